This design comes from an exercise in tuning for small area on the open sky130 flow, not from production work. Only simulation tests tie the RTL to the original design; equivalence was not proved. Runs are listed by start time; runs that overlapped did not see each other's results, and the first one shown may already differ from the original design. Not every run is shown, and edits may drop behaviour that the tests do not exercise. Power figures rest on the tool's default switching activity, not on a simulated workload.

===== flow/config.mk =====
export PLATFORM = sky130hd
export DESIGN_NAME = top
export DESIGN_NICKNAME = top
export VERILOG_FILES = /design/flow/design.v
export SDC_FILE = /design/flow/constraint.sdc
export NUM_CORES = 4
export LEC_CHECK = 0
export CAP_MARGIN = 20
export CORE_MARGIN = 2
export CORE_UTILIZATION = 40
export SLEW_MARGIN = 20

===== flow/constraint.sdc =====
create_clock -name core_clock -period 20.0 [get_ports {CLOCK_50}]
set_input_delay 4.0000 -clock core_clock [delete_from_list [all_inputs] [get_ports {CLOCK_50}]]
set_output_delay 4.0000 -clock core_clock [all_outputs]
set_load 0.01 [all_outputs]

===== flow/design.v =====
module pe (
    input  logic clk,
    input  logic rst,
    input  logic signed [7:0]  a_in,
    input  logic signed [7:0]  b_in,
    output logic signed [7:0]  a_out,
    output logic signed [7:0]  b_out,
    output logic signed [31:0] sum
);
    always_ff @(posedge clk) begin
        if (rst) begin
            sum   <= 32'sd0;
            a_out <= 8'sd0;
            b_out <= 8'sd0;
        end else begin
            sum   <= sum + (a_in * b_in);
            a_out <= a_in;
            b_out <= b_in;
        end
    end
endmodule
module systolic_4x4 (
    input  logic clk,
    input  logic rst,
    input  logic [31:0] a_in_row,    
    input  logic [31:0] b_in_col,    
    output logic [511:0] c_out        
);
    logic signed [7:0]  a_bus [0:3][0:4];  
    logic signed [7:0]  b_bus [0:4][0:3];  
    logic signed [31:0] sum   [0:3][0:3];
    genvar r, c;
    generate
        for (r = 0; r < 4; r++) begin : EDGE_A
            assign a_bus[r][0] = a_in_row[8*r +: 8];
        end
        for (c = 0; c < 4; c++) begin : EDGE_B
            assign b_bus[0][c] = b_in_col[8*c +: 8];
        end
    endgenerate
    generate
        for (r = 0; r < 4; r++) begin : ROW
            for (c = 0; c < 4; c++) begin : COL
                pe u_pe (
                    .clk   (clk),
                    .rst   (rst),
                    .a_in  (a_bus[r][c]),
                    .b_in  (b_bus[r][c]),
                    .a_out (a_bus[r][c+1]),
                    .b_out (b_bus[r+1][c]),
                    .sum   (sum[r][c])
                );
            end
        end
    endgenerate
    always_comb begin
        c_out[0 +: 32] = sum[0][0];
        c_out[32 +: 32] = sum[0][1];
        c_out[64 +: 32] = sum[0][2];
        c_out[96 +: 32] = sum[0][3];
        c_out[128 +: 32] = sum[1][0];
        c_out[160 +: 32] = sum[1][1];
        c_out[192 +: 32] = sum[1][2];
        c_out[224 +: 32] = sum[1][3];
        c_out[256 +: 32] = sum[2][0];
        c_out[288 +: 32] = sum[2][1];
        c_out[320 +: 32] = sum[2][2];
        c_out[352 +: 32] = sum[2][3];
        c_out[384 +: 32] = sum[3][0];
        c_out[416 +: 32] = sum[3][1];
        c_out[448 +: 32] = sum[3][2];
        c_out[480 +: 32] = sum[3][3];
    end
endmodule
module uart_rx #(
    parameter int CLK_HZ = 50_000_000,
    parameter int BAUD   = 115200
)(
    input  logic clk,
    input  logic rst,             
    input  logic rx,              
    output logic [7:0] data_out,
    output logic       data_valid
);
    localparam int CLKS_PER_BIT = (CLK_HZ + (BAUD/2)) / BAUD;
    localparam int HALF_BIT     = CLKS_PER_BIT / 2;
    logic rx_ff1, rx_ff2;
    always_ff @(posedge clk) begin
        rx_ff1 <= rx;
        rx_ff2 <= rx_ff1;
    end
    wire rx_s = rx_ff2;
    typedef enum logic [1:0] { IDLE, START, DATA, STOP } state_t;
    state_t state;
    int unsigned count;
    logic [2:0]  bit_idx;
    logic [7:0]  rx_buf;
    always_ff @(posedge clk) begin
        if (rst) begin
            state      <= IDLE;
            count      <= 0;
            bit_idx    <= 0;
            rx_buf     <= 8'h00;
            data_out   <= 8'h00;
            data_valid <= 1'b0;
        end else begin
            data_valid <= 1'b0;  
            case (state)
                IDLE: begin
                    count   <= 0;
                    bit_idx <= 0;
                    if (rx_s == 1'b0) begin
                        state <= START;
                        count <= 0;
                    end
                end
                START: begin
                    if (count == HALF_BIT) begin
                        if (rx_s == 1'b0) begin
                            state   <= DATA;
                            count   <= 0;
                            bit_idx <= 0;
                        end else begin
                            state <= IDLE;  
                        end
                    end else begin
                        count <= count + 1;
                    end
                end
                DATA: begin
                    if (count == CLKS_PER_BIT-1) begin
                        count <= 0;
                        rx_buf[bit_idx] <= rx_s;
                        if (bit_idx == 3'd7) begin
                            state <= STOP;
                        end else begin
                            bit_idx <= bit_idx + 1;
                        end
                    end else begin
                        count <= count + 1;
                    end
                end
                STOP: begin
                    if (count == CLKS_PER_BIT-1) begin
                        count <= 0;
                        data_out   <= rx_buf;
                        data_valid <= 1'b1;
                        state      <= IDLE;
                    end else begin
                        count <= count + 1;
                    end
                end
            endcase
        end
    end
endmodule
module uart_tx #(
    parameter int CLK_HZ = 50_000_000,
    parameter int BAUD   = 115200
)(
    input  logic clk,
    input  logic rst,          
    input  logic [7:0] data_in,
    input  logic       start,  
    output logic       tx,     
    output logic       busy,   
    output logic       done    
);
    localparam int CLKS_PER_BIT = (CLK_HZ + (BAUD/2)) / BAUD;
    typedef enum logic [1:0] { IDLE, START_BIT, DATA_BITS, STOP_BIT } state_t;
    state_t state;
    int unsigned count;
    logic [2:0]  bit_idx;
    logic [7:0]  shreg;
    always_ff @(posedge clk) begin
        if (rst) begin
            state   <= IDLE;
            tx      <= 1'b1;
            busy    <= 1'b0;
            done    <= 1'b0;
            count   <= 0;
            bit_idx <= 0;
            shreg   <= 8'h00;
        end else begin
            done <= 1'b0;  
            case (state)
                IDLE: begin
                    tx   <= 1'b1;
                    busy <= 1'b0;
                    count <= 0;
                    bit_idx <= 0;
                    if (start) begin
                        shreg <= data_in;
                        busy  <= 1'b1;
                        tx    <= 1'b0;  
                        state <= START_BIT;
                        count <= 0;
                    end
                end
                START_BIT: begin
                    busy <= 1'b1;
                    if (count == CLKS_PER_BIT-1) begin
                        count   <= 0;
                        bit_idx <= 0;
                        tx      <= shreg[0];
                        state   <= DATA_BITS;
                    end else begin
                        count <= count + 1;
                    end
                end
                DATA_BITS: begin
                    busy <= 1'b1;
                    if (count == CLKS_PER_BIT-1) begin
                        count <= 0;
                        if (bit_idx == 3'd7) begin
                            tx    <= 1'b1;    
                            state <= STOP_BIT;
                        end else begin
                            bit_idx <= bit_idx + 1;
                            tx      <= shreg[bit_idx + 1];
                        end
                    end else begin
                        count <= count + 1;
                    end
                end
                STOP_BIT: begin
                    busy <= 1'b1;
                    if (count == CLKS_PER_BIT-1) begin
                        count <= 0;
                        tx    <= 1'b1;
                        busy  <= 1'b0;
                        done  <= 1'b1;   
                        state <= IDLE;
                    end else begin
                        count <= count + 1;
                    end
                end
                default: state <= IDLE;
            endcase
        end
    end
endmodule
module top (
    input  logic CLOCK_50,
    input  logic rst,        
    input  logic uart_rx,    
    output logic uart_tx     
);
    logic [7:0] rx_data;
    logic       rx_valid;
    uart_rx #(
        .CLK_HZ(50_000_000),
        .BAUD  (115200)
    ) u_rx (
        .clk        (CLOCK_50),
        .rst        (rst),
        .rx         (uart_rx),
        .data_out   (rx_data),
        .data_valid (rx_valid)
    );
    logic [7:0] tx_data;
    logic       tx_start;
    logic       tx_busy;
    logic       tx_done;
    uart_tx #(
        .CLK_HZ(50_000_000),
        .BAUD  (115200)
    ) u_tx (
        .clk     (CLOCK_50),
        .rst     (rst),
        .data_in (tx_data),
        .start   (tx_start),
        .tx      (uart_tx),
        .busy    (tx_busy),
        .done    (tx_done)
    );
    logic signed [7:0] A [0:3][0:3];
    logic signed [7:0] B [0:3][0:3];
    logic compute_rst;
    logic [31:0]  a_in_row;    
    logic [31:0]  b_in_col;    
    logic [511:0] c_out;       
    systolic_4x4 u_sys (
        .clk      (CLOCK_50),
        .rst      (compute_rst),
        .a_in_row (a_in_row),
        .b_in_col (b_in_col),
        .c_out    (c_out)
    );
    logic [31:0] compute_cycles;
    typedef enum logic [3:0] {
        WAIT_A5,
        RECV_PAYLOAD,
        RECV_DONE,        
        CLEAR_SYS,        
        WAIT_CLEAR,       
        RUN_SYS,
        SEND_ACK,
        WAIT_ACK_DONE,
        SEND_DATA,
        WAIT_DATA_DONE,
        SEND_CYCLES,
        WAIT_CYCLES_DONE,
        SEND_END,
        WAIT_END_DONE
    } state_t;
    state_t state;
    logic [5:0] rx_idx;     
    logic [3:0] t_cycle;    
    logic [6:0] tx_idx;     
    logic [1:0] cyc_idx;    
    function automatic logic [7:0] get_c_byte(input logic [6:0] byte_index);
        logic [3:0]  word_i;
        logic [1:0]  byte_i;
        logic [31:0] w;
        begin
            word_i = byte_index[6:2];   
            byte_i = byte_index[1:0];   
            w = c_out[32*word_i +: 32];
            case (byte_i)
                2'd0: get_c_byte = w[7:0];
                2'd1: get_c_byte = w[15:8];
                2'd2: get_c_byte = w[23:16];
                default: get_c_byte = w[31:24];
            endcase
        end
    endfunction
    function automatic logic [7:0] get_cycle_byte(input logic [1:0] byte_index);
        case (byte_index)
            2'd0: get_cycle_byte = compute_cycles[7:0];
            2'd1: get_cycle_byte = compute_cycles[15:8];
            2'd2: get_cycle_byte = compute_cycles[23:16];
            default: get_cycle_byte = compute_cycles[31:24];
        endcase
    endfunction
    integer i;
    always_comb begin
        for (i = 0; i < 4; i++) begin
            a_in_row[8*i +: 8] = 8'd0;
            b_in_col[8*i +: 8] = 8'd0;
        end
        if (state == RUN_SYS) begin
            for (i = 0; i < 4; i++) begin
                if ((t_cycle >= i) && ((t_cycle - i) < 4))
                    a_in_row[8*i +: 8] = A[i][t_cycle - i];
            end
            for (i = 0; i < 4; i++) begin
                if ((t_cycle >= i) && ((t_cycle - i) < 4))
                    b_in_col[8*i +: 8] = B[t_cycle - i][i];
            end
        end
    end
    always_ff @(posedge CLOCK_50) begin
        tx_start    <= 1'b0;
        compute_rst <= 1'b0;
        if (rst) begin
            state          <= WAIT_A5;
            rx_idx         <= 6'd0;
            t_cycle        <= 4'd0;
            tx_idx         <= 7'd0;
            cyc_idx        <= 2'd0;
            tx_data        <= 8'h00;
            compute_cycles <= 32'd0;
        end else begin
            case (state)
                WAIT_A5: begin
                    rx_idx       <= 6'd0;
                    if (rx_valid && rx_data == 8'hA5) begin
                        state <= RECV_PAYLOAD;
                    end
                end
                RECV_PAYLOAD: begin
                    if (rx_valid) begin
                        if (rx_idx < 6'd16) begin
                            A[rx_idx[3:2]][rx_idx[1:0]] <= $signed(rx_data);
                        end else begin
                            B[rx_idx[3:2]][rx_idx[1:0]] <= $signed(rx_data);
                        end
                        if (rx_idx == 6'd31) begin
                            state <= RECV_DONE;   
                        end else begin
                            rx_idx <= rx_idx + 6'd1;
                        end
                    end
                end
                RECV_DONE: begin
                    state <= CLEAR_SYS;
                end
                CLEAR_SYS: begin
                    compute_rst    <= 1'b1;
                    t_cycle        <= 4'd0;
                    compute_cycles <= 32'd0;
                    state          <= WAIT_CLEAR;
                end
                WAIT_CLEAR: begin
                    state <= RUN_SYS;
                end
                RUN_SYS: begin
                    compute_cycles <= compute_cycles + 32'd1;
                    if (t_cycle == 4'd9) begin
                        state <= SEND_ACK;
                    end else begin
                        t_cycle <= t_cycle + 4'd1;
                    end
                end
                SEND_ACK: begin
                    if (!tx_busy) begin
                        tx_data      <= 8'h5A;
                        tx_start     <= 1'b1;
                        tx_idx       <= 7'd0;
                        state        <= WAIT_ACK_DONE;
                    end
                end
                WAIT_ACK_DONE: begin
                    if (tx_done) begin
                        state <= SEND_DATA;
                    end
                end
                SEND_DATA: begin
                    tx_data      <= get_c_byte(tx_idx);
                    tx_start     <= 1'b1;
                    state        <= WAIT_DATA_DONE;
                end
                WAIT_DATA_DONE: begin
                    if (tx_done) begin
                        if (tx_idx == 7'd63) begin
                            cyc_idx <= 2'd0;
                            state   <= SEND_CYCLES;
                        end else begin
                            tx_idx <= tx_idx + 7'd1;
                            state  <= SEND_DATA;
                        end
                    end
                end
                SEND_CYCLES: begin
                    tx_data      <= get_cycle_byte(cyc_idx);
                    tx_start     <= 1'b1;
                    state        <= WAIT_CYCLES_DONE;
                end
                WAIT_CYCLES_DONE: begin
                    if (tx_done) begin
                        if (cyc_idx == 2'd3) begin
                            state <= SEND_END;
                        end else begin
                            cyc_idx <= cyc_idx + 2'd1;
                            state   <= SEND_CYCLES;
                        end
                    end
                end
                SEND_END: begin
                    tx_data      <= 8'hA6;
                    tx_start     <= 1'b1;
                    state        <= WAIT_END_DONE;
                end
                WAIT_END_DONE: begin
                    if (tx_done) begin
                        state <= WAIT_A5;
                    end
                end
                default: state <= WAIT_A5;
            endcase
        end
    end
endmodule

===== flow/run.sh =====
#!/bin/bash
# synth_recipe.tcl (not shown) runs the flow's synth.tcl, then flattens the netlist and writes it again
# the make line also repeats each setting of config.mk as NAME=value (left out here)
make -C /OpenROAD-flow-scripts/flow DESIGN_CONFIG=/design/flow/config.mk WORK_HOME=/design/flow/orfs CLKGATE_MAP_FILE= SYNTH_SCRIPT=/design/flow/synth_recipe.tcl finish

==> results of run 1 <==
placed cells by master (no fill, tap or decap), types with 76 or more instances in the layout:
cell type / synthesis / routed
xnor2_1: 478 / 462
edfxtp_1: 256 / 256
dfxtp_1: 877 / 869
and3_1: 93 / 93
nand3_1: 164 / 164
fa_1: 896 / 896
o21bai_1: 85 / 85
inv_1: 1340 / 1340
a21oi_1: 545 / 545
nand4_1: 76 / 76
o21ai_0: 282 / 282
nor3_1: 147 / 143
xor2_1: 264 / 263
clkbuf_16: 0 / 137
o21a_1: 76 / 76
and2_1: 706 / 706
nand2_1: 585 / 585
nor2_1: 970 / 969
a21o_1: 297 / 297
nand2b_1: 139 / 139
mux4_2: 316 / 316
ha_1: 1006 / 1005
nor2b_1: 266 / 265
flip-flops by register name, indices dropped and copies added, names as in the netlist, 3 cells and up, named ones only:
register,flops
compute_cycles,32
tx_data,8
u_rx.data_out,8
u_tx.count,32
t_cycle,4
tx_idx,7
u_sys.ROW.COL.u_pe.b_out,96
u_sys.ROW.COL.u_pe.sum,512
u_tx.bit_idx,3
state,4
u_sys.ROW.COL.u_pe.a_out,96
B,128
rx_idx,6
u_rx.bit_idx,3
u_rx.rx_buf,8
u_tx.shreg,8
A,128
u_rx.count,32
metrics by stage:
stage	hold WS, ps	power [mW]	util (%)	instances
finish	332	6.72	43.6	14300
global route	345	7.00	43.6	14300
CTS	337	6.75	43.5	14300
detailed placement	322	4.07	41.7	14000
global placement	314	4.04	41.7	14000
floorplan	310	3.64	-	10900
layout make-up:
| type | count | area share, % |
|---|---|---|
| multi-input cells | 8108 | 64.8 |
| flip-flops and latches | 1133 | 22.3 |
| inverters | 1343 | 4.46 |
| well taps | 3402 | 3.77 |
| clock buffers | 179 | 3.30 |
| clock inverters | 70 | 0.903 |
| repair buffers | 62 | 0.449 |
| diodes | 7 | 0.0155 |
power groups by stage:
stage	logic, mW	clock network (mW)	registers, mW
2_1_floorplan	0.923	0	2.72
3_3_place_gp	1.19	0	2.85
3_5_place_dp	1.22	0	2.85
4_1_cts	1.23	2.70	2.81
5_1_grt	1.37	2.79	2.83
6_report	1.25	2.65	2.81
critical path, delay by kind of cell (launching register included):
family | cells | cell delay [ps]
flops | 1 | 340
buf+inv | 4 | 880
fa+ha+maj | 8 | 3420
compound gates | 10 | 2570
xor+xnor | 3 | 1810
simple gates | 6 | 2050
cell usage after synthesis, drive strengths merged, types with 297 or more instances:
cell type / n
a21o: 297
a21oi: 546
and2: 706
dfxtp: 877
fa: 896
ha: 1006
inv: 1340
mux4: 316
nand2: 585
nor2: 971
o21ai: 297
xnor2: 478
final timing paths:
kind	cells past startpoint	from	slack, ps	end
hold / removal	0	u_rx.rx_ff1	330	u_rx.rx_ff2
hold reg to reg	0	u_rx.rx_ff1	330	u_rx.rx_ff2
setup reg to reg	31	t_cycle[0]	8690	u_sys.ROW[3].COL[0].u_pe.sum[30]
setup / recovery	31	t_cycle[0]	8690	u_sys.ROW[3].COL[0].u_pe.sum[30]
cells by family (layout without fill, tap and decap cells):
group	Yosys count	count (layout)	share of synthesized area [%]
muxes	367	367	7.34
adders and majority gates	1902	1902	29.3
and+or+nand+nor	3354	3354	16.2
DFF	1133	1133	24.2
buffers and inverters	1609	1654	5.85
other	0	7	0
xor gates and xnor gates	745	745	6.29
AOI/OAI and AO/OA	1740	1740	10.9
per-layer routing:
| metal | part of all wire [%] | vias to the layer above | global-route usage (%) |
|---|---|---|---|
| li1 | - | 36600 | - |
| met1 | 43 | 39400 | 29.8 |
| met2 | 47 | 2286 | 37.4 |
| met3 | 6.2 | 461 | 3.07 |
| met4 | 4.3 | 4 | 8.80 |
| met5 | 0.019 | - | 0 |
==> key figures, run 1 <==
Clock tree
  – H-tree levels: 4
  – CTS Buffer Depth: 3
  – Num CTS Buffers: 137
  – Post-CTS Setup Inserts: 0
  – Clock slew at reported path FFs: 60 ps
  – CTS tree: built
  – Hold bufs inserted after CTS: 0
  – Root Driver: clkbuf_16
  – Clk latency of the worst-skew pair: 830 ps
  – PostCTS Resize Cnt: 0
  – CTS Sinks: 1133

Logic synthesis
  – Yosys reg bits: 1133
  – Post-synth top area share: 17.2%
  – Avg Cell Area, Syn: between 9 and 10 um2
  – Post-synth top area cell: fa_1
  – Main flop type after synthesis: dfxtp_1
  – Post-synth ARST share: 0%
  – Mapped Area: 104000 um2
  – Top cells by area, synth: fa_1 17%, dfxtp_1 17%, ha_1 12%
  – Syn Nets: around 13k
  – Post-synthesis sequential area ratio: 24.2%
  – Netlist cell types: 97
  – Synth Instances: 10.9k
  – YS warnings: 10
  – Post-synth EDFFs: 256

Power
  – Pint: 4.63 mW
  – Clock power frac: 39.5%
  – PwrDens: between 50 and 60 nW/um2
  – Logic pwr share: 18.6%
  – Leakage: 50.4 nW
  – Flop pwr share: between 40% and 50%
  – Max IR drop VDD: 0.0000915 V
  – Net Sw Power: 2.09 mW
  – Sw Share: around 31%

Floorplan
  – Rows: 187
  – I/O pins: 4
  – Die Footprint: ~260000 um2
  – Die Wd: 515 um
  – Core area: 259000 um2
  – Die Y: roughly 510 um
  – Initial Util: 40.2%

Setup path
  – WS Path Type: reg -> reg
  – Worst Path Required: approximately 21000 ps
  – CP peak stage delay: 840 ps
  – Critical Path AT: 11960 ps
  – Peak fanout along the critical path: just under 60
  – Slowest CP cell: xnor2_2
  – Setup crit end kind: register
  – Critical Path Start Type: register

Timing
  – Final Cycle Share: 56.5%
  – Headroom to the max-slew limit: 21.2%
  – Final hold violation count: 0
  – Slew Viols, Final: 0
  – TNS Setup: 0 ps
  – Clock skew: 52.2 ps
  – Final setup viols: 0
  – Max Freq: about 90 MHz
  – RSZ-0062 raised after global routing: no
  – Worst-margin pin slew: 1180 ps
  – Period minus WS final: ~11000 ps
  – Final setup margin: a little under 9000 ps

Global routing
  – Pin count of the biggest net entering global routing: 141
  – Initial antenna violation count: 30
  – Vias in the first global route: 81.2k
  – First-pass GRT wire length: 466000 um
  – Gr ovfl total: 0
  – Total track usage: 22.6%

Routing
  – Wire per inst: 20.7 um
  – DRC violations left: 0
  – Routed WL: between 200000 and 300000 um
  – DRT iter0 DRCs: 5927
  – First-pass iteration count of the detailed router: 6
  – Vias: ~79k
  – DR vias/cell: 5.51
  – Remaining antenna violation count after routing: 0

Hold path
  – Worst Hold Class: reg -> reg

Placement
  – Pre-CTS WS: 8740 ps
  – HPWL after DPL: 235000 um
  – Placer Congestion: about 0.95
  – Number of buffers added on ports: 3
  – Dpl cell area: 108000 um2

Status
  – Status: timing/DRC/antenna clean

Finish
  – # fillers: 24.7k
  – Layout cells sized above 1: between 6 and 7%
  – Layout Nets: 12.7k
  – Area delta synth->final: 8.39%
  – Area of the multi-input gates: 73200 um2
  – Reg area: 25300 um2
  – Finished Cell Area: 113000 um2

Job
  – MaxCap Viol Count: 0
==> run 2, diff against run 1 <==
==> flow/design.v (replaced) <==
module top (
    input  logic CLOCK_50,
    input  logic rst,
    input  logic uart_rx,
    output logic uart_tx
);
    localparam logic [8:0] LAST = 9'd433;    
    localparam logic [1:0] M_WAIT = 2'd0, M_PAY = 2'd1, M_TX = 2'd2;
    logic [127:0] ra, rb;
    logic [6:0]   ph;
    logic [8:0]   timer;
    logic [3:0]   per;       
    logic [6:0]   b;         
    logic [1:0]   mode;
    logic         act;
    logic         match;
    logic [3:0]   s;         
    logic [1:0]   cap;
    logic signed [6:0] acc;
    wire [6:0] ph_n = ph + 7'd1;
    wire [6:0] waddr = b[4] ? {b[1:0], b[3:2] + 2'd1, per[2:0]} : {b[3:0], per[2:0]};
    wire win  = act && (mode != M_TX) && !per[3] && (timer[8:7] == 2'b01) && (ph_n == waddr);
    wire wa   = win && (mode == M_PAY) && !b[4];
    wire wb   = win && (mode == M_PAY) &&  b[4];
    always_ff @(posedge CLOCK_50) begin
        ra <= {ra[126:0], wa ? uart_rx : ra[127]};
        rb <= {rb[126:0], wb ? uart_rx : rb[127]};
    end
    wire [1:0] ma = ph[6:5] - b[5:4];
    wire [1:0] mb = ph[6:5] - b[3:2];
    logic atap, btap;
    always_comb begin
        case (ma)
            2'd0: atap = ra[0];
            2'd1: atap = ra[32];
            2'd2: atap = ra[64];
            default: atap = ra[96];
        endcase
        case (mb)
            2'd0: btap = rb[0];
            2'd1: btap = rb[32];
            2'd2: btap = rb[64];
            default: btap = rb[96];
        endcase
    end
    wire [3:0] c    = per + 4'd1;
    wire       cmp  = !c[3] && !b[1];
    wire [3:0] n    = {b[0], c[2:0]};
    wire       k0   = (ph[4:3] == 2'd0);
    wire [3:0] peff = s - {3'd0, k0};
    wire       uval = k0 ? (s != 4'd0 && s <= 4'd8) : (s <= 4'd7);
    wire [3:0] qsum = {1'b0, ph[2:0]} + peff;
    wire       use_ = cmp && uval && (qsum == n) && cap[~ph[3]] && btap;
    wire       neg  = (peff[2:0] == 3'd7) ^ (ph[2:0] == 3'd7);
    wire       capt = (s <= 4'd7) && (ph[2:0] == s[2:0]);
    logic cbit;
    always_comb begin
        case (b)
            7'd127:  cbit = 8'h5A >> c[2:0];
            7'd64:   cbit = 8'h0A >> c[2:0];
            7'd68:   cbit = 8'hA6 >> c[2:0];
            default: cbit = 1'b0;
        endcase
    end
    wire abit = 8'hA5 >> per[2:0];
    wire wrap = (timer == LAST);
    always_ff @(posedge CLOCK_50) begin
        ph <= rst ? 7'd0 : ph_n;
        if (capt) cap[ph[3]] <= atap;
        if (ph[4:0] == 5'd31 && s != 4'd9) s <= s + 4'd1;
        if (use_) acc <= neg ? acc - 7'sd1 : acc + 7'sd1;
        if (win && mode == M_WAIT) match <= match & (uart_rx == abit);
        timer <= timer + 9'd1;
        if (rst) begin
            mode    <= M_WAIT;
            act     <= 1'b0;
            uart_tx <= 1'b1;
        end else if (!act) begin
            if (!uart_rx) begin
                act   <= 1'b1;
                timer <= 9'd0;
                per   <= 4'hF;
                match <= 1'b1;
                s     <= 4'hF;
                if (mode == M_WAIT) b <= 7'd0;
            end
        end else begin
            if (per == 4'd8 && b[1:0] == 2'd3) acc <= 7'sd0;
            if (wrap) begin
                timer <= 9'd0;
                per   <= per + 4'd1;
                s     <= 4'hF;
                if (mode == M_TX) begin
                    if (per == 4'd8) begin
                        per <= 4'hF;
                        if (b == 7'd68) begin
                            mode <= M_WAIT;
                            act  <= 1'b0;
                        end else begin
                            b       <= b + 7'd1;
                            uart_tx <= 1'b0;
                        end
                    end else if (per == 4'd7) begin
                        uart_tx <= 1'b1;
                    end else begin
                        uart_tx <= b[6] ? cbit : acc[0];
                        acc     <= acc >>> 1;
                    end
                end else if (per == 4'd7) begin
                    if (mode == M_WAIT) begin
                        act <= 1'b0;
                        if (match) mode <= M_PAY;
                    end else if (b == 7'd31) begin
                        mode <= M_TX;
                        b    <= 7'd126;
                    end else begin
                        act <= 1'b0;
                        b   <= b + 7'd1;
                    end
                end
            end
        end
    end
endmodule
==> key figures, run 2 <==
Status
  – Status: timing/DRC/antenna clean

Finish
  – Core Util, Final: about 47%
  – Antenna Cells: 0
  – Commonest non-fill, non-tap cell in the layout: dfxtp_1
  – Non-Filler Instances: 916
  – # fillers: 1801
  – Layout Nets: 660
  – Layout cells sized above 1: 8.20%
  – Area delta synth->final: 14.7%
  – Commonest non-fill, non-tap cells in the layout: 287 x dfxtp_1, 34 x nor2_1, 32 x xnor2_1
  – Finished Cell Area: 9530 um2

Clock tree
  – Post-CTS Setup Inserts: 0
  – CTS Buffer Depth: 3
  – CTS tree: built
  – Clk latency of the worst-skew pair: 540 ps
  – Num CTS Buffers: 28
  – Root Driver: clkbuf_16
  – CTS Sinks: 301
  – Hold bufs inserted after CTS: 0
  – H-tree levels: 1
  – PostCTS Resize Cnt: 0
  – Clock slew at reported path FFs: 60 ps

Hold path
  – Worst Hold Class: reg -> reg
  – Worst Hold Depth: 0

Logic synthesis
  – Synth cell count leaders: 287 x dfxtp_1, 34 x nor2_1, 32 x xnor2_1, 31 x inv_1, 27 x ha_1
  – Netlist cell types: 58
  – Avg Cell Area, Syn: 13.7 um2
  – Most common cell in the synthesized netlist: dfxtp_1
  – Main flop type after synthesis: dfxtp_1
  – Post-synth top area cell: dfxtp_1
  – Post-synth EDFFs: 14
  – Yosys reg bits: 301
  – Top cells by area, synth: dfxtp_1 69%, edfxtp_1 5.1%, ha_1 4.1%
  – YS warnings: 1
  – Mapped Area: 8310 um2
  – Post-synthesis sequential area ratio: 74.2%
  – Synth Instances: 605
  – Post-synth top area share: 69.1%
  – Post-synth ARST share: 0%
  – Syn Nets: around 640

Timing
  – RSZ-0062 raised after global routing: no
  – TNS Setup: 0 ps
  – Worst-margin pin slew: 736 ps
  – Final setup margin: 14190 ps
  – Headroom to the max-slew limit: 50.8%
  – Period minus WS final: 5810 ps
  – Clock skew: 8.22 ps
  – Final Cycle Share: 29.0%
  – Hold slack: 322 ps
  – Max Freq: 172 MHz
  – Final hold violation count: 0
  – Final setup viols: 0
  – Slew Viols, Final: 0

Floorplan
  – Die Y: 148 um
  – Rows: 52
  – Initial Util: slightly above 40%
  – I/O pins: 4
  – Die Footprint: 21900 um2
  – Core area: 20300 um2
  – Die Wd: ~150 um

Power
  – Max IR drop VDD: 0.0000675 V
  – PnR Total Power: 1.16 mW
  – Leakage: 3.76 nW
  – PwrDens: 121 nW/um2

Setup path
  – WS Path Type: in -> reg
  – Worst Path Required: around 20000 ps
  – Critical path depth: 5
  – CP peak stage delay: about 800 ps
  – FF-to-FF setup slack: 16190 ps
  – Critical Path Start Type: input port
  – Slowest CP cell: clkdlybuf4s50_1
  – Worst r2r path cells: 14
  – Critical path's top delay family: buffers and inverters
  – Crit path cell chain: clkdlybuf4s50_1 > nor4_2 > a41o_2 > nor2_1 > mux2_2
  – Critical Path AT: 6100 ps
  – Setup crit end kind: register
  – Peak fanout along the critical path: 15
  – CP Buf/Inv Count: 1

Routing
  – DRT iter0 DRCs: 194
  – Wire per inst: 13.1 um
  – DR vias/cell: 4.44
  – First-pass iteration count of the detailed router: 4
  – Vias: just over 4k
  – DRC violations left: 0
  – Remaining antenna violation count after routing: 0
  – Routed WL: about 12000 um

Placement
  – HPWL after DPL: 7500 um
  – Number of buffers added on ports: 3
  – Dpl cell area: 8620 um2
  – Pre-CTS WS: 13370 ps
  – Placer Congestion: 0.788
  – Cell total after placement: 868

Global routing
  – Vias in the first global route: 4126
  – Pin count of the biggest net entering global routing: 16
  – Total track usage: approximately 11%
  – Initial antenna violation count: 0
  – First-pass GRT wire length: approximately 21000 um
  – Gr ovfl total: 0

Job
  – MaxCap Viol Count: 0
==> run 2: cell types whose count changed after synthesis, moves of 315 or more <==
cell,change
inv_1,-1309
ha_1,-979
and2_1,-706
fa_1,-894
nor2_1,-936
mux4_2,-315
xnor2_1,-446
a21oi_1,-528
dfxtp_1,-590
nand2_1,-562
==> run 2: worst paths after layout <==
kind,from,endpoint
worst max-delay path,rst,acc[6]
worst min-delay path,ra[57],ra[58]
worst max register to register,s[0],acc[6]
worst min register to register,ra[57],ra[58]
==> run 2: area by class of cell <==
type / instances / area (um2) / area share (%)
clock buffer: 40 / 808 / 8.48
clock inverter: 8 / 97.6 / 1.02
inverter: 32 / 120 / 1.26
multi-input combinational: 262 / 1970 / 20.7
sequential: 301 / 6170 / 64.7
tap: 270 / 338 / 3.55
timing repair buffer: 3 / 30.0 / 0.315
==> run 2: worst register-to-register path, cell delays in order (launching register included) <==
cell and delay, ps:
dfxtp_1 430, inv_1 120, ha_1 230, ha_1 190
xor2_1 190, nand3_1 130, xnor2_1 550, inv_1 120
fa_1 440, nor2b_1 170, o31a_1 170, o21ai_0 100
and3_1 190, o21ai_0 180, mux2_2 350
==> run 2: where the power goes <==
part           leakage, nW  internal, mW  switching [mW]
Combinational        0.876        0.0148          0.0157
Clock                0.440         0.295           0.211
Sequential            2.44         0.611         0.00851
==> run 2: routing by layer <==
| metal | part of all wire [%] | up-vias | wire length [um] | track usage [%] |
|---|---|---|---|---|
| li1 | - | 2055 | - | - |
| met5 | 0 | - | 0 | 0 |
| met3 | 4.3 | 31 | 519 | 2.67 |
| met1 | 50 | 1928 | 6010 | 16.0 |
| met4 | 3.0 | 0 | 365 | 4.71 |
| met2 | 43 | 57 | 5130 | 17.2 |
==> run 2: cells by family (layout without fill, tap and decap cells) <==
| group | after synthesis | after routing | synth area share, % |
|---|---|---|---|
| AOI/OAI and AO/OA | 52 | 52 | 4.06 |
| xor gates and xnor gates | 47 | 47 | 5.50 |
| adders and majority gates | 29 | 29 | 4.55 |
| buffers and inverters | 42 | 83 | 2.18 |
| DFF | 301 | 301 | 74.2 |
| muxes | 16 | 16 | 2.14 |
| and+or+nand+nor | 118 | 118 | 7.38 |
==> run 3, diff against run 2 <==
--- a/flow/config.mk
+++ b/flow/config.mk
@@ -7,5 +7,7 @@
 export LEC_CHECK = 0
 export CAP_MARGIN = 20
 export CORE_MARGIN = 2
-export CORE_UTILIZATION = 40
+export CORE_UTILIZATION = 60
+export CTS_BUF_LIST = sky130_fd_sc_hd__clkbuf_4
+export CTS_CLUSTER_SIZE = 30
 export SLEW_MARGIN = 20
==> key figures, run 3 <==
Logic synthesis
  – Most common cell in the synthesized netlist: dfxtp_1
  – Post-synth top area share: 69.1%
  – Syn Nets: 637
  – Mux contribution to synthesized area: 2.14%
  – Top cells by area, synth: dfxtp_1 69%, edfxtp_1 5.1%, ha_1 4.1%
  – Synth Area in XOR/XNOR: 5.50%
  – YS warnings: 1
  – Main flop type after synthesis: dfxtp_1
  – Avg Cell Area, Syn: 13.7 um2
  – Synth Instances: 605
  – Largest family of logic cells by synthesized area: simple AND/OR/NAND/NOR gates
  – Post-Synth Simple-Gate Area: 7.38%
  – Post-synth top area cell: dfxtp_1
  – Post-synthesis sequential area ratio: roughly 74%
  – Netlist cell types: between 50 and 60
  – Post-synth ARST share: 0%
  – Synth cell count leaders: 287 x dfxtp_1, 34 x nor2_1, 32 x xnor2_1, 31 x inv_1, 27 x ha_1
  – Synth Area in Compound Gates: 4.07%
  – Post-synth EDFFs: 14
  – Mapped Area: approximately 8300 um2
  – Yosys reg bits: 301
  – Post-Synth Adder-Cell Area: roughly 4.5%

Setup path
  – WS Path Type: in -> reg
  – Critical Path Start Type: input port
  – Worst Path Required: ~20000 ps
  – Critical Path AT: 6210 ps
  – Peak fanout along the critical path: 15
  – Setup crit end kind: register

Timing
  – Hold slack: 312 ps
  – RSZ-0062 raised after global routing: no
  – Final setup viols: 0
  – Slew Viols, Final: 0
  – TNS Setup: 0 ps
  – Worst-margin pin slew: 862 ps
  – Period minus WS final: about 5800 ps
  – Clock skew: 29.5 ps
  – Max Freq: ~170 MHz
  – Final hold violation count: 0
  – Headroom to the max-slew limit: 42.0%
  – Final Cycle Share: 29.0%

Global routing
  – Initial antenna violation count: 0
  – Total track usage: 18.5%
  – Pin count of the biggest net entering global routing: 16
  – Gr ovfl total: 0
  – First-pass GRT wire length: 21300 um
  – Vias in the first global route: 4567

Placement
  – Placer Congestion: 0.839
  – Number of buffers added on ports: 3
  – HPWL after DPL: 7580 um

Finish
  – Antenna Cells: 0
  – Commonest non-fill, non-tap cell in the layout: dfxtp_1
  – Layout Nets: 703
  – Area delta synth->final: 13.2%
  – Layout cells sized above 1: 16.8%
  – Commonest non-fill, non-tap cells in the layout: 287 x dfxtp_1, 105 x clkbuf_4, 34 x nor2_1
  – Core Util, Final: 68.5%

Job
  – MaxCap Viol Count: 0

Clock tree
  – H-tree levels: 3
  – Root Driver: clkbuf_4
  – Post-CTS Setup Inserts: 0
  – Clock slew at reported path FFs: 60 ps
  – CTS Sinks: 301
  – CTS Buffer Depth: 3
  – Num CTS Buffers: 71
  – Hold bufs inserted after CTS: 0
  – Clk latency of the worst-skew pair: 650 ps
  – PostCTS Resize Cnt: 0
  – CTS tree: built

Routing
  – Wire per inst: 13.7 um
  – Routed WL: between 10000 and 15000 um
  – First-pass iteration count of the detailed router: 5
  – DRT iter0 DRCs: 206
  – Vias: 4282
  – DR vias/cell: 4.75
  – DRC violations left: 0
  – Remaining antenna violation count after routing: 0

Power
  – Leakage: around 3.8 nW
  – Max IR drop VDD: 0.0000992 V
  – PnR Total Power: 1.12 mW
  – PwrDens: 119 nW/um2

Floorplan
  – Die Y: 122 um
  – Initial Util: 60.6%
  – Die Wd: 122 um
  – Core area: 13700 um2
  – Die Footprint: approximately 15000 um2
  – Rows: 43
  – I/O pins: 4

Hold path
  – Worst Hold Class: reg -> reg

Status
  – Status: timing/DRC/antenna clean
[run 3: cell counts after synthesis]
No cell type changed its count.
[run 3: worst max-delay path: stages]
cell             delay (ps)
clkdlybuf4s50_1         710
nor4_1                  870
a41o_2                  310
nor2_1                   60
mux2_2                  260
[run 3: final cells by class]
| type | count | area [um2] |
|---|---|---|
| Clock buffer | 105 | 788 |
| Fill cell | 1023 | 4320 |
| Inverter | 32 | 120 |
| Timing Repair Buffer | 3 | 30.0 |
| Sequential cell | 301 | 6170 |
| Multi-Input combinational cell | 262 | 1960 |
| Clock inverter | 19 | 111 |
| Tap cell | 180 | 225 |
[run 3: stage by stage]
step                      instances  worst slack, ps  area, um2
after detailed placement        778            13580       8500
after floorplan                 605            14600       8310
after CTS                       902            14280       9400
final                           902            14200       9400
after global placement          778            13630       8500
after global routing            902            14150       9400
[run 3: path summary, 6_finish.rpt]
kind / from / endpoint / slack (ps) / depth (start not counted)
max: rst / acc[6] / 14200 / 5
min: ra[92] / ra[93] / 310 / 0
max reg2reg: ph[3] / acc[6] / 16050 / 14
min reg2reg: ra[92] / ra[93] / 310 / 0
[run 3: logic make-up after synthesis]
| kind of cell | count (synthesis) |
|---|---|
| multiplexers | 16 |
| flip-flops | 301 |
| AND/OR/NAND/NOR | 118 |
| XOR/XNOR | 47 |
| adder cells (fa/ha/maj) | 29 |
| buffers and inverters | 42 |
| AO/OA/AOI/OAI | 52 |
[run 3: power breakdown]
| group | internal (mW) | switching [mW] | leakage [nW] | total (mW) |
|---|---|---|---|---|
| combinational | 0.0147 | 0.0156 | 0.876 | 0.0303 |
| clock | 0.254 | 0.219 | 0.529 | 0.473 |
| sequential | 0.610 | 0.00869 | 2.44 | 0.619 |
| total | 0.879 | 0.243 | 3.85 | 1.12 |
[run 3: metal layers]
| metal | up-vias | track usage, % | wire length [um] |
|---|---|---|---|
| li1 | 2180 | - | - |
| met2 | 68 | 26.8 | 5580 |
| met4 | 0 | 9.27 | 239 |
| met3 | 28 | 6.98 | 540 |
| met1 | 2006 | 24.5 | 5990 |
| met5 | - | 0 | 0 |
==> run 4, diff against run 3 <==
--- a/flow/config.mk
+++ b/flow/config.mk
@@ -8,6 +8,6 @@
 export CAP_MARGIN = 20
 export CORE_MARGIN = 2
 export CORE_UTILIZATION = 60
-export CTS_BUF_LIST = sky130_fd_sc_hd__clkbuf_4
-export CTS_CLUSTER_SIZE = 30
+export CTS_BUF_LIST = sky130_fd_sc_hd__clkbuf_2 sky130_fd_sc_hd__clkbuf_4
+export CTS_CLUSTER_SIZE = 20
 export SLEW_MARGIN = 20
==> key figures, run 4 <==
Finish
  – Area delta synth->final: 13.2%
  – Layout Nets: ~700
  – Layout cells sized above 1: 16.9%
  – Antenna Cells: 0
  – Commonest non-fill, non-tap cells in the layout: 287 x dfxtp_1, 105 x clkbuf_4, 34 x nor2_1
  – Commonest non-fill, non-tap cell in the layout: dfxtp_1

Status
  – Status: timing/DRC/antenna clean

Logic synthesis
  – Post-synth top area cell: dfxtp_1
  – Netlist cell types: 58
  – Most common cell in the synthesized netlist: dfxtp_1
  – Syn Nets: 637
  – Synth Instances: 605
  – Post-synth ARST share: 0%
  – Post-synthesis sequential area ratio: 74.2%
  – Synth cell count leaders: 287 x dfxtp_1, 34 x nor2_1, 32 x xnor2_1, 31 x inv_1, 27 x ha_1
  – Post-synth top area share: 69.1%
  – YS warnings: 1
  – Top cells by area, synth: dfxtp_1 69%, edfxtp_1 5.1%, ha_1 4.1%
  – Main flop type after synthesis: dfxtp_1
  – Avg Cell Area, Syn: 13.7 um2
  – Yosys reg bits: between 300 and 400
  – Post-synth EDFFs: 14
  – Mapped Area: 8310 um2

Timing
  – Headroom to the max-slew limit: 41.8%
  – Final setup margin: between 10000 and 15000 ps
  – Period minus WS final: 5820 ps
  – Clock skew: 27.9 ps
  – Hold slack: 314 ps
  – Max Freq: 172 MHz
  – TNS Setup: 0 ps
  – RSZ-0062 raised after global routing: no
  – Final hold violation count: 0
  – Final setup viols: 0
  – Worst-margin pin slew: 865 ps
  – Slew Viols, Final: 0
  – Final Cycle Share: 29.1%

Floorplan
  – Rows: 43
  – Core area: 13700 um2
  – Die Wd: roughly 120 um
  – I/O pins: 4
  – Die Y: 122 um
  – Initial Util: 60.6%
  – Die Footprint: 14800 um2

Setup path
  – Worst r2r path cells: 14
  – FF-to-FF setup slack: 16050 ps
  – Worst R2R End: acc[6]
  – Peak fanout along the critical path: 15
  – Reg-to-Reg Start: ph[3]
  – Critical Path AT: 6210 ps
  – CP Launch Point: rst
  – Worst Path Required: roughly 20000 ps
  – WS Path Type: in -> reg
  – Critical Path Start Type: input port
  – Setup crit end kind: register

Clock tree
  – H-tree levels: 3
  – CTS Buffer Depth: 3
  – Num CTS Buffers: between 70 and 80
  – Clock slew at reported path FFs: 60 ps
  – Post-CTS Setup Inserts: 0
  – CTS tree: built
  – Root Driver: clkbuf_4
  – Hold bufs inserted after CTS: 0
  – PostCTS Resize Cnt: 0
  – CTS Sinks: approximately 300
  – Clk latency of the worst-skew pair: 640 ps

Global routing
  – Initial antenna violation count: 0
  – Pin count of the biggest net entering global routing: 16
  – First-pass GRT wire length: between 20000 and 25000 um
  – Total track usage: 18.5%
  – Gr ovfl total: 0
  – Vias in the first global route: around 4.6k

Job
  – MaxCap Viol Count: 0

Routing
  – Remaining antenna violation count after routing: 0
  – Vias: 4343
  – Wire per inst: roughly 14 um
  – DR vias/cell: 4.81
  – DRT iter0 DRCs: 193
  – Routed WL: 12400 um
  – First-pass iteration count of the detailed router: 5
  – DRC violations left: 0

Power
  – Leakage: 3.85 nW
  – PwrDens: 119 nW/um2
  – Max IR drop VDD: 0.0000816 V

Placement
  – Pre-CTS WS: around 14000 ps
  – Placer Congestion: 0.839
  – HPWL after DPL: between 7000 and 8000 um
  – Number of buffers added on ports: 3

Hold path
  – Worst Hold Depth: 0
  – Hold EP: ra[48]
  – Worst Hold Class: reg -> reg
  – Hold Startpoint: ra[47]
==> run 4: cell counts after synthesis <==
Identical to the previous run, type by type.
==> run 4: cells by family after synthesis <==
logic type      synth area share, %
compound gates                 4.06
xor+xnor                       5.50
fa+ha+maj                      4.55
buf+inv                        2.18
flops                          74.2
mux                            2.14
simple gates                   7.38
==> run 4: through the flow <==
step | cells | total power [mW] | utilization [%] | instance area (um2)
after floorplan | 605 | 0.655 | - | 8310
after global placement | 778 | 0.661 | 62.0 | 8500
after detailed placement | 778 | 0.663 | 62.0 | 8500
after CTS | 902 | 1.14 | 68.5 | 9400
after global routing | 902 | 1.18 | 68.5 | 9400
final | 902 | 1.12 | 68.5 | 9400
==> run 4: final cells by class <==
class                   count  area, um2
multi-input cells         262       1960
inverters                  32        120
clock buffers             105        788
clock inverters            19        111
fillers                  1019       4320
well taps                 180        225
flip-flops and latches    301       6170
repair buffers              3       30.0
==> run 4: per-layer routing <==
layer	vias to the layer above	wire, um	GRT usage (%)
li1	2181	-	-
met1	2037	5850	24.6
met2	93	5590	27.0
met3	32	674	6.93
met4	0	282	8.98
met5	-	0	0
==> run 4: critical path, stage by stage <==
cell and delay, ps:
clkdlybuf4s50_1 710, nor4_1 870, a41o_2 320, nor2_1 60
mux2_2 260
==> run 4: how the worst max path moves through the flow <==
stage	end	depth (start not counted)	slack, ps
2_1_floorplan	acc[6]	4	14600
3_3_place_gp	acc[6]	5	13630
3_5_place_dp	acc[6]	5	13580
4_1_cts	acc[6]	5	14270
5_1_grt	acc[6]	5	14150
6_report	acc[6]	5	14180
==> run 4: report_power, final <==
part / internal, mW / total, mW / switching [mW]
Sequential: 0.610 / 0.619 / 0.00869
Clock: 0.255 / 0.474 / 0.220
Combinational: 0.0147 / 0.0304 / 0.0157
Total: 0.879 / 1.12 / 0.244
==> run 5, diff against run 4 <==
--- a/flow/design.v
+++ b/flow/design.v
@@ -65,7 +65,7 @@
     wire abit = 8'hA5 >> per[2:0];
     wire wrap = (timer == LAST);
     always_ff @(posedge CLOCK_50) begin
-        ph <= rst ? 7'd0 : ph_n;
+        ph <= ph_n;
         if (capt) cap[ph[3]] <= atap;
         if (ph[4:0] == 5'd31 && s != 4'd9) s <= s + 4'd1;
         if (use_) acc <= neg ? acc - 7'sd1 : acc + 7'sd1;
@@ -82,26 +82,26 @@
                 per   <= 4'hF;
                 match <= 1'b1;
                 s     <= 4'hF;
-                if (mode == M_WAIT) b <= 7'd0;
+                if (mode == M_WAIT) b <= 7'd96;
             end
         end else begin
-            if (per == 4'd8 && b[1:0] == 2'd3) acc <= 7'sd0;
+            if (per == 4'd8 && b[1:0] == 2'd0) acc <= 7'sd0;
             if (wrap) begin
                 timer <= 9'd0;
                 per   <= per + 4'd1;
                 s     <= 4'hF;
                 if (mode == M_TX) begin
                     if (per == 4'd8) begin
-                        per <= 4'hF;
+                        per     <= 4'hF;
+                        uart_tx <= 1'b0;
+                    end else if (per == 4'd7) begin
+                        uart_tx <= 1'b1;
                         if (b == 7'd68) begin
                             mode <= M_WAIT;
                             act  <= 1'b0;
                         end else begin
-                            b       <= b + 7'd1;
-                            uart_tx <= 1'b0;
+                            b <= b + 7'd1;
                         end
-                    end else if (per == 4'd7) begin
-                        uart_tx <= 1'b1;
                     end else begin
                         uart_tx <= b[6] ? cbit : acc[0];
                         acc     <= acc >>> 1;
@@ -110,9 +110,8 @@
                     if (mode == M_WAIT) begin
                         act <= 1'b0;
                         if (match) mode <= M_PAY;
-                    end else if (b == 7'd31) begin
+                    end else if (b == 7'd127) begin
                         mode <= M_TX;
-                        b    <= 7'd126;
                     end else begin
                         act <= 1'b0;
                         b   <= b + 7'd1;
==> flow/flow/run.sh (new file) <==
#!/bin/bash
# Standard layout (standard.sh) with a smaller clock tree: clkbuf_4 only,
# sink clusters of up to 12 flip-flops within 40 um, and no dummy loads.
set -euo pipefail
export CTS_ARGS="-sink_clustering_enable -repair_clock_nets -dont_use_dummy_load -sink_clustering_size 12 -sink_clustering_max_diameter 40 -buf_list sky130_fd_sc_hd__clkbuf_4"
bash standard.sh > standard_flow.log 2>&1
==> flow/standard.sh (new file) <==
#!/bin/bash
# synth_recipe.tcl (not shown) runs the flow's synth.tcl, then flattens the netlist and writes it again
# the make line also repeats each setting of config.mk as NAME=value (left out here)
make -C /OpenROAD-flow-scripts/flow DESIGN_CONFIG=/design/flow/config.mk WORK_HOME=/design/flow/orfs CLKGATE_MAP_FILE= SYNTH_SCRIPT=/design/flow/synth_recipe.tcl "${@:-finish}"
--- a/flow/config.mk
+++ b/flow/config.mk
@@ -8,6 +8,4 @@
 export CAP_MARGIN = 20
 export CORE_MARGIN = 2
 export CORE_UTILIZATION = 60
-export CTS_BUF_LIST = sky130_fd_sc_hd__clkbuf_2 sky130_fd_sc_hd__clkbuf_4
-export CTS_CLUSTER_SIZE = 20
 export SLEW_MARGIN = 20
removed: flow/run.sh
==> key figures, run 5 <==
Status
  – Status: timing/DRC/antenna clean

Routing
  – First-pass iteration count of the detailed router: 4
  – Remaining antenna violation count after routing: 0
  – DRC violations left: 0
  – DRT iter0 DRCs: 125
  – Routed WL: approximately 11000 um
  – DR vias/cell: 5.00
  – Vias: 3982
  – Wire per inst: 13.9 um

Logic synthesis
  – Post-synth ARST share: 0%
  – Top cells by area, synth: dfxtp_1 69%, edfxtp_1 5.1%, ha_1 4.2%
  – Synth Instances: 596
  – Syn Nets: roughly 630
  – Post-synth top area cell: dfxtp_1
  – Post-synth top area share: 69.3%
  – Most common cell in the synthesized netlist: dfxtp_1
  – Synth cell count leaders: 287 x dfxtp_1, 30 x nor2_1, 29 x nand2_1, 28 x ha_1, 23 x xnor2_1
  – Netlist cell types: 58
  – Main flop type after synthesis: dfxtp_1
  – Yosys reg bits: 301
  – Post-synth EDFFs: 14
  – Mapped Area: 8290 um2
  – Avg Cell Area, Syn: about 14 um2
  – Post-synthesis sequential area ratio: roughly three quarters
  – YS warnings: 1

Floorplan
  – Initial Util: 62.1%
  – I/O pins: 4
  – Rows: 42
  – Die Y: 122 um
  – Die Footprint: 14800 um2
  – Die Wd: 122 um
  – Core area: 13300 um2

Setup path
  – CP Buf/Inv Count: 1
  – Slowest CP cell: clkdlybuf4s50_1
  – Critical Path Start Type: register
  – Setup crit end kind: output pin
  – Critical Path AT: 1470 ps
  – Critical path's top delay family: buffers and inverters
  – CP peak stage delay: about 530 ps
  – Peak fanout along the critical path: 2
  – Worst Path Required: 16000 ps
  – Crit path cell chain: clkdlybuf4s50_1
  – WS Path Type: reg -> out

Timing
  – Final Cycle Share: 27.3%
  – Clock skew: around 54 ps
  – Period minus WS final: 5470 ps
  – Worst-margin pin slew: ~760 ps
  – Slew Viols, Final: 0
  – TNS Setup: 0 ps
  – Hold slack: around 300 ps
  – RSZ-0062 raised after global routing: no
  – Final hold violation count: 0
  – Final setup viols: 0
  – Headroom to the max-slew limit: 49.4%
  – Max Freq: ~180 MHz
  – Final setup margin: 14530 ps

Clock tree
  – PostCTS Resize Cnt: 0
  – CTS Sinks: 301
  – Num CTS Buffers: 31
  – Clock slew at reported path FFs: 110 ps
  – CTS tree: built
  – Clk latency of the worst-skew pair: 640 ps
  – Root Driver: clkbuf_4
  – Hold bufs inserted after CTS: 0
  – H-tree levels: 1
  – Post-CTS Setup Inserts: 0
  – CTS Buffer Depth: 3

Finish
  – # fillers: 1026
  – Commonest non-fill, non-tap cell in the layout: dfxtp_1
  – Area delta synth->final: 5.35%
  – Layout Nets: ~660
  – Layout cells sized above 1: 7.58%
  – Area of the multi-input gates: 1990 um2
  – Reg area: 6170 um2
  – Commonest non-fill, non-tap cells in the layout: 287 x dfxtp_1, 31 x clkbuf_4, 30 x nor2_1

Hold path
  – Worst Hold Class: reg -> reg

Global routing
  – Initial antenna violation count: 1
  – Pin count of the biggest net entering global routing: 16
  – Gr ovfl total: 0
  – Met1 Track Usage GR: 22.3%
  – Most crowded layer after global routing: met2
  – M3 GR Usage: 3.62%
  – First-pass GRT wire length: 18800 um
  – Vias in the first global route: 3947
  – M2 GR Usage: 24.5%
  – Total track usage: 16.0%

Power
  – Leakage: 3.50 nW
  – Net Sw Power: roughly 0.17 mW
  – Max IR drop VDD: 0.0000667 V
  – Pint: 0.690 mW
  – Sw Share: 20.0%
  – Flop pwr share: 71.3%
  – Clock power frac: 26.3%
  – PwrDens: 98.8 nW/um2
  – Logic pwr share: 2.3%

Placement
  – HPWL after DPL: a little over 7000 um
  – Number of buffers added on ports: 3
  – Placer Congestion: 0.811
  – Pre-CTS WS: 13980 ps

Job
  – MaxCap Viol Count: 0
[run 5: cell types whose count changed after synthesis, sizes merged, moves of 4 or more]
cell | previous run | this run
nor2 | 34 | 30
xnor2 | 32 | 23
inv | 32 | 23
nand2 | 23 | 29
a21oi | 17 | 12
clkbuf | 4 | 8
nor4 | 4 | 0
xor2 | 12 | 20
nand3 | 13 | 8
buf | 6 | 2
and2 | 0 | 5
[run 5: area by class of cell]
class / count / area share [%]
well taps: 176 / 2.52
flip-flops and latches: 301 / 70.6
clock buffers: 31 / 2.67
inverters: 23 / 0.989
repair buffers: 3 / 0.344
multi-input cells: 262 / 22.8
diodes: 1 / 0.0287
[run 5: power groups by stage]
stage          Sequential [mW]  Combinational (mW)  Clock, mW
2_1_floorplan            0.626              0.0173          0
3_3_place_gp             0.629              0.0193          0
3_5_place_dp             0.629              0.0203          0
4_1_cts                  0.615              0.0204      0.241
5_1_grt                  0.617              0.0229      0.264
6_report                 0.615              0.0202      0.227
[run 5: kinds of logic after synthesis]
family	synth area share (%)
multiplexers	2.51
adder cells (fa/ha/maj)	4.71
AND/OR/NAND/NOR	7.78
buffers and inverters	1.56
flip-flops	74.4
XOR/XNOR	5.36
AO/OA/AOI/OAI	3.67
[run 5: routing by layer]
layer,part of all wire (%),vias to the layer above
li1,-,2007
met3,3.3,19
met1,50,1897
met5,0,-
met2,43,59
met4,2.9,0
[run 5: final timing paths]
path	start	slack, ps	depth (start not counted)	to
max	uart_tx	14530	1	uart_tx
min reg2reg	ra[35]	300	0	ra[36]
min	ra[35]	300	0	ra[36]
max reg2reg	s[0]	16260	13	acc[6]
[run 5: metrics by stage]
| stage | cell area (um2) | power, mW | instances | utilization, % |
|---|---|---|---|---|
| after global routing | 8730 | 0.903 | 797 | 65.4 |
| after floorplan | 8290 | 0.644 | 596 | - |
| after detailed placement | 8490 | 0.649 | 765 | 63.6 |
| after global placement | 8490 | 0.648 | 765 | 63.6 |
| final | 8730 | 0.862 | 797 | 65.4 |
| after CTS | 8730 | 0.877 | 796 | 65.4 |
==> run 6, diff against run 5 <==
--- a/flow/design.v
+++ b/flow/design.v
@@ -4,11 +4,10 @@
     input  logic uart_rx,
     output logic uart_tx
 );
-    localparam logic [8:0] LAST = 9'd433;    
     localparam logic [1:0] M_WAIT = 2'd0, M_PAY = 2'd1, M_TX = 2'd2;
     logic [127:0] ra, rb;
     logic [6:0]   ph;
-    logic [8:0]   timer;
+    logic [8:0]   timer;     
     logic [3:0]   per;       
     logic [6:0]   b;         
     logic [1:0]   mode;
@@ -16,10 +15,10 @@
     logic         match;
     logic [3:0]   s;         
     logic [1:0]   cap;
-    logic signed [6:0] acc;
+    logic [5:0]   acc;       
     wire [6:0] ph_n = ph + 7'd1;
     wire [6:0] waddr = b[4] ? {b[1:0], b[3:2] + 2'd1, per[2:0]} : {b[3:0], per[2:0]};
-    wire win  = act && (mode != M_TX) && !per[3] && (timer[8:7] == 2'b01) && (ph_n == waddr);
+    wire win  = act && (mode != M_TX) && !per[3] && !wrap && (ph_n == waddr);
     wire wa   = win && (mode == M_PAY) && !b[4];
     wire wb   = win && (mode == M_PAY) &&  b[4];
     always_ff @(posedge CLOCK_50) begin
@@ -50,27 +49,28 @@
     wire [3:0] peff = s - {3'd0, k0};
     wire       uval = k0 ? (s != 4'd0 && s <= 4'd8) : (s <= 4'd7);
     wire [3:0] qsum = {1'b0, ph[2:0]} + peff;
-    wire       use_ = cmp && uval && (qsum == n) && cap[~ph[3]] && btap;
     wire       neg  = (peff[2:0] == 3'd7) ^ (ph[2:0] == 3'd7);
+    wire       term = cmp && uval && (qsum == n) && ((cap[~ph[3]] & btap) ^ neg);
+    wire [4:0] n5   = {b[1:0], c[2:0]};
+    wire       kbit = !c[3] && (n5 == 5'd10 || n5 >= 5'd17);
+    wire       kinc = kbit && (s == 4'hF) && (ph[4:0] == 5'd31);
     wire       capt = (s <= 4'd7) && (ph[2:0] == s[2:0]);
     logic cbit;
     always_comb begin
-        case (b)
-            7'd127:  cbit = 8'h5A >> c[2:0];
-            7'd64:   cbit = 8'h0A >> c[2:0];
-            7'd68:   cbit = 8'hA6 >> c[2:0];
-            default: cbit = 1'b0;
-        endcase
+        if (b[5])                cbit = 8'h5A >> c[2:0];    
+        else if (b[2])           cbit = 8'hA6 >> c[2:0];    
+        else if (b[1:0] == 2'd0) cbit = 8'h0A >> c[2:0];    
+        else                     cbit = 1'b0;               
     end
     wire abit = 8'hA5 >> per[2:0];
-    wire wrap = (timer == LAST);
+    wire wrap = (timer == 9'd182);
     always_ff @(posedge CLOCK_50) begin
         ph <= ph_n;
         if (capt) cap[ph[3]] <= atap;
-        if (ph[4:0] == 5'd31 && s != 4'd9) s <= s + 4'd1;
-        if (use_) acc <= neg ? acc - 7'sd1 : acc + 7'sd1;
+        if (ph[4:0] == 5'd31) s <= s + 4'd1;
+        if (term || kinc) acc <= acc + 6'd1;
         if (win && mode == M_WAIT) match <= match & (uart_rx == abit);
-        timer <= timer + 9'd1;
+        timer <= {timer[7:0], ~(timer[8] ^ timer[4])};
         if (rst) begin
             mode    <= M_WAIT;
             act     <= 1'b0;
@@ -85,7 +85,7 @@
                 if (mode == M_WAIT) b <= 7'd96;
             end
         end else begin
-            if (per == 4'd8 && b[1:0] == 2'd0) acc <= 7'sd0;
+            if (per == 4'd8 && b[1:0] == 2'd0) acc <= 6'd0;
             if (wrap) begin
                 timer <= 9'd0;
                 per   <= per + 4'd1;
@@ -96,7 +96,7 @@
                         uart_tx <= 1'b0;
                     end else if (per == 4'd7) begin
                         uart_tx <= 1'b1;
-                        if (b == 7'd68) begin
+                        if (b[6] && !b[5] && b[2]) begin    
                             mode <= M_WAIT;
                             act  <= 1'b0;
                         end else begin
@@ -104,13 +104,13 @@
                         end
                     end else begin
                         uart_tx <= b[6] ? cbit : acc[0];
-                        acc     <= acc >>> 1;
+                        acc     <= acc >> 1;
                     end
                 end else if (per == 4'd7) begin
                     if (mode == M_WAIT) begin
                         act <= 1'b0;
                         if (match) mode <= M_PAY;
-                    end else if (b == 7'd127) begin
+                    end else if (b[4:0] == 5'd31) begin    
                         mode <= M_TX;
                     end else begin
                         act <= 1'b0;
==> key figures, run 6 <==
Logic synthesis
  – Post-synth EDFFs: 13
  – Avg Cell Area, Syn: between 10 and 15 um2
  – Synth Instances: 547
  – Top cells by area, synth: dfxtp_1 73%, edfxtp_1 4.9%, ha_1 3.6%
  – Netlist cell types: 51
  – Post-synthesis sequential area ratio: between 70% and 80%
  – Main flop type after synthesis: dfxtp_1
  – Post-synth top area share: between 70% and 80%
  – Mapped Area: ~8000 um2
  – Most common cell in the synthesized netlist: dfxtp_1
  – Yosys reg bits: 300
  – Post-synth ARST share: 0%
  – YS warnings: 1
  – Syn Nets: ~570
  – Post-synth top area cell: dfxtp_1
  – Synth cell count leaders: 287 x dfxtp_1, 23 x ha_1, 20 x xor2_1, 18 x nor2_1

Clock tree
  – Hold bufs inserted after CTS: 0
  – Clk latency of the worst-skew pair: between 600 and 700 ps
  – CTS Buffer Depth: 3
  – Root Driver: clkbuf_4
  – Clock slew at reported path FFs: ~110 ps
  – Post-CTS Setup Inserts: 0
  – CTS Sinks: 300
  – CTS tree: built
  – PostCTS Resize Cnt: 0
  – H-tree levels: 2
  – Num CTS Buffers: 35

Routing
  – First-pass iteration count of the detailed router: 4
  – Metal3 WL: 482 um
  – Vias: between 3k and 4k
  – DRC violations left: 0
  – Routed WL: 10400 um
  – DR vias/cell: 4.91
  – DR top layer: met4
  – M1 WL: 5250 um
  – Remaining antenna violation count after routing: 0
  – Met2 WL: 4420 um
  – DRT iter0 DRCs: 184
  – Wire per inst: 14.0 um

Finish
  – Core Util, Final: ~66%
  – Commonest non-fill, non-tap cell in the layout: dfxtp_1
  – Area delta synth->final: 5.92%
  – Antenna Cells: 0
  – Commonest non-fill, non-tap cells in the layout: 287 x dfxtp_1, 35 x clkbuf_4, 23 x ha_1
  – Non-Filler Instances: 745
  – Finished Cell Area: 8390 um2
  – Layout Nets: 602
  – Layout cells sized above 1: 9.08%

Timing
  – Final Cycle Share: 28.4%
  – Headroom to the max-slew limit: 45.8%
  – Slew Viols, Final: 0
  – Final setup margin: 14330 ps
  – Max Freq: 176 MHz
  – Final hold violation count: 0
  – TNS Setup: 0 ps
  – Final setup viols: 0
  – Clock skew: 102 ps
  – Hold slack: 247 ps
  – Worst-margin pin slew: 805 ps
  – Period minus WS final: approximately 5700 ps
  – RSZ-0062 raised after global routing: no

Floorplan
  – Core area: about 13000 um2
  – Rows: 41
  – Die Wd: around 120 um
  – Die Y: ~120 um
  – I/O pins: 4
  – Die Footprint: about 14000 um2
  – Initial Util: 62.0%

Global routing
  – First-pass GRT wire length: 18000 um
  – Gr ovfl total: 0
  – Pin count of the biggest net entering global routing: 13
  – Initial antenna violation count: 0
  – Vias in the first global route: 3837
  – Total track usage: about 16%

Setup path
  – Peak fanout along the critical path: 8
  – Critical Path AT: about 6200 ps
  – Critical path's top delay family: simple AND/OR/NAND/NOR gates
  – CP peak stage delay: 570 ps
  – WS Path Type: in -> reg
  – CP Buf/Inv Count: 1
  – Worst R2R End: acc[2]
  – Worst Path Required: ~20000 ps
  – Crit path cell chain: clkdlybuf4s50_1 > nor2b_1 > nand3_1 > nor3_1 > a31o_2 > a211oi_1 > a21oi_1 > nand3b_1
  – Slowest CP cell: nor3_1
  – Worst r2r path cells: 11
  – Setup crit end kind: register
  – FF-to-FF setup slack: 16820 ps
  – Reg-to-Reg Start: ph[3]
  – Critical path depth: 8
  – Critical Path Start Type: input port

Placement
  – Number of buffers added on ports: 3
  – Dpl cell area: 8130 um2
  – HPWL after DPL: 6420 um
  – Cell total after placement: around 700
  – Pre-CTS WS: 13810 ps
  – Placer Congestion: between 0.8 and 0.9

Hold path
  – Hold Startpoint: ra[24]
  – Hold EP: ra[25]
  – Worst Hold Class: reg -> reg
  – Worst Hold Depth: 0

Status
  – Status: timing/DRC/antenna clean

Power
  – Leakage: between 3 and 4 nW
  – Max IR drop VDD: 0.0000859 V
  – PwrDens: 104 nW/um2
  – PnR Total Power: a little under 0.9 mW

Job
  – MaxCap Viol Count: 0
run 6: cell types whose count changed after synthesis, moves of 4 or more:
cell | before | now
nand3_1 | 8 | 14
nor2_1 | 30 | 18
inv_2 | 4 | 0
xnor2_1 | 23 | 15
nand2_1 | 29 | 17
o21ai_1 | 8 | 1
mux2i_1 | 14 | 6
nor2b_1 | 8 | 12
ha_1 | 28 | 23
run 6: kinds of logic after synthesis:
logic type | share of synthesized area [%]
DFF | 77.4
and+or+nand+nor | 7.31
AOI/OAI and AO/OA | 3.36
xor gates and xnor gates | 5.08
buffers and inverters | 1.45
adders and majority gates | 3.88
muxes | 1.47
run 6: cell type report:
class	instances	area (um2)
flip-flops and latches	300	6140
inverters	17	63.8
multi-input cells	217	1680
clock buffers	35	263
fillers	940	4380
repair buffers	4	37.5
well taps	172	215
run 6: worst max path at each step:
stage	startpoint	end	slack (ps)
after CTS	rst	acc[3]	14460
final	rst	acc[3]	14330
after global routing	rst	acc[3]	14220
after detailed placement	rst	acc[3]	13810
after global placement	uart_rx	per[0]	13880
after floorplan	uart_rx	b[0]	14700
run 6: metal layers:
layer,vias up,global-route usage [%]
li1,1848,-
met1,1721,22.4
met2,67,23.1
met3,24,4.41
met4,0,7.96
met5,-,0
run 6: power breakdown:
group	switching [mW]	total (mW)	internal, mW
combinational	0.00806	0.0167	0.00859
clock	0.163	0.244	0.0812
sequential	0.00508	0.613	0.607
==> run 7, diff against run 6 <==
==> flow/design.v (replaced) <==
module top (
    input  logic CLOCK_50,
    input  logic rst,
    input  logic uart_rx,
    output logic uart_tx
);
    logic [127:0] ra, rb;
    logic [6:0]   ph;
    logic [8:0]   timer;     
    logic [3:0]   per;       
    logic [6:0]   b;         
    logic         pay;       
    logic         txm;       
    logic         act;
    logic         match;
    logic [3:0]   s;         
    logic         cap0, cap1;    
    logic [5:0]   acc;       
    wire [6:0] ph_n = ph + 7'd1;
    wire [6:0] waddr = b[4] ? {b[1:0], b[3:2] + 2'd1, per[2:0]} : {b[3:0], per[2:0]};
    wire win  = !per[3] && !wrap && (ph_n == waddr);
    wire wa   = win && pay && !b[4];
    wire wb   = win && pay &&  b[4];
    always_ff @(posedge CLOCK_50) begin
        ra <= {ra[126:0], wa ? uart_rx : ra[127]};
        rb <= {rb[126:0], wb ? uart_rx : rb[127]};
    end
    wire [1:0] ma = ph[6:5] - b[5:4];
    wire [1:0] mb = ph[6:5] - b[3:2];
    logic atap, btap;
    always_comb begin
        case (ma)
            2'd0: atap = ra[0];
            2'd1: atap = ra[32];
            2'd2: atap = ra[64];
            default: atap = ra[96];
        endcase
        case (mb)
            2'd0: btap = rb[0];
            2'd1: btap = rb[32];
            2'd2: btap = rb[64];
            default: btap = rb[96];
        endcase
    end
    wire [3:0] c    = per + 4'd1;
    wire       p7   = !per[3] && (per[2:0] == 3'd7);
    wire       p8   = per[3] && !per[0];       
    wire       cmp  = !p7 && !p8 && !b[1];
    wire [3:0] n    = {b[0], c[2:0]};
    wire       k0   = (ph[4:3] == 2'd0);
    wire [3:0] peff = s - {3'd0, k0};
    wire       uval = k0 ? ((!s[3] && s[2:0] != 3'd0) || s == 4'd8) : !s[3];
    wire [3:0] qsum = {1'b0, ph[2:0]} + peff;
    wire       neg  = (peff[2:0] == 3'd7) ^ (ph[2:0] == 3'd7);
    wire       term = cmp && uval && (qsum == n) && (((ph[3] ? cap0 : cap1) & btap) ^ neg);
    wire [4:0] n5   = {b[1:0], c[2:0]};
    wire       kbit = !p7 && !p8 && (n5 == 5'd10 || n5 >= 5'd17);
    wire       kinc = kbit && (s == 4'hF) && (ph[4:0] == 5'd31);
    wire       capt = !s[3] && (ph[2:0] == s[2:0]);
    logic cbit;
    always_comb begin
        if (b[5])                cbit = 8'h5A >> c[2:0];    
        else if (b[2])           cbit = 8'hA6 >> c[2:0];    
        else if (b[1:0] == 2'd0) cbit = 8'h0A >> c[2:0];    
        else                     cbit = 1'b0;               
    end
    wire abit = 8'hA5 >> per[2:0];
    wire wrap = (timer == 9'd182);
    always_ff @(posedge CLOCK_50) begin
        ph <= ph_n;
        if (capt && !ph[3]) cap0 <= atap;
        if (capt &&  ph[3]) cap1 <= atap;
        if (ph[4:0] == 5'd31) s <= s + 4'd1;
        if (term || kinc) acc <= acc + 6'd1;
        if (win && !pay) match <= match & (uart_rx == abit);
        timer <= {timer[7:0], ~(timer[8] ^ timer[4])};
        if (rst) begin
            pay     <= 1'b0;
            txm     <= 1'b0;
            act     <= 1'b0;
            uart_tx <= 1'b1;
        end else if (!act) begin
            if (!uart_rx) begin
                act   <= 1'b1;
                timer <= 9'd0;
                per   <= 4'hF;
                match <= 1'b1;
                s     <= 4'hF;
                if (!pay) b <= 7'd96;
            end
        end else begin
            if (p8 && b[1:0] == 2'd0) acc <= 6'd0;
            if (wrap) begin
                timer <= 9'd0;
                per   <= per + 4'd1;
                s     <= 4'hF;
                if (txm) begin
                    if (p8) begin
                        per     <= 4'hF;
                        uart_tx <= 1'b0;
                    end else if (p7) begin
                        uart_tx <= 1'b1;
                        if (b[6] && !b[5] && b[2]) begin    
                            txm <= 1'b0;
                            act <= 1'b0;
                        end else begin
                            b <= b + 7'd1;
                        end
                    end else begin
                        uart_tx <= b[6] ? cbit : acc[0];
                        acc     <= acc >> 1;
                    end
                end else if (p7) begin
                    if (!pay) begin
                        act <= 1'b0;
                        if (match) pay <= 1'b1;
                    end else if (b[4:0] == 5'd31) begin    
                        pay <= 1'b0;
                        txm <= 1'b1;
                    end else begin
                        act <= 1'b0;
                        b   <= b + 7'd1;
                    end
                end
            end
        end
    end
endmodule
==> flow/flow/run.sh (replaced) <==
#!/bin/bash
# The standard layout (standard.sh) with two changes:
#  1. synthesis maps the logic with an area-oriented ABC script (flow/abc_area.script)
#     in place of ORFS's delay-oriented one; everything else in synthesis is unchanged,
#     so the registers are the standard synthesis's;
#  2. a smaller clock tree: clkbuf_4 only, sink clusters of up to 11 flip-flops within
#     35 um, and no dummy loads.
set -euo pipefail
cp -r "$FLOW_HOME/scripts" scripts_area
cp flow/abc_area.script scripts_area/abc_speed.script
SCRIPTS_DIR="$PWD/scripts_area" bash standard.sh synth > synth_flow.log 2>&1
export CTS_ARGS="-sink_clustering_enable -repair_clock_nets -dont_use_dummy_load -sink_clustering_size 11 -sink_clustering_max_diameter 35 -buf_list sky130_fd_sc_hd__clkbuf_4"
bash standard.sh > standard_flow.log 2>&1
==> flow/flow/abc_area.script (new file) <==
&get -n
&st
&syn2
&dch -f
&nf -R 1000 -p
&put
topo
dnsize
==> key figures, run 7 <==
Timing
  – RSZ-0062 raised after global routing: no
  – Final setup viols: 0
  – Slew Viols, Final: 0
  – Period minus WS final: 5620 ps
  – Final hold violation count: 0
  – Final setup margin: 14380 ps
  – Clock skew: 53.0 ps
  – Worst-margin pin slew: 930 ps
  – Headroom to the max-slew limit: 38.0%
  – Final Cycle Share: 28.1%
  – TNS Setup: 0 ps
  – Max Freq: about 180 MHz

Routing
  – Remaining antenna violation count after routing: 0
  – First-pass iteration count of the detailed router: 4
  – DRC violations left: 0
  – DRT iter0 DRCs: 118
  – Vias: 3494
  – Wire per inst: about 13 um
  – Routed WL: between 9000 and 10000 um
  – DR vias/cell: 4.75

Floorplan
  – Die Y: 117 um
  – Rows: slightly above 40
  – I/O pins: 4
  – Die Wd: about 120 um
  – Die Footprint: 13700 um2
  – Initial Util: 61.2%
  – Core area: 12600 um2

Setup path
  – Critical Path AT: 5840 ps
  – Peak fanout along the critical path: 14
  – Setup crit end kind: register
  – Worst Path Required: slightly above 20000 ps
  – Critical Path Start Type: input port
  – FF-to-FF setup slack: 16560 ps
  – WS Path Type: in -> reg
  – Reg-to-Reg Start: s[0]
  – Worst R2R End: acc[5]
  – Worst r2r path cells: 13

Placement
  – Placer Congestion: 0.813
  – Number of buffers added on ports: 3
  – Dpl cell area: 7940 um2
  – HPWL after DPL: approximately 6100 um
  – Pre-CTS WS: 13800 ps

Finish
  – Layout cells sized above 1: around 6.9%
  – Layout Nets: between 500 and 600
  – # fillers: ~950
  – Antenna Cells: 0
  – Reg area: just over 6000 um2
  – Area delta synth->final: 6.90%
  – Area of the multi-input gates: 1500 um2
  – Commonest non-fill, non-tap cell in the layout: dfxtp_1
  – Commonest non-fill, non-tap cells in the layout: 287 x dfxtp_1, 37 x clkbuf_4, 23 x nand2_1, 23 x ha_1, 21 x xnor2_1
  – Finished Cell Area: ~8200 um2

Global routing
  – First-pass GRT wire length: 16600 um
  – Pin count of the biggest net entering global routing: 16
  – Vias in the first global route: around 3.5k
  – Gr ovfl total: 0
  – Initial antenna violation count: 0
  – Total track usage: 15.7%

Logic synthesis
  – Post-synthesis sequential area ratio: around 80%
  – Syn Nets: 549
  – Avg Cell Area, Syn: 14.7 um2
  – Top cells by area, synth: dfxtp_1 75%, edfxtp_1 5.1%, ha_1 3.7%
  – Post-synth EDFFs: 13
  – Synth cell count leaders: 287 x dfxtp_1, 23 x ha_1, 23 x nand2_1, 21 x xnor2_1, 19 x xor2_1
  – Post-synth top area cell: dfxtp_1
  – Synth Instances: 522
  – Yosys reg bits: 300
  – Netlist cell types: 41
  – YS warnings: 1
  – Main flop type after synthesis: dfxtp_1
  – Most common cell in the synthesized netlist: dfxtp_1
  – Post-synth ARST share: 0%
  – Mapped Area: 7690 um2
  – Post-synth top area share: 74.7%

Power
  – Clock power frac: between 20% and 30%
  – PwrDens: 108 nW/um2
  – Net Sw Power: 0.179 mW
  – Max IR drop VDD: between 0.00007 and 0.00008 V
  – Pint: ~0.71 mW
  – Sw Share: 20.2%
  – Leakage: about 3.2 nW
  – Logic pwr share: 1.9%
  – Flop pwr share: between 60% and 70%

Clock tree
  – Root Driver: clkbuf_4
  – CTS Buffer Depth: 3
  – CTS Sinks: 300
  – PostCTS Resize Cnt: 0
  – Hold bufs inserted after CTS: 0
  – Post-CTS Setup Inserts: 0
  – CTS tree: built
  – H-tree levels: 2
  – Clk latency of the worst-skew pair: roughly 590 ps
  – Num CTS Buffers: 37
  – Clock slew at reported path FFs: approximately 100 ps

Hold path
  – Hold EP: rb[87]
  – Hold Startpoint: rb[86]
  – Worst Hold Depth: 0
  – Worst Hold Class: reg -> reg

Job
  – MaxCap Viol Count: 0

Status
  – Status: timing/DRC/antenna clean
==> run 7: changes by cell type in the layout (fill, tap and decap cells not counted), moves of 6 or more <==
cell	previous run	this run
nor3_1	3	9
clkinv_1	0	15
inv_1	17	0
and2_0	0	12
nand2_1	17	23
xnor2_1	15	21
nor2b_1	12	5
==> run 7: power by group through the flow <==
stage	logic [mW]	clock network [mW]	registers [mW]
after floorplan	0.0136	0	0.629
after global placement	0.0162	0	0.632
after detailed placement	0.0173	0	0.632
after CTS	0.0173	0.261	0.618
after global routing	0.0198	0.284	0.620
final	0.0169	0.249	0.618
==> run 7: critical path, cell delays in order <==
cell,delay [ps]
clkdlybuf4s50_1,580
nor2b_1,120
a21oi_1,730
clkinv_1,400
==> run 7: per-layer routing <==
layer | vias to the layer above | share of wire (%) | wire length (um) | global-route usage (%)
met5 | - | 0 | 0 | 0
met4 | 0 | 2.5 | 246 | 8.71
met3 | 18 | 4.1 | 407 | 4.33
met2 | 49 | 42 | 4110 | 22.5
met1 | 1625 | 52 | 5110 | 21.5
li1 | 1802 | - | - | -
==> run 7: through the flow <==
step                power, mW  cells  hold WS (ps)  utilization (%)
global placement        0.648    698           312             63.2
finish                  0.884    735           303             65.4
floorplan               0.643    522           310                -
global route            0.923    735           313             65.4
CTS                     0.897    735           310             65.4
detailed placement      0.649    698           312             63.2
==> run 7: worst max-delay path by stage <==
stage | from | endpoint | slack (ps) | cells past startpoint
floorplan | rst | b[0] | 14820 | 3
global placement | rst | per[0] | 13860 | 4
detailed placement | rst | per[1] | 13800 | 4
CTS | rst | per[2] | 14410 | 4
global route | rst | per[2] | 14220 | 4
finish | rst | per[2] | 14380 | 4
==> run 7: kinds of logic (layout without fill, tap and decap cells) <==
group / Yosys count / in the layout / share of synthesized area (%)
AOI/OAI and AO/OA: 32 / 32 / 2.49
adders and majority gates: 24 / 24 / 4.00
muxes: 9 / 9 / 1.38
buffers and inverters: 15 / 56 / 0.732
DFF: 300 / 300 / 79.8
and+or+nand+nor: 102 / 102 / 7.03
xor gates and xnor gates: 40 / 40 / 4.56
==> run 7: cell type report <==
type / instances / share of cell area, %
clock buffer: 37 / 3.38
inverter: 15 / 0.685
multi-input combinational: 207 / 18.2
sequential: 300 / 74.7
tap: 172 / 2.62
timing repair buffer: 4 / 0.457
==> run 8, diff against run 7 <==
==> flow/flow/run.sh (replaced) <==
#!/bin/bash
# The standard layout (standard.sh) with these changes:
#  1. synthesis maps the logic with an area-oriented ABC script (flow/abc_area.script)
#     in place of ORFS's delay-oriented one, and leaves adders to ABC instead of
#     extracting them into full/half-adder cells (ADDER_MAP_FILE empty); everything else
#     in synthesis is unchanged, so the registers are the standard synthesis's;
#  2. a smaller clock tree: clkbuf_4 only, sink clusters of up to 12 flip-flops within
#     35 um, and no dummy loads.
set -euo pipefail
cp -r "$FLOW_HOME/scripts" scripts_area
cp flow/abc_area.script scripts_area/abc_speed.script
ADDER_MAP_FILE= SCRIPTS_DIR="$PWD/scripts_area" bash standard.sh synth > synth_flow.log 2>&1
export CTS_ARGS="-sink_clustering_enable -repair_clock_nets -dont_use_dummy_load -sink_clustering_size 12 -sink_clustering_max_diameter 35 -buf_list sky130_fd_sc_hd__clkbuf_4"
bash standard.sh > standard_flow.log 2>&1
==> flow/flow/abc_area.script (replaced) <==
&get -n
&st
&deepsyn -T 30
&dch -f
&nf -R 1000 -p
&put
topo
dnsize
--- a/flow/config.mk
+++ b/flow/config.mk
@@ -7,5 +7,6 @@
 export LEC_CHECK = 0
 export CAP_MARGIN = 20
 export CORE_MARGIN = 2
-export CORE_UTILIZATION = 60
+export CORE_UTILIZATION = 70
+export PLACE_DENSITY = 0.8
 export SLEW_MARGIN = 20
==> key figures, run 8 <==
Routing
  – First-pass iteration count of the detailed router: 4
  – Routed WL: 10800 um
  – DR vias/cell: 5.22
  – Vias: 3620
  – Wire per inst: 15.6 um
  – DRC violations left: 0
  – DRT iter0 DRCs: 235
  – Remaining antenna violation count after routing: 0

Clock tree
  – PostCTS Resize Cnt: 0
  – CTS Sinks: 300
  – Post-CTS Setup Inserts: 0
  – CTS Buffer Depth: 3
  – H-tree levels: 1
  – Num CTS Buffers: 31
  – Clock slew at reported path FFs: 120 ps
  – CTS tree: built
  – Root Driver: clkbuf_4
  – Clk latency of the worst-skew pair: 630 ps
  – Hold bufs inserted after CTS: 0

Finish
  – # fillers: roughly 600
  – Reg area: 6140 um2
  – Commonest non-fill, non-tap cell in the layout: dfxtp_1
  – Commonest non-fill, non-tap cells in the layout: 287 x dfxtp_1, 32 x nand2_1, 31 x clkbuf_4
  – Non-Filler Instances: 693
  – Antenna Cells: 0
  – Layout Nets: 562
  – Area of the multi-input gates: 1280 um2
  – Area delta synth->final: 5.82%
  – Layout cells sized above 1: 5.57%

Floorplan
  – Rows: 37
  – I/O pins: 4
  – Die Wd: 107 um
  – Initial Util: 72.1%
  – Die Footprint: between 10000 and 15000 um2
  – Die Y: 107 um
  – Core area: 10300 um2

Logic synthesis
  – Most common cell in the synthesized netlist: dfxtp_1
  – YS warnings: 1
  – Syn Nets: 526
  – Post-synth top area share: 77.2%
  – Post-synth EDFFs: 13
  – Avg Cell Area, Syn: 14.2 um2
  – Yosys reg bits: 300
  – Post-synth top area cell: dfxtp_1
  – Main flop type after synthesis: dfxtp_1
  – Post-synthesis sequential area ratio: 82.5%
  – Netlist cell types: 43
  – Synth cell count leaders: 287 x dfxtp_1, 32 x nand2_1, 26 x nor2_1, 24 x a21oi_1, 20 x o21ai_0
  – Mapped Area: approximately 7400 um2
  – Synth Instances: around 520
  – Top cells by area, synth: dfxtp_1 77%, edfxtp_1 5.2%, xor2_1 1.8%
  – Post-synth ARST share: 0%

Power
  – Pint: 0.688 mW
  – Max IR drop VDD: between 0.00007 and 0.00008 V
  – Flop pwr share: 71.6%
  – Sw Share: 20.1%
  – PwrDens: 109 nW/um2
  – Net Sw Power: 0.173 mW
  – Logic pwr share: 1.8%
  – PnR Total Power: approximately 0.86 mW
  – Clock power frac: 26.7%
  – Leakage: a little over 3 nW

Setup path
  – Slowest CP cell: clkdlybuf4s50_1
  – Critical Path AT: 1480 ps
  – CP peak stage delay: 530 ps
  – Worst Path Required: between 15000 and 20000 ps
  – Critical path's top delay family: buffers and inverters
  – Peak fanout along the critical path: 2
  – CP Buf/Inv Count: 1
  – Critical Path Start Type: register
  – Crit path cell chain: clkdlybuf4s50_1
  – WS Path Type: reg -> out
  – Setup crit end kind: output pin

Timing
  – Period minus WS final: 5480 ps
  – Hold slack: roughly 270 ps
  – Final setup margin: 14520 ps
  – Final Cycle Share: a little over a quarter
  – Slew Viols, Final: 0
  – TNS Setup: 0 ps
  – Worst-margin pin slew: 842 ps
  – Final hold violation count: 0
  – Final setup viols: 0
  – RSZ-0062 raised after global routing: no
  – Max Freq: 183 MHz
  – Headroom to the max-slew limit: 43.1%
  – Clock skew: 75.0 ps

Placement
  – Cell total after placement: 662
  – Number of buffers added on ports: 3
  – Placer Congestion: around 0.80
  – HPWL after DPL: 6820 um
  – Pre-CTS WS: 14060 ps

Global routing
  – Pin count of the biggest net entering global routing: 16
  – Gr ovfl total: 0
  – First-pass GRT wire length: roughly 18000 um
  – Total track usage: 19.9%
  – Initial antenna violation count: 0
  – Vias in the first global route: ~3.7k

Hold path
  – Worst Hold Class: reg -> reg

Job
  – MaxCap Viol Count: 0

Status
  – Status: timing/DRC/antenna clean
run 8: cell count changes after synthesis, sizes merged, moves of 3 or more:
cell	previous run	this run
ha	23	0
a21oi	12	24
o21ai	8	20
nand2	23	32
nor2	17	26
xnor2	21	12
clkinv	15	7
nand3	10	4
xor2	19	15
and3	5	8
nand4	3	0
run 8: power groups by stage:
stage	sequential, mW	clock [mW]	combinational (mW)
floorplan	0.627	0	0.0118
detailed placement	0.630	0	0.0151
finish	0.617	0.230	0.0151
CTS	0.616	0.238	0.0151
global placement	0.629	0	0.0140
global route	0.618	0.258	0.0170
run 8: path summary, 6_finish.rpt:
| check | slack, ps | depth (start not counted) | to | startpoint |
|---|---|---|---|---|
| worst max-delay path | 14520 | 1 | uart_tx | uart_tx |
| worst min-delay path | 270 | 0 | ra[32] | ra[31] |
| worst max register to register | 16950 | 12 | acc[4] | ph[1] |
| worst min register to register | 270 | 0 | ra[32] | ra[31] |
run 8: cells by family (layout without fill, tap and decap cells):
logic type | Yosys count | after routing | synth area share (%)
AO/OA/AOI/OAI | 71 | 71 | 5.77
XOR/XNOR | 27 | 27 | 3.18
buffers and inverters | 7 | 41 | 0.353
flip-flops | 300 | 300 | 82.5
multiplexers | 6 | 6 | 0.841
AND/OR/NAND/NOR | 112 | 112 | 7.40
run 8: layout make-up:
type | instances | area share (%)
timing repair buffer | 3 | 0.381
multi-input combinational | 216 | 16.2
tap | 136 | 2.16
sequential | 300 | 77.9
inverter | 7 | 0.334
clock buffer | 31 | 2.96
run 8: metal layers:
metal  global-route usage [%]  share of wire (%)
met1                     27.4                 46
met2                     31.4                 47
met3                     4.68                5.1
met4                     6.77                1.8
met5                        0                  0
run 8: metrics by stage:
stage | utilization [%] | cell area (um2)
floorplan | - | 7440
global placement | 74.0 | 7640
detailed placement | 74.0 | 7640
CTS | 76.3 | 7870
global route | 76.3 | 7870
finish | 76.3 | 7870

port drivers added, routing unchanged:
No port has a modelled driver above. Below, the same layouts with a new extraction and two added sets of constraints.
Step 1, drivers: a clkbuf_16 drives CLOCK_50 and a buf_2 each remaining input, both assumed.
Step 2 times the ports against the registers' clock, not the clock port: input delays grow and output delays shrink by t, the midpoint of the rising clock arrivals with the driver on.
Three values: no drivers, after step 1, after step 2; two values: the first two.
run	t (ns)	setup WS [ns]	worst setup path at the end	worst data-port slew with drivers (ns)
run 1	0.887	8.694 / 8.694 / 8.694	register to register	0.05
run 2	0.577	14.193 / 14.206 / 13.630	input to register	0.03
run 3	0.671	14.196 / 14.200 / 13.530	input to register	0.03
run 4	0.663	14.184 / 14.188 / 13.526	input to register	0.03
run 5	0.647	14.531 / 14.496 / 13.969	input to register	0.03
run 6	0.608	14.327 / 14.335 / 13.727	input to register	0.03
run 7	0.608	14.383 / 14.392 / 13.784	input to register	0.03
run 8	0.621	14.524 / 14.494 / 14.042	input to register	0.03
After both steps every run listed still meets setup and hold. For run 3, which loses most, drivers alone change the setup slack by +0.004 ns; drivers and shift together by -0.666 ns.
